This design comes from an exercise in tuning for small area on the open sky130 flow, not from production work.
The RTL was checked by simulation tests, not by an equivalence proof against the original design.
The runs stand in the order in which they began. Some may have run side by side, so a run need not build on the results above it, and the first need not be the original design.
The series may have gaps, and a smaller design here may also do less where the tests do not look.
No driver is modelled on the clock port, so clocking that relies on it looks cheaper here than on a real chip.
No activity file was given, so power comes from the tool's default toggle rates.

==> design.v <==
module rot_encoder
  #(parameter
    BAND_WIDTH = 32)
   (input logic                   sa,
    input logic                   sb,
    output logic [BAND_WIDTH-1:0] count,
    input logic                   clk,
    input logic                   rstn);
   logic [BAND_WIDTH-1:0]         count_r;
   logic [3:0]                    patern;
   logic [1:0]                    sa_q, sb_q;
   always_comb begin
      count  = count_r;
      patern = {sa_q[1], sb_q[1], sa_q[0], sb_q[0]};
   end
   always_ff @(posedge clk) begin
      if(!rstn) begin
         count_r <= 0;
         sa_q    <= 0;
         sb_q    <= 0;
      end
      else begin
         sa_q[1] <= sa_q[0];
         sb_q[1] <= sb_q[0];
         sa_q[0] <= sa;
         sb_q[0] <= sb;
         case(patern)
           4'b0010: count_r <= count_r + 1;
           4'b1011: count_r <= count_r + 1;
           4'b1101: count_r <= count_r + 1;
           4'b0100: count_r <= count_r + 1;
           4'b0001: count_r <= count_r - 1;
           4'b0111: count_r <= count_r - 1;
           4'b1110: count_r <= count_r - 1;
           4'b1000: count_r <= count_r - 1;
           default: count_r <= count_r;
         endcase
      end
   end
endmodule
module pwm_generator
  #(parameter
    BAND_WIDTH       = 32,
    PWM_PERIOD_CYCLE = 1000)
   (input logic [BAND_WIDTH-1:0] width,
    output logic                 pwm,
    input logic                  clk,
    input logic                  rstn);
   logic [BAND_WIDTH-1:0]        count_r;
   always_comb begin
      pwm = (count_r < width) ? 1 : 0;
   end
   always_ff @(posedge clk) begin
      if(!rstn) begin
         count_r <= 0;
      end
      else if(count_r < PWM_PERIOD_CYCLE) begin
         count_r <= count_r + 1;
      end
      else begin
         count_r <= 0;
      end
   end
endmodule
module p_controller
  #(parameter
    BAND_WIDTH         = 32,
    CLK_FREQ           = 100_000_000,
    ONE_ROTATION_PULSE = 630,  
    SAMPLING_RATE      = 100,  
    localparam
    PI_FIXED           = 804,  
    RESOLUTION         = 2 * PI_FIXED * SAMPLING_RATE / ONE_ROTATION_PULSE,
    UPDATE_INTERVAL    = CLK_FREQ / SAMPLING_RATE)
   (input  logic [31:0]           target_rot_v,
    input  logic [31:0]           p_gain,
    input  logic [31:0]           rot_cnt,
    output logic [BAND_WIDTH-1:0] pulse_width,
    input  logic                  clk,
    input  logic                  rstn);
   typedef enum logic [1:0] {STT_GET_ERROR,
                             STT_CALC_TERM,
                             STT_CALC_PULSE,
                             STT_WAIT} p_statetype;
   p_statetype  p_state;
   logic [31:0] cnt_r;
   logic        update_flag;
   logic [31:0] rot_cnt_r;
   logic signed [BAND_WIDTH*2-1:0] pulse_width_r, pulse_width_w;
   logic signed [BAND_WIDTH*2-1:0] rotate_samp_cnt_r;
   logic signed [BAND_WIDTH*2-1:0] error_w;
   logic signed [BAND_WIDTH*2-1:0] error_r, p_error_r;
   logic signed [BAND_WIDTH*2-1:0] p_term_r;
   logic signed [BAND_WIDTH*2-1:0] p_term_w;
   logic [31:0] p_gain_r;
   always_comb begin
      update_flag   = (cnt_r == UPDATE_INTERVAL) ? 1 : 0;
      error_w       = $signed(target_rot_v) - (rotate_samp_cnt_r * $signed(RESOLUTION));
      p_term_w      = ($signed(p_gain_r) * error_r);
      pulse_width_w = pulse_width_r + p_term_r;
      pulse_width   = pulse_width_r;
   end
   always_ff @(posedge clk) begin
      if(!rstn) begin
         p_state           <= STT_WAIT;
         cnt_r             <= 0;
         pulse_width_r     <= 0;
         rotate_samp_cnt_r <= 0;
         rot_cnt_r         <= 0;
         error_r           <= 0;
         p_error_r         <= 0;
         p_term_r          <= 0;
      end
      else begin
         p_gain_r <= p_gain;
         if(update_flag) begin
            cnt_r <= 0;
         end
         else begin
            cnt_r <= cnt_r + 1;
         end
         case(p_state)
           STT_GET_ERROR: begin
              p_error_r <= error_r;
              error_r   <= error_w;
              p_state <= STT_CALC_TERM;
           end
           STT_CALC_TERM: begin
              p_term_r <= p_term_w >>> 16;
              p_state  <= STT_CALC_PULSE;
           end
           STT_CALC_PULSE: begin
              pulse_width_r <= (target_rot_v != 0) ? pulse_width_w : 0;
              p_state       <= STT_WAIT;
           end
           STT_WAIT: begin
              if(update_flag) begin
                 rotate_samp_cnt_r <= $signed(rot_cnt) - $signed(rot_cnt_r);
                 rot_cnt_r         <= rot_cnt;
                 p_state           <= STT_GET_ERROR;
              end
           end
         endcase
      end
   end
endmodule
module motor_ctrl
  #(parameter
    CLK_FREQ = 100_000,
    localparam
    BAND_WIDTH         = 32,
    ONE_ROTATION_PULSE = 630,  
    SAMPLING_RATE      = 100,  
    PWM_PERIOD         = 40,   
    PWM_PERIOD_CYCLE   = (CLK_FREQ / 100_000) * PWM_PERIOD)
   (output logic                  pwm,
    output logic                  dir,
    output logic [BAND_WIDTH-1:0] pulse_width,
    output logic [BAND_WIDTH-1:0] rot_cnt,
    input  logic [31:0]           target_rot_v,
    input  logic [31:0]           p_gain,
    input  logic                  sa,
    input  logic                  sb,
    input  logic                  clk,
    input  logic                  rstn);
   logic [BAND_WIDTH-1:0] pwm_pulse_width;
   pwm_generator #(.BAND_WIDTH(BAND_WIDTH),
                   .PWM_PERIOD_CYCLE(PWM_PERIOD_CYCLE))
   pwm_gen_inst(.width(pwm_pulse_width),
                .pwm(pwm),
                .clk(clk),
                .rstn(rstn));
   rot_encoder #(.BAND_WIDTH(BAND_WIDTH))
   rot_encoder_inst(.sa(sa),
                    .sb(sb),
                    .count(rot_cnt),
                    .clk(clk),
                    .rstn(rstn));
   p_controller #(.BAND_WIDTH(BAND_WIDTH),
                  .CLK_FREQ(CLK_FREQ),
                  .ONE_ROTATION_PULSE(ONE_ROTATION_PULSE),
                  .SAMPLING_RATE(SAMPLING_RATE))
   p_ctrl_inst(.target_rot_v(target_rot_v),
               .p_gain(p_gain),
               .rot_cnt(rot_cnt),
               .pulse_width(pulse_width),
               .clk(clk),
               .rstn(rstn));
   always_comb begin
      dir             = pulse_width[31:31] ? 1'b1 : 1'b0;
      pwm_pulse_width = pulse_width[31:31] ? ~pulse_width : pulse_width;
   end
endmodule
==> run.sh <==
#!/bin/bash
# synth_recipe.tcl (not shown) runs the flow's synth.tcl, then flattens the netlist and writes it again
# the make line also repeats each setting of config.mk as NAME=value (left out here)
make -C /OpenROAD-flow-scripts/flow DESIGN_CONFIG=/design/flow/config.mk WORK_HOME=/design/flow/orfs CLKGATE_MAP_FILE= SYNTH_SCRIPT=/design/flow/synth_recipe.tcl finish
==> config.mk <==
export PLATFORM = sky130hd
export DESIGN_NAME = motor_ctrl
export DESIGN_NICKNAME = motor_ctrl
export VERILOG_FILES = /design/flow/design.v
export SDC_FILE = /design/flow/constraint.sdc
export NUM_CORES = 4
export LEC_CHECK = 0
export CAP_MARGIN = 20
export CORE_MARGIN = 2
export CORE_UTILIZATION = 45
export PLACE_DENSITY = 0.6
export SLEW_MARGIN = 20
==> constraint.sdc <==
create_clock -name core_clock -period 10.0 [get_ports {clk}]
set_input_delay 2.0000 -clock core_clock [delete_from_list [all_inputs] [get_ports {clk}]]
set_output_delay 2.0000 -clock core_clock [all_outputs]
set_load 0.01 [all_outputs]
==> out/metrics.cfg, run 1 <==
[floorplan]
dieArea_um2 = 125000
rows = 128
core_area_um2 = 121000
initial_core_util = 0.452
die_h_um = 353
die_w_um = 353
ios = 134

[power]
combinationalPowerShare = 0.586
p_per_area_nw_per_um2 = 123
p_sw_w = 0.00334
leakagePower_nw = 27.7
clock_power_share = 0.201
p_sw_frac = 0.458
peakVddDrop_uv = 141
seq_power_share = 0.213
p_int_w = 0.00395

[worst_setup_path]
required_ns = 10.47
worstPathCellList = buf_4 > nand2_1 > fa_1 > fa_1 > fa_1 > fa_1 > inv_1 > fa_1 > fa_1 > fa_1 > fa_1 > ha_1 > a21oi_1 > o21ai_1 > a221o_1 > a221oi_1 > o21ai_1 > a221oi_2 > o21ai_2 > a31o_2 > a21oi_1 > xor2_1 > o21ai_1
timing.rr.start = p_ctrl_inst.p_gain_r[2]
cp_max_fo = 26
worstSetupStartpointType = flip-flop
crit_top_cell = fa_1
end_kind = flip-flop
crit_type = reg2reg
max_stage_delay_ns = 1.01
path_buf_inv = 2
startpoint = p_ctrl_inst.p_gain_r[2]
crit_family = adder cells
crit_slowest_cell = edfxtp_1
arrival_ns = 9.05

[synth]
synth.area.top_cells = fa_1 40%, dfxtp_1 10%, ha_1 9.4%, inv_1 8.0%, and2_1 5.6%
avgSynthCellArea_um2 = 9.06
synth.distinct_cells = 82
ys.warnings.count = 4
synth_edf_count = 32
yosys_register_bits = 311
synthesis.area_um2 = 54800
syn_inst = 6052
ys.flop_type = dfxtp_1
synth-seq-area-share = 0.119
async_flop_share = 0
yosysTopAreaCellShare = 0.400
yosysTopAreaCell = fa_1

[sta]
final.setup_skew_ns = 0.0256
worst-slew-pin-transition_ns = 1.18
setup_violations = 0
min_period_ns = 8.58
finalCritPeriodShare = 0.858
fmax_mhz = 117
slew_violations = 0
fin_tns_setup_ns = 0
rsz0062_at_grt = false
final-hold-violation-count = 0
relSlewSlack = 0.215

[cells_and_area]
mostFrequentLayoutCell = inv_1
areaGrowthSynthToFinish_pct = 7.92
layout_common_cells = 1169 x inv_1, 1095 x fa_1, 797 x nand2_1, 489 x and2_1, 412 x ha_1
diodes = 0
nNetsFinal = 7634
drive_gt1_frac = 0.0296
utilization = 0.487

[run]
cap_viol_max_count = 0

[routing]
viasPerCell = 5.13
drt_wl_total_um = 142000
vias = 39545
drtIter0Drc = 1694
first_pass_iters = 8
drc = 0
antenna_violating_nets_post_route = 0
wl_per_cell_um = 18.4

[place]
hpwl_um = 116000
port_buffers = 133
gp_congestion = 0.888

[clock_tree]
clk_pin_slew_ns = 0.06
cts_resized = 0
cts.path.max_buffers = 3
cts_tree = built
clkLatencyLatePin_ns = 0.60
holdBufCountCts = 0
cts_made_buffers = 39
post_cts_buffers = 0
cts-root-buf = clkbuf_16
cts.sinks = 311
cts_max_level = 2

[run_status]
status = finished clean

[grt]
grt_max_degree = 93
track_usage = 0.232
grt_pass1_vias = 42771
grt_pass1_wl_um = 230000
antenna_found_initial = 3
grt_overflow_total = 0

[hold_path]
worstHoldStart = p_ctrl_inst.rot_cnt_r[17]
hold_class = reg2reg

[sequential cells by signal, summed over array words and instances, names as in the netlist]
register / count
p_ctrl_inst.cnt_r: 32
p_ctrl_inst.pulse_width_r: 32
p_ctrl_inst.p_gain_r: 32
pwm_gen_inst.count_r: 32
p_ctrl_inst.error_r: 48
rot_encoder_inst.count_r: 32
p_ctrl_inst.rot_cnt_r: 32
rot_encoder_inst.sa_q: 2
rot_encoder_inst.sb_q: 2
p_ctrl_inst.p_state: 2
p_ctrl_inst.rotate_samp_cnt_r: 33
p_ctrl_inst.p_term_r: 32
[power groups by stage]
| stage | Sequential [W] | Combinational (W) | Clock, W |
|---|---|---|---|
| 3_5_place_dp | 0.00157 | 0.00432 | 0 |
| 6_report | 0.00155 | 0.00427 | 0.00147 |
| 5_1_grt | 0.00157 | 0.00478 | 0.00155 |
| 3_3_place_gp | 0.00157 | 0.00426 | 0 |
| 2_1_floorplan | 0.00146 | 0.00300 | 0 |
| 4_1_cts | 0.00155 | 0.00434 | 0.00152 |
[metal layers]
metal | up-vias | GRT usage | part of all wire
met1 | 20034 | 0.272 | 0.39
met3 | 247 | 0.0207 | 0.035
met2 | 802 | 0.432 | 0.53
li1 | 18462 | - | -
met4 | 0 | 0.101 | 0.049
met5 | - | 0 | 0
[final timing paths]
path	end	slack [ns]	depth (start not counted)
setup / recovery	p_ctrl_inst.p_term_r[27]	1.42	23
hold / removal	p_ctrl_inst.rot_cnt_r[17]	0.45	2
setup reg to reg	p_ctrl_inst.p_term_r[27]	1.42	23
hold reg to reg	p_ctrl_inst.rot_cnt_r[17]	0.45	2
[layout make-up]
type                            instances  area (µm²)
Sequential cell                       311        6550
Inverter                             1174        4410
Clock inverter                         17         165
Multi-Input combinational cell       4321       42900
Tap cell                             1625        2030
Clock buffer                           53        1140
Timing Repair Buffer                  211        1910
Fill cell                           11775       62200
[worst register-to-register path, cell delays in order, from the launching register on]
cell      delay, ns
edfxtp_1       1.01
buf_4          0.46
nand2_1        0.13
fa_1           0.58
fa_1           0.42
fa_1           0.47
fa_1           0.54
inv_1          0.05
fa_1           0.48
fa_1           0.58
fa_1           0.44
fa_1           0.46
ha_1           0.39
a21oi_1        0.18
o21ai_1        0.09
a221o_1        0.34
a221oi_1       0.28
o21ai_1        0.18
a221oi_2       0.49
o21ai_2        0.15
a31o_2         0.30
a21oi_1        0.18
xor2_1         0.18
o21ai_1        0.07
[Yosys cell counts (all sizes together) (33+ instances only)]
| master | n |
|---|---|
| inv | 1171 |
| fa | 1095 |
| nand2 | 798 |
| and2 | 490 |
| ha | 413 |
| dfxtp | 279 |
| clkbuf | 256 |
| a21oi | 239 |
| nor2 | 233 |
| xnor2 | 187 |
| o21ai | 113 |
| a21o | 88 |
| xor2 | 82 |
| nand3 | 61 |
| mux2i | 57 |
| nand4 | 37 |
| nand2b | 35 |
| nor2b | 34 |
| nor3 | 33 |
[cells by family after synthesis]
kind of cell,after synthesis,synth area share
buffers and inverters,1445,0.0990
XOR/XNOR,269,0.0430
flip-flops,311,0.119
AO/OA/AOI/OAI,642,0.0745
AND/OR/NAND/NOR,1818,0.159
adder cells (fa/ha/maj),1508,0.494
other,1,0.0000684
multiplexers,58,0.0106
[through the flow]
| step | worst slack, ns | instances | instance area [µm²] | power (W) | hold WS, ns |
|---|---|---|---|---|---|
| floorplan | 2.44 | 6077 | 54900 | 0.00446 | 0.425 |
| detailed placement | 1.50 | 7642 | 57900 | 0.00589 | 0.444 |
| global placement | 1.53 | 7642 | 57900 | 0.00583 | 0.438 |
| global route | 1.06 | 7712 | 59200 | 0.00790 | 0.465 |
| finish | 1.42 | 7712 | 59200 | 0.00729 | 0.448 |
| CTS | 1.49 | 7712 | 59200 | 0.00741 | 0.451 |
==> inputs of run 2 (changes only) <==
==> design.v (replaced) <==
module motor_ctrl
  (output logic        pwm,
   output logic        dir,
   output logic [31:0] pulse_width,
   output logic [31:0] rot_cnt,
   input  logic [31:0] target_rot_v,
   input  logic [31:0] p_gain,
   input  logic        sa,
   input  logic        sb,
   input  logic        clk,
   input  logic        rstn);
   logic       sa_q0, sb_q0, sa_q1, sb_q1;
   logic       en, dn;
   logic [31:0] cnt_r;
   always_comb begin
      en = sa_q1 ^ sb_q1 ^ sa_q0 ^ sb_q0;
      dn = sa_q1 ^ sb_q0;
   end
   logic [9:0] ph;      
   logic       samp;    
   logic [5:0] pc;      
   always_comb begin
      samp = &ph[9:5] & ph[3];       
   end
   logic signed [10:0] dcnt;   
   logic signed [10:0] d_r;    
   logic       t_i, d_i, dm_i, u_i, e_i;
   logic       c1, b2, e_r, c_r, tnz, pend;
   logic [4:0] ti, pi;
   logic [3:0] di, dmi;
   logic       ewin, cwin, awin, ld;
   always_comb begin
      ewin = ~|ph[9:6] & ~(ph[5] & ph[4]);    
      cwin = ~|ph[9:6] & (ph[5] ^ ph[4]);     
      awin = ~|ph[9:5];                       
      ld   = pend & (ph == 10'd49);
      ti   = ph[4:0] | {5{ph[5]}};
      pi   = {~ph[4], ph[3:0]};
      di   = (ph[5:0] >= 6'd10) ? 4'd10 : ph[3:0];
      dmi  = (ph[5:0] >= 6'd18) ? 4'd10 : {ph[4], ph[2:0]};
      t_i  = target_rot_v[ti];
      d_i  = d_r[di];
      dm_i = (ph[5:0] >= 6'd8) ? d_r[dmi] : 1'b0;
      u_i  = t_i ^ d_i ^ c1;
      e_i  = u_i ^ dm_i ^ b2;
   end
   logic [31:0] acc, lo, pw_r;
   logic [32:0] s;
   always_comb begin
      s = {acc[31], acc} + (e_r ? {p_gain[31], p_gain} : 33'd0) + {32'd0, c_r};
   end
   always_ff @(posedge clk) begin
      lo  <= {s[0], lo[31:1]};
      acc <= {s[32] & awin, s[31:1]};
      c1  <= ~samp & ((t_i & d_i) | (t_i & c1) | (d_i & c1));
      b2  <= ~samp & ((~u_i & dm_i) | (~u_i & b2) | (dm_i & b2));
      e_r <= e_i & ewin;
      c_r <= pw_r[pi] & cwin;
      tnz <= ~samp & (tnz | t_i);
      if (samp) d_r <= dcnt;
      if (!rstn) begin
         sa_q0 <= 0; sb_q0 <= 0; sa_q1 <= 0; sb_q1 <= 0;
         cnt_r <= 0;
         ph    <= 0;
         pc    <= 0;
         dcnt  <= 0;
         pend  <= 0;
         pw_r  <= 0;
      end else begin
         sa_q0 <= sa; sb_q0 <= sb; sa_q1 <= sa_q0; sb_q1 <= sb_q0;
         cnt_r <= cnt_r + {{31{en & dn}}, en};
         dcnt  <= (samp ? 11'sd0 : dcnt) + {{10{en & dn}}, en};
         ph    <= samp ? 10'd0 : ph + 10'd1;
         pc    <= (pc[5] & pc[3]) ? 6'd0 : pc + 6'd1;
         pend  <= pend | samp;
         if (ld) pw_r <= tnz ? lo : 32'd0;
      end
   end
   always_comb begin
      rot_cnt     = cnt_r;
      pulse_width = pw_r;
      dir         = pw_r[31];
      pwm         = {26'd0, pc} < (pw_r ^ {32{pw_r[31]}});
   end
endmodule
==> run 2 against run 1 <==
  * Clock-buffer cell count is 36 lower
  * Clock power down 52%
  * Fmax rose by 68%
  * Critical endpoint is now pwm
==> out/metrics.cfg, run 2 <==
[routing]
wl_met2_um = 12200
first_pass_iters = 5
drc = 0
vias = 9155
drtIter0Drc = 508
drt-met1-wl_um = 12800
wl_met3_um = 941
routed.top_layer = met4
antenna_violating_nets_post_route = 0
viasPerCell = 5.74
drt_wl_total_um = 26300
wl_per_cell_um = 16.4

[clock_tree]
clkLatencyLatePin_ns = 0.44
cts_tree = built
cts_made_buffers = 17
cts_resized = 0
cts-root-buf = clkbuf_16
cts.path.max_buffers = 2
holdBufCountCts = 0
cts_max_level = 4
cts.sinks = 176
clk_pin_slew_ns = 0.09
post_cts_buffers = 0

[worst_setup_path]
r2r_end = e_r
crit_type = reg2out
r2r_slack_ns = 6.26
required_ns = 8.00
cp_max_fo = 16
timing.rr.start = ph[0]
reg2reg_depth = 12
arrival_ns = 3.12
end_kind = primary output
worstSetupStartpointType = flip-flop

[run]
cap_viol_max_count = 0

[synth]
ys.warnings.count = 1
synth_edf_count = 11
synth_xor_xnor_area_share = 0.0690
yosysTopAreaCell = dfxtp_1
synth.area.top_cells = dfxtp_1 32%, ha_1 5.8%, xnor2_1 5.3%, and2_1 4.9%, nand2_1 3.5%
yosysMostFrequentCell = dfxtp_1
synth_top_family_by_area = simple AND/OR/NAND/NOR gates
async_flop_share = 0
ys.flop_type = dfxtp_1
avgSynthCellArea_um2 = 8.60
synth_fa_ha_area_frac = 0.0673
yosysTopAreaCellShare = 0.317
synth_compound_area_frac = 0.177
synth-simple-area-share = 0.248
synth.distinct_cells = 77
synth-seq-area-share = 0.349
synth_mux_area_frac = 0.0518
yosys_register_bits = 176
synthesis.area_um2 = 10400
syn_inst = 1210
synth_commonest_cells = 165 x dfxtp_1, 96 x nand2_1, 82 x and2_1

[hold_path]
worstHoldStart = lo[17]
hold_class = reg2reg
min_delay_path_depth = 0
hold_end = lo[16]

[grt]
grt_overflow_total = 0
grt_pass1_vias = 8739
grt_max_degree = 92
grt_pass1_wl_um = 43200
antenna_found_initial = 0
track_usage = 0.217

[cells_and_area]
layout_common_cells = 165 x dfxtp_1, 132 x clkdlybuf4s50_1, 96 x nand2_1, 82 x and2_1, 71 x nor2_1
diodes = 0
drive_gt1_frac = 0.0618
filler_cell_count = 2094
mostFrequentLayoutCell = dfxtp_1
nNetsFinal = 1419
seq_area_um2 = 3630
areaGrowthSynthToFinish_pct = 20.5
utilization = 0.554
multi_input_area_um2 = 6380
finalInstanceArea_um2 = 12500

[sta]
setup_violations = 0
final.setup_skew_ns = 0.0160
setup_slack_ns = 4.88
finalCritPeriodShare = 0.512
min_period_ns = 5.12
rsz0062_at_grt = false
worst-slew-pin-transition_ns = 1.00
fmax_mhz = 195
slew_violations = 0
relSlewSlack = 0.332
final-hold-violation-count = 0
fin_tns_setup_ns = 0

[floorplan]
dieArea_um2 = 24400
initial_core_util = 0.460
rows = 55
ios = 134
die_w_um = 156
die_h_um = 156
core_area_um2 = 22600

[run_status]
status = finished clean

[power]
peakVddDrop_uv = 106
leakagePower_nw = 4.78
p_per_area_nw_per_um2 = 245

[place]
hpwl_um = 18000
pre_cts_ws_ns = 4.52
port_buffers = 133
placed_cell_area_um2 = 11900
gp_congestion = 0.864

run 2: how the worst max path moves through the flow:
stage	start	to	slack (ns)	depth (start not counted)
4_1_cts	pw_r[31]	pwm	4.84	9
3_3_place_gp	p_gain[0]	acc[31]	4.58	11
5_1_grt	pw_r[31]	pwm	4.66	9
3_5_place_dp	p_gain[0]	acc[31]	4.52	11
2_1_floorplan	p_gain[0]	acc[31]	5.35	10
6_report	pw_r[31]	pwm	4.88	9
run 2: cells by family after synthesis:
family,Yosys count
XOR/XNOR,82
AND/OR/NAND/NOR,490
AO/OA/AOI/OAI,271
adder cells (fa/ha/maj),53
flip-flops,176
multiplexers,36
buffers and inverters,102
run 2: power by group:
part | internal [W] | switching [W] | leakage, nW
logic | 0.000611 | 0.000670 | 3.01
clock network | 0.000350 | 0.000356 | 0.307
registers | 0.000910 | 0.000175 | 1.46
total | 0.00187 | 0.00120 | 4.78
run 2: cell type report:
cell class	count	area share
multi-input combinational	932	0.509
sequential	176	0.290
timing repair buffer	147	0.114
clock buffer	17	0.0339
tap	285	0.0284
clock inverter	15	0.0177
inverter	24	0.00719
run 2: critical path, stage by stage (launching register included):
cell,delay [ns]
dfxtp_1,0.81
xnor2_1,0.16
ha_1,0.29
o21a_1,0.11
o21a_1,0.16
o21ai_0,0.14
nand2b_1,0.07
a211oi_1,0.25
or4_1,0.16
clkdlybuf4s50_1,0.53
run 2: through the flow:
step                      total power [W]  hold slack (ns)  cells
after floorplan                   0.00204            0.332   1210
after global placement            0.00236            0.335   1564
after detailed placement          0.00237            0.339   1564
after CTS                         0.00309            0.352   1596
after global routing              0.00330            0.357   1596
final                             0.00307            0.345   1596
run 2: routing by layer:
metal  global-route usage  vias to the layer above
met3               0.0308                       28
met4               0.0629                        0
met5                    0                        -
li1                     -                     4569
met1                0.299                     4368
met2                0.355                      190
==> inputs of run 3 (changes only) <==
--- a/design.v
+++ b/design.v
@@ -17,4 +17,11 @@
       dn = sa_q1 ^ sb_q0;
    end
+   logic [31:0] cnt_sum, cnt_c;
+   always_comb begin
+      cnt_c[0] = en & ~dn;
+      for (int i = 0; i < 31; i++)
+        cnt_c[i+1] = (cnt_r[i] & (en & dn)) | (cnt_r[i] & cnt_c[i]) | ((en & dn) & cnt_c[i]);
+      cnt_sum = cnt_r ^ {32{en & dn}} ^ cnt_c;
+   end
    logic [9:0] ph;      
    logic       samp;    
@@ -25,4 +32,12 @@
    logic signed [10:0] dcnt;   
    logic signed [10:0] d_r;    
+   logic [10:0] dc_a, dc_sum, dc_c;
+   always_comb begin
+      dc_a    = samp ? 11'd0 : dcnt;
+      dc_c[0] = en & ~dn;
+      for (int i = 0; i < 10; i++)
+        dc_c[i+1] = (dc_a[i] & (en & dn)) | (dc_a[i] & dc_c[i]) | ((en & dn) & dc_c[i]);
+      dc_sum = dc_a ^ {11{en & dn}} ^ dc_c;
+   end
    logic       t_i, d_i, dm_i, u_i, e_i;
    logic       c1, b2, e_r, c_r, tnz, pend;
@@ -46,7 +61,11 @@
    end
    logic [31:0] acc, lo, pw_r;
-   logic [32:0] s;
+   logic [32:0] s, ma, mb, mc;
    always_comb begin
-      s = {acc[31], acc} + (e_r ? {p_gain[31], p_gain} : 33'd0) + {32'd0, c_r};
+      ma = {acc[31], acc};
+      mb = {33{e_r}} & {p_gain[31], p_gain};
+      mc[0] = c_r;
+      for (int i = 0; i < 32; i++) mc[i+1] = (ma[i] & mb[i]) | (ma[i] & mc[i]) | (mb[i] & mc[i]);
+      s = ma ^ mb ^ mc;
    end
    always_ff @(posedge clk) begin
@@ -69,6 +88,6 @@
       end else begin
          sa_q0 <= sa; sb_q0 <= sb; sa_q1 <= sa_q0; sb_q1 <= sb_q0;
-         cnt_r <= cnt_r + {{31{en & dn}}, en};
-         dcnt  <= (samp ? 11'sd0 : dcnt) + {{10{en & dn}}, en};
+         cnt_r <= cnt_sum;
+         dcnt  <= dc_sum;
          ph    <= samp ? 10'd0 : ph + 10'd1;
          pc    <= (pc[5] & pc[3]) ? 6'd0 : pc + 6'd1;
==> run 3 against run 2 <==
  * Largest power group is now registers
  * Now fails the layout checks on negative setup slack
  * Critical path depth up 26
  * Clock skew decreased by 0.0060 ns
  * Clock power down 5.7%
==> out/metrics.cfg, run 3 <==
[place]
hpwl_um = 12100
gp_congestion = 0.805
pre_cts_ws_ns = -4.05
place_inst = 1059
port_buffers = 133

[clock_tree]
cts.path.max_buffers = 2
cts_made_buffers = 17
cts_max_level = 4
clk_pin_slew_ns = 0.07
clkLatencyLatePin_ns = 0.43
cts_tree = built
holdBufCountCts = 0
cts.sinks = 176
cts-root-buf = clkbuf_16

[synth]
ys.warnings.count = 1
yosysTopAreaCell = dfxtp_1
synth_edf_count = 11
yosys_register_bits = 176
syn_inst = 721
ys.flop_type = dfxtp_1
synthesis.area_um2 = 8210
synth-seq-area-share = 0.443
yosysTopAreaCellShare = 0.402
synth.distinct_cells = 60
async_flop_share = 0
avgSynthCellArea_um2 = 11.4
yosysMostFrequentCell = dfxtp_1
synth_commonest_cells = 165 x dfxtp_1, 75 x fa_1, 56 x nand2_1
synth.area.top_cells = dfxtp_1 40%, fa_1 18%, mux4_2 4.1%, edfxtp_1 4.0%, nor2b_1 3.4%

[sta]
worst-slew-pin-transition_ns = 0.725
final-hold-violation-count = 0
fmax_mhz = 75.7
slew_violations = 0
min_period_ns = 13.21
setup_slack_ns = -3.21
finalCritPeriodShare = 1.32
rsz0062_at_grt = true
setup_violations = 17
relSlewSlack = 0.517
fin_tns_setup_ns = -26.34
final.setup_skew_ns = 0.0100

[routing]
antenna_violating_nets_post_route = 0
wl_per_cell_um = 16.0
drt_wl_total_um = 17400
drc = 0
first_pass_iters = 4
viasPerCell = 5.10
vias = 5573
drtIter0Drc = 260

[worst_setup_path]
crit_top_cell = fa_2
crit_type = in2reg
max_stage_delay_ns = 0.37
arrival_ns = 13.57
crit_slowest_cell = fa_2
required_ns = 10.35
worstSetupStartpointType = input port
reg2reg_depth = 38
cp_max_fo = 2
r2r_end = cnt_r[31]
end_kind = flip-flop
r2r_slack_ns = -1.93
timing.rr.start = sb_q1

[hold_path]
hold_end = lo[14]
min_delay_path_depth = 0
hold_class = reg2reg
worstHoldStart = lo[15]

[floorplan]
core_area_um2 = 17900
rows = 49
die_h_um = 139
die_w_um = 139
initial_core_util = 0.459
dieArea_um2 = 19300
ios = 134

[cells_and_area]
diodes = 0
seq_area_um2 = 3640
fin_cells = 1092
mostFrequentLayoutCell = dfxtp_1
utilization = 0.589
drive_gt1_frac = 0.173
layout_common_cells = 162 x dfxtp_1, 130 x clkdlybuf4s50_1, 62 x fa_2, 55 x nand2_1, 44 x nor2b_1
filler_cell_count = 1496
areaGrowthSynthToFinish_pct = 28.5
nNetsFinal = 1007
multi_input_area_um2 = 4410

[run]
cap_viol_max_count = 0

[power]
total_power_w = 0.00226
leakagePower_nw = 3.74
p_per_area_nw_per_um2 = 215
peakVddDrop_uv = 145

[run_status]
violations = negative setup slack
status = failed layout checks

[grt]
grt_pass1_wl_um = 29800
grt_pass1_vias = 5927
grt_overflow_total = 0
antenna_found_initial = 0
grt_max_degree = 87
track_usage = 0.193

run 3: changes by cell type after synthesis, moves of 30 or more:
cell,change
fa_1,+70
nor2_1,-49
xnor2_1,-46
a21oi_1,-45
clkbuf_1,-43
o21ai_0,-43
and2_1,-40
nand2_1,-40
nor3_1,-38
a21boi_0,-34
ha_1,-34
nor2b_1,+32
a21boi_1,+30
run 3: metrics by stage:
step | cell area [µm²] | hold WS [ns]
floorplan | 8410 | 0.332
global placement | 9910 | 0.336
detailed placement | 9910 | 0.339
CTS | 10500 | 0.347
global route | 10500 | 0.359
finish | 10500 | 0.348
run 3: routing by layer:
| layer | vias up | track usage | routed length (µm) |
|---|---|---|---|
| li1 | 2667 | - | - |
| met1 | 2736 | 0.258 | 7890 |
| met2 | 156 | 0.302 | 8140 |
| met3 | 14 | 0.0632 | 1170 |
| met4 | 0 | 0.0542 | 216 |
| met5 | - | 0 | 0 |
run 3: cell type report:
cell class,instances,share of cell area
Multi-Input combinational cell,461,0.418
Sequential cell,176,0.345
Timing Repair Buffer,150,0.138
Clock buffer,18,0.0427
Tap cell,229,0.0272
Inverter,44,0.0157
Clock inverter,14,0.0135
run 3: kinds of logic (layout without fill, tap and decap cells):
family          Yosys count  in the layout  synth area share
fa+ha+maj                89             89             0.204
flops                   176            176             0.443
compound gates           82             82            0.0735
buf+inv                  84            226            0.0453
simple gates            246            246             0.160
mux                      24             24            0.0526
xor+xnor                 20             20            0.0213
run 3: power breakdown:
part | switching (W) | internal [W] | total, W
Clock | 0.000299 | 0.000367 | 0.000666
Sequential | 0.000112 | 0.000913 | 0.00103
Combinational | 0.000270 | 0.000303 | 0.000573
run 3: what timing repair did:
action / CTS / global route
endpoints found under the setup margin: 19 / 18
resized for setup: 8 / 5
buffers inserted: 0 / 1
pin swaps: 2 / 2
run 3: how the worst max path moves through the flow:
stage                   end      start  slack (ns)  cells past startpoint
floorplan           acc[30]  p_gain[0]       -3.25                     33
global placement    acc[31]  p_gain[0]       -3.80                     35
detailed placement  acc[31]  p_gain[0]       -4.05                     35
CTS                 acc[31]  p_gain[0]       -3.24                     35
global route        acc[31]  p_gain[0]       -3.42                     35
finish              acc[31]  p_gain[0]       -3.21                     35
run 3: worst max-delay path, delay by kind of cell:
family        cells  cell delay [ns]
fa+ha+maj        32            11.17
simple gates      2             0.31
buf+inv           1             0.09
==> inputs of run 4 (changes only) <==
==> design.v (replaced) <==
module motor_ctrl
  (output logic        pwm,
   output logic        dir,
   output logic [31:0] pulse_width,
   output logic [31:0] rot_cnt,
   input  logic [31:0] target_rot_v,
   input  logic [31:0] p_gain,
   input  logic        sa,
   input  logic        sb,
   input  logic        clk,
   input  logic        rstn);
   logic        sa_q0, sb_q0, sa_q1, sb_q1;
   logic        en, dn, up;
   logic [31:0] cnt_r, cnt_sum;
   logic [16:0] cnt_c;
   logic [15:0] hi_c, hi_pm;
   always_comb begin
      en = sa_q1 ^ sb_q1 ^ sa_q0 ^ sb_q0;
      dn = en & (sa_q1 ^ sb_q0);
      up = en & ~(sa_q1 ^ sb_q0);
      cnt_c[0] = up;
      for (int i = 0; i < 16; i++)
        cnt_c[i+1] = (cnt_r[i] & dn) | (cnt_r[i] & cnt_c[i]) | (dn & cnt_c[i]);
      cnt_sum[15:0] = cnt_r[15:0] ^ {16{dn}} ^ cnt_c[15:0];
      hi_c[0] = ~dn;
      for (int i = 0; i < 15; i++)
        hi_c[i+1] = (cnt_r[16+i] & dn) | (cnt_r[16+i] & hi_c[i]) | (dn & hi_c[i]);
      hi_pm = cnt_r[31:16] ^ {16{dn}} ^ hi_c;
      cnt_sum[31:16] = (cnt_c[16] ^ dn) ? hi_pm : cnt_r[31:16];
   end
   logic [9:0] ph;      
   logic       samp;    
   logic [5:0] pc;      
   always_comb samp = &ph[9:5] & ph[3];       
   logic [10:0] dcnt, dc_a, dc_sum, dc_c;     
   always_comb begin
      dc_a    = samp ? 11'd0 : dcnt;
      dc_c[0] = up;
      for (int i = 0; i < 10; i++)
        dc_c[i+1] = (dc_a[i] & dn) | (dc_a[i] & dc_c[i]) | (dn & dc_c[i]);
      dc_sum = dc_a ^ {11{dn}} ^ dc_c;
   end
   logic [10:0] d_r;
   logic        d_sg, d_hi, p_sg;
   logic        kneg, kpos;
   always_comb begin
      kneg = ~p_sg & cnt_r[31] & ~cnt_r[30];    
      kpos = p_sg & ~cnt_r[31] & cnt_r[30];     
   end
   logic       t_i, d_i, dm_i, u_i, e_i;
   logic       c1, b2, tnz, pend;
   logic [4:0] ti, pi;
   logic       ewin, cwin, awin, ld;
   always_comb begin
      ewin = ~|ph[9:6] & ~(ph[5] & ph[4]);    
      cwin = ~|ph[9:6] & (ph[5] ^ ph[4]);     
      awin = ~|ph[9:5];                       
      ld   = pend & (ph == 10'd49);
      ti   = ph[4:0] | {5{ph[5]}};
      pi   = {~ph[4], ph[3:0]};
      t_i  = target_rot_v[ti];
      d_i  = (ph[5:0] <= 6'd10) ? d_r[0] : (ph[5] ? d_hi : d_sg);
      dm_i = (ph[5:0] <  6'd8)  ? 1'b0 :
             (ph[5:0] <= 6'd18) ? d_r[3] :
             (ph[5:0] <= 6'd39) ? d_sg : d_hi;
      u_i  = t_i ^ d_i ^ c1;
      e_i  = u_i ^ dm_i ^ b2;
   end
   logic [31:0] lo, pw_r;
   logic [14:0] a_lo;
   logic [15:0] a_hi;
   logic        e_r, e_d, c_r, k_r;
   logic [15:0] la, lb, ls;
   logic [16:0] lc;
   logic [16:0] ha, hb, hs, hc;
   always_comb begin
      ha = {a_hi[15], a_hi};
      hb = {17{e_d}} & {p_gain[31], p_gain[31:16]};
      hc[0] = k_r;
      for (int i = 0; i < 16; i++) hc[i+1] = (ha[i] & hb[i]) | (ha[i] & hc[i]) | (hb[i] & hc[i]);
      hs = ha ^ hb ^ hc;
      la = {hs[0], a_lo};
      lb = {16{e_r}} & p_gain[15:0];
      lc[0] = c_r;
      for (int i = 0; i < 16; i++) lc[i+1] = (la[i] & lb[i]) | (la[i] & lc[i]) | (lb[i] & lc[i]);
      ls = la ^ lb ^ lc[15:0];
   end
   always_ff @(posedge clk) begin
      lo   <= {ls[0], lo[31:1]};
      a_lo <= ls[15:1];
      k_r  <= lc[16];
      a_hi <= {hs[16] & awin, hs[15:1]};
      e_r  <= e_i & ewin;
      e_d  <= e_r;
      c_r  <= pw_r[pi] & cwin;
      c1  <= ~samp & ((t_i & d_i) | (t_i & c1) | (d_i & c1));
      b2  <= ~samp & ((~u_i & dm_i) | (~u_i & b2) | (dm_i & b2));
      tnz <= ~samp & (tnz | t_i);
      d_r <= samp ? dcnt : {d_r[0], d_r[10:1]};
      if (samp) begin
         d_sg <= dcnt[10];
         d_hi <= kneg | (~kpos & dcnt[10]);
      end
      if (!rstn) begin
         sa_q0 <= 0; sb_q0 <= 0; sa_q1 <= 0; sb_q1 <= 0;
         cnt_r <= 0;
         ph    <= 0;
         pc    <= 0;
         dcnt  <= 0;
         p_sg  <= 0;
         pend  <= 0;
         pw_r  <= 0;
      end else begin
         sa_q0 <= sa; sb_q0 <= sb; sa_q1 <= sa_q0; sb_q1 <= sb_q0;
         cnt_r <= cnt_sum;
         dcnt  <= dc_sum;
         ph    <= samp ? 10'd0 : ph + 10'd1;
         pc    <= (pc[5] & pc[3]) ? 6'd0 : pc + 6'd1;
         pend  <= pend | samp;
         if (samp) p_sg <= cnt_r[31];
         if (ld) pw_r <= tnz ? lo : 32'd0;
      end
   end
   always_comb begin
      rot_cnt     = cnt_r;
      pulse_width = pw_r;
      dir         = pw_r[31];
      pwm         = {26'd0, pc} < (pw_r ^ {32{pw_r[31]}});
   end
endmodule
--- a/config.mk
+++ b/config.mk
@@ -9,4 +9,5 @@
 export CORE_MARGIN = 2
 export CORE_UTILIZATION = 45
+export CTS_BUF_LIST = sky130_fd_sc_hd__clkbuf_4 sky130_fd_sc_hd__clkbuf_8
 export PLACE_DENSITY = 0.6
 export SLEW_MARGIN = 20
==> run 4 against run 3 <==
  * Now clean on timing, DRC and antenna
  * Area after synthesis increased by 1.0%
  * Critical path type unchanged
  * First-iteration DRC count decreased by 18%
  * Flip-flop and latch count increased by 4
  * Clock power decreased by 21%
  * Largest power group unchanged
  * Cell count increased by 3.5%
==> out/metrics.cfg, run 4 <==
[run_status]
status = finished clean

[floorplan]
initial_core_util = 0.460
rows = 49
die_w_um = 140
die_h_um = 140
core_area_um2 = 18000
ios = 134
dieArea_um2 = 19500

[worst_setup_path]
max_stage_delay_ns = 0.43
startpoint = p_gain[0]
crit_type = in2reg
end_kind = flip-flop
path_buf_inv = 1
reg2reg_depth = 25
worstSetupStartpointType = input port
r2r_slack_ns = 1.50
r2r_end = cnt_r[17]
required_ns = 10.32
crit_top_cell = fa_1
worstPathCellList = clkdlybuf4s50_1 > and2_1 > fa_1 > fa_1 > fa_1 > fa_1 > fa_1 > fa_1 > fa_1 > fa_1 > fa_1 > fa_1 > fa_1 > fa_1 > fa_1 > fa_1 > fa_1 > fa_1
cp_max_fo = 1
cp_num_cells = 18
timing.rr.start = sa_q0
crit_family = adder cells
crit_end = a_lo[14]
crit_slowest_cell = fa_1
arrival_ns = 8.85

[synth]
ys.warnings.count = 1
synth.area.top_cells = dfxtp_1 43%, fa_1 18%, nand2_1 4.9%, mux4_2 3.8%, and2_1 3.0%
yosys_register_bits = 180
yosysMostFrequentCell = dfxtp_1
synthesis.area_um2 = 8290
async_flop_share = 0
syn_inst = 768
yosysTopAreaCellShare = 0.430
synth.distinct_cells = 52
yosysTopAreaCell = dfxtp_1
synth_edf_count = 2
ys.flop_type = dfxtp_1
synth_commonest_cells = 178 x dfxtp_1, 108 x nand2_1, 74 x fa_1
synth-seq-area-share = 0.437
avgSynthCellArea_um2 = 10.8

[clock_tree]
cts_max_level = 4
holdBufCountCts = 0
clkLatencyLatePin_ns = 0.45
clk_pin_slew_ns = 0.08
cts_made_buffers = 17
cts_resized = 0
cts-root-buf = clkbuf_8
cts.sinks = 180
cts.path.max_buffers = 2
cts_tree = built
post_cts_buffers = 0

[sta]
worst-slew-pin-transition_ns = 0.760
fmax_mhz = 117
relSlewSlack = 0.493
hold_slack_ns = 0.348
min_period_ns = 8.52
slew_violations = 0
final.setup_skew_ns = 0.0119
setup_violations = 0
finalCritPeriodShare = 0.852
rsz0062_at_grt = false
fin_tns_setup_ns = 0
final-hold-violation-count = 0

[routing]
drtIter0Drc = 214
wl_per_cell_um = 15.6
antenna_violating_nets_post_route = 0
first_pass_iters = 4
drt_wl_total_um = 17600
viasPerCell = 5.07
vias = 5725
drc = 0

[grt]
antenna_found_initial = 0
grt_pass1_vias = 5963
track_usage = 0.188
grt_overflow_total = 0
grt_pass1_wl_um = 29800
grt_max_degree = 88

[place]
gp_congestion = 0.803
port_buffers = 133
hpwl_um = 12400

[cells_and_area]
diodes = 0
areaGrowthSynthToFinish_pct = 22.9
mostFrequentLayoutCell = dfxtp_1
nNetsFinal = 1046
layout_common_cells = 177 x dfxtp_1, 132 x clkdlybuf4s50_1, 107 x nand2_1, 74 x fa_1, 48 x inv_1
filler_cell_count = 1576
drive_gt1_frac = 0.0721
largestRegisters = cnt_r: 32 flops, lo: 32 flops, pw_r: 32 flops

[power]
clock_power_share = 0.264
seq_power_share = 0.515
combinationalPowerShare = 0.220
p_int_w = 0.00141
leakagePower_nw = 3.89
p_sw_frac = 0.291
p_sw_w = 0.000577
p_per_area_nw_per_um2 = 194
total_power_w = 0.00198
peakVddDrop_uv = 97.9

[run]
cap_viol_max_count = 0

[hold_path]
hold_class = reg2reg

==> run 4: cell types whose count changed after synthesis, sizes merged, moves of 3 or more <==
cell    delta
and3       +4
buf        -3
clkinv     -3
dfxtp     +13
edfxtp     -9
inv        +8
nand2     +52
nor2b     -16
o211a     +13
o21ai      +7
==> run 4: cells by family after synthesis <==
| kind of cell | share of synthesized area |
|---|---|
| AND/OR/NAND/NOR | 0.166 |
| flip-flops | 0.437 |
| AO/OA/AOI/OAI | 0.0807 |
| adder cells (fa/ha/maj) | 0.201 |
| buffers and inverters | 0.0453 |
| multiplexers | 0.0490 |
| XOR/XNOR | 0.0210 |
==> run 4: layout make-up <==
| cell class | instances | area (µm²) | share of cell area |
|---|---|---|---|
| Multi-Input combinational cell | 501 | 4300 | 0.421 |
| Tap cell | 229 | 287 | 0.0281 |
| Clock buffer | 20 | 275 | 0.0270 |
| Sequential cell | 180 | 3620 | 0.355 |
| Timing Repair Buffer | 140 | 1380 | 0.135 |
| Clock inverter | 11 | 150 | 0.0147 |
| Inverter | 49 | 184 | 0.0180 |
==> run 4: stage by stage <==
stage          instance area, µm²  utilization  instances  setup WS, ns
2_1_floorplan                8290            -        768          1.04
3_3_place_gp                 9770        0.542       1099          1.18
3_5_place_dp                 9770        0.542       1099         0.987
4_1_cts                     10200        0.566       1130          1.42
5_1_grt                     10200        0.566       1130          1.03
6_report                    10200        0.566       1130          1.48
==> run 4: layer usage <==
metal / GRT usage / vias to the layer above / part of all wire / routed length (µm)
met5: 0 / - / 0 / 0
met4: 0.0553 / 0 / 0.014 / 243
met3: 0.0454 / 22 / 0.056 / 980
met2: 0.294 / 147 / 0.46 / 8160
met1: 0.260 / 2796 / 0.47 / 8250
li1: - / 2760 / - / -
==> run 4: how the worst min path moves through the flow <==
stage	cells after the start	end	from	slack, ns
finish	0	lo[29]	lo[30]	0.35
global route	0	lo[29]	lo[30]	0.35
CTS	0	lo[29]	lo[30]	0.35
detailed placement	0	lo[28]	lo[29]	0.34
global placement	0	lo[28]	lo[29]	0.34
floorplan	0	lo[3]	lo[4]	0.33
==> run 4: power groups by stage <==
stage	clock (W)	combinational, W	sequential, W
CTS	0.000540	0.000455	0.00103
detailed placement	0	0.000451	0.00104
floorplan	0	0.000268	0.00102
finish	0.000524	0.000437	0.00102
global route	0.000566	0.000519	0.00105
global placement	0	0.000411	0.00103
==> run 4: worst reg2reg max path: cells and delay by family (launching register included) <==
kind          cells  cell delay, ns
simple gates      3            0.62
mux               1            0.22
flops             1            0.33
xor+xnor          2            0.38
buf+inv           3            0.69
fa+ha+maj        16            6.18
==> inputs of run 5 (changes only) <==
==> flow/run.sh (new file) <==
#!/bin/bash
set -euo pipefail
export BUFFER_PORTS_ARGS="-buffer_cell sky130_fd_sc_hd__buf_1"
export CTS_ARGS="-sink_clustering_enable -repair_clock_nets -dont_use_dummy_load -buf_list {sky130_fd_sc_hd__clkbuf_4 sky130_fd_sc_hd__clkbuf_8}"
bash standard.sh > standard.log 2>&1
==> standard.sh (new file) <==
#!/bin/bash
# synth_recipe.tcl (not shown) runs the flow's synth.tcl, then flattens the netlist and writes it again
# the make line also repeats each setting of config.mk as NAME=value (left out here)
make -C /OpenROAD-flow-scripts/flow DESIGN_CONFIG=/design/flow/config.mk WORK_HOME=/design/flow/orfs CLKGATE_MAP_FILE= SYNTH_SCRIPT=/design/flow/synth_recipe.tcl "${@:-finish}"
--- a/config.mk
+++ b/config.mk
@@ -9,5 +9,4 @@
 export CORE_MARGIN = 2
 export CORE_UTILIZATION = 45
-export CTS_BUF_LIST = sky130_fd_sc_hd__clkbuf_4 sky130_fd_sc_hd__clkbuf_8
 export PLACE_DENSITY = 0.6
 export SLEW_MARGIN = 20
removed: run.sh
==> run 5 against run 4 <==
  * Still clean
  * Sequential power is essentially flat
  * Clock power shrank about 30%
  * Area after synthesis is the same
  * Via count shrank 3.8%
  * Non-clock buffer count is the same
  * Cell count shrank 1.2%
  * Worst setup slack gained 0.091 ns
  * Die area is the same
  * Utilization shrank 5.6 points
  * Routed wire length shrank 8.3%
  * Clock-buffer cell count shrank 3
  * Largest cell class unchanged
==> out/metrics.cfg, run 5 <==
[sta]
fmax_mhz = 119
setup_slack_ns = 1.57
final.setup_skew_ns = 0.0256
fin_tns_setup_ns = 0
min_period_ns = 8.43
setup_violations = 0
relSlewSlack = 0.463
final-hold-violation-count = 0
finalCritPeriodShare = 0.843
hold_slack_ns = 0.336
slew_violations = 0
worst-slew-pin-transition_ns = 0.804
rsz0062_at_grt = false

[synth]
ys.flop_type = dfxtp_1
async_flop_share = 0
yosysTopAreaCellShare = 0.430
syn_inst = 768
synth_edf_count = 2
avgSynthCellArea_um2 = 10.8
synth.distinct_cells = 52
ys.warnings.count = 1
synthesis.area_um2 = 8290
yosysMostFrequentCell = dfxtp_1
yosysTopAreaCell = dfxtp_1
synth-seq-area-share = 0.437
synth.area.top_cells = dfxtp_1 43%, fa_1 18%, nand2_1 4.9%, mux4_2 3.8%, and2_1 3.0%
synth_commonest_cells = 178 x dfxtp_1, 108 x nand2_1, 74 x fa_1
yosys_register_bits = 180

[clock_tree]
cts_max_level = 4
cts-root-buf = clkbuf_8
cts_resized = 0
cts_made_buffers = 17
post_cts_buffers = 0
clk_pin_slew_ns = 0.09
cts_tree = built
holdBufCountCts = 0
cts.path.max_buffers = 2
cts.sinks = 180
clkLatencyLatePin_ns = 0.46

[grt]
grt_pass1_wl_um = 27100
track_usage = 0.173
grt_use_met1 = 0.256
grt_max_degree = 88
grt_overflow_total = 0
grt-busiest-layer = met1
grt_use_met2 = 0.243
use_met3 = 0.0547
grt_pass1_vias = 5336
antenna_found_initial = 0

[cells_and_area]
diodes = 0
layout_common_cells = 177 x dfxtp_1, 132 x buf_1, 107 x nand2_1, 74 x fa_1, 48 x inv_1
areaGrowthSynthToFinish_pct = 10.7
mostFrequentLayoutCell = dfxtp_1
seq_area_um2 = 3620
largestRegisters = cnt_r: 32 flops, lo: 32 flops, pw_r: 32 flops
nNetsFinal = 1046
filler_cell_count = 1671
drive_gt1_frac = 0.0575
multi_input_area_um2 = 4300
utilization = 0.509

[power]
p_sw_frac = 0.300
p_per_area_nw_per_um2 = 192
combinationalPowerShare = 0.213
clock_power_share = 0.209
p_int_w = 0.00123
p_sw_w = 0.000528
leakagePower_nw = 3.47
peakVddDrop_uv = 152
seq_power_share = 0.578

[floorplan]
die_h_um = 140
die_w_um = 140
rows = 49
ios = 134
dieArea_um2 = 19500
initial_core_util = 0.460
core_area_um2 = 18000

[routing]
drc = 0
viasPerCell = 4.93
drt_wl_total_um = 16200
vias = 5506
drtIter0Drc = 237
first_pass_iters = 4
wl_per_cell_um = 14.5
antenna_violating_nets_post_route = 0

[worst_setup_path]
cp_max_fo = 27
required_ns = 10.34
crit_top_cell = fa_1
crit_slowest_cell = fa_1
max_stage_delay_ns = 0.51
path_buf_inv = 3
crit_family = adder cells
crit_type = reg2reg
arrival_ns = 8.77
worstSetupStartpointType = flip-flop
end_kind = flip-flop

[place]
pre_cts_ws_ns = 1.38
gp_congestion = 0.742
hpwl_um = 11100
port_buffers = 133

[run_status]
status = finished clean

[hold_path]
hold_class = reg2reg

[run]
cap_viol_max_count = 0

[run 5: power groups by stage]
stage / registers (W) / logic (W) / clock network [W]
2_1_floorplan: 0.00102 / 0.000268 / 0
3_3_place_gp: 0.00104 / 0.000376 / 0
3_5_place_dp: 0.00104 / 0.000383 / 0
4_1_cts: 0.00102 / 0.000389 / 0.000386
5_1_grt: 0.00105 / 0.000454 / 0.000412
6_report: 0.00102 / 0.000376 / 0.000368
[run 5: final cells by class]
type	instances	share of cell area
Inverter	49	0.0200
Tap cell	229	0.0312
Sequential cell	180	0.395
Timing Repair Buffer	140	0.0602
Clock buffer	17	0.0255
Multi-Input combinational cell	501	0.468
[run 5: metrics by stage]
| stage | std cells | power (W) | instance area, µm² |
|---|---|---|---|
| 4_1_cts | 1116 | 0.00180 | 9180 |
| 3_5_place_dp | 1099 | 0.00142 | 8940 |
| 2_1_floorplan | 768 | 0.00129 | 8290 |
| 5_1_grt | 1116 | 0.00191 | 9180 |
| 6_report | 1116 | 0.00176 | 9180 |
| 3_3_place_gp | 1099 | 0.00141 | 8940 |
[run 5: cell families after synthesis]
| group | Yosys count | share of synthesized area |
|---|---|---|
| AND/OR/NAND/NOR | 280 | 0.166 |
| flip-flops | 180 | 0.437 |
| AO/OA/AOI/OAI | 90 | 0.0807 |
| adder cells (fa/ha/maj) | 89 | 0.201 |
| buffers and inverters | 87 | 0.0453 |
| multiplexers | 23 | 0.0490 |
| XOR/XNOR | 19 | 0.0210 |
[run 5: routing by layer]
| metal | wire length [µm] | up-vias | share of wire |
|---|---|---|---|
| met5 | 0 | - | 0 |
| met3 | 1050 | 22 | 0.065 |
| li1 | - | 2757 | - |
| met1 | 7960 | 2591 | 0.49 |
| met2 | 6930 | 136 | 0.43 |
| met4 | 226 | 0 | 0.014 |
[run 5: worst paths after layout]
| path | startpoint | end | slack (ns) | cells after the start |
|---|---|---|---|---|
| max | sa_q0 | cnt_r[17] | 1.57 | 25 |
| min | lo[6] | lo[5] | 0.34 | 0 |
| max reg2reg | sa_q0 | cnt_r[17] | 1.57 | 25 |
| min reg2reg | lo[6] | lo[5] | 0.34 | 0 |
==> inputs of run 6 (changes only) <==
--- a/design.v
+++ b/design.v
@@ -51,9 +51,8 @@
    logic       c1, b2, tnz, pend;
    logic [4:0] ti, pi;
-   logic       ewin, cwin, awin, ld;
+   logic       ewin, cwin, ld;
    always_comb begin
       ewin = ~|ph[9:6] & ~(ph[5] & ph[4]);    
       cwin = ~|ph[9:6] & (ph[5] ^ ph[4]);     
-      awin = ~|ph[9:5];                       
       ld   = pend & (ph == 10'd49);
       ti   = ph[4:0] | {5{ph[5]}};
@@ -67,5 +66,7 @@
       e_i  = u_i ^ dm_i ^ b2;
    end
-   logic [31:0] lo, pw_r;
+   logic [31:0] pw_r;
+   logic [15:0] lo;
+   logic        sh_top, sh_off;
    logic [14:0] a_lo;
    logic [15:0] a_hi;
@@ -85,12 +86,14 @@
       for (int i = 0; i < 16; i++) lc[i+1] = (la[i] & lb[i]) | (la[i] & lc[i]) | (lb[i] & lc[i]);
       ls = la ^ lb ^ lc[15:0];
+      sh_top = ~|ph[9:6] & (ph[5] ? lo[0] : hs[16]);
+      sh_off = ~|ph[9:6] & ph[5] & (|ph[4:0]);   
    end
    always_ff @(posedge clk) begin
-      lo   <= {ls[0], lo[31:1]};
+      lo   <= {ls[0], lo[15:1]};
       a_lo <= ls[15:1];
-      k_r  <= lc[16];
-      a_hi <= {hs[16] & awin, hs[15:1]};
+      k_r  <= lc[16] & ~sh_off;
+      a_hi <= {sh_top, hs[15:1]};
       e_r  <= e_i & ewin;
-      e_d  <= e_r;
+      e_d  <= e_r & ~sh_off;
       c_r  <= pw_r[pi] & cwin;
       c1  <= ~samp & ((t_i & d_i) | (t_i & c1) | (d_i & c1));
@@ -119,5 +122,5 @@
          pend  <= pend | samp;
          if (samp) p_sg <= cnt_r[31];
-         if (ld) pw_r <= tnz ? lo : 32'd0;
+         if (ld) pw_r <= tnz ? {lo, a_hi} : 32'd0;
       end
    end
==> run 6 against run 5 <==
  * Area after synthesis is 3.7% lower
  * Clock skew shrank 0.0086 ns
  * Clock-buffer cell count did not move
  * Sequential power fell by about 10%
  * Register-to-register slack worse by 0.14 ns
  * Flip-flop and latch count down 16
  * Die area is 3.6% lower
  * Final area is 3.2% lower
  * Critical path type unchanged
  * Critical endpoint is now cnt_r[30]
  * Largest cell class unchanged
  * Highest routed layer unchanged
==> out/metrics.cfg, run 6 <==
[worst_setup_path]
r2r_end = cnt_r[30]
required_ns = 10.33
timing.rr.start = sa_q1
crit_type = reg2reg
reg2reg_depth = 23
cp_max_fo = 15
end_kind = flip-flop
r2r_slack_ns = 1.43
arrival_ns = 8.90
worstSetupStartpointType = flip-flop

[routing]
drc = 0
wl_per_cell_um = 15.9
drt_wl_total_um = 17200
viasPerCell = 5.14
drtIter0Drc = 279
routed.top_layer = met4
wl_met2_um = 8330
drt-met1-wl_um = 7630
wl_met3_um = 1060
first_pass_iters = 4
antenna_violating_nets_post_route = 0
vias = 5560

[synth]
yosysTopAreaCell = dfxtp_1
synthesis.area_um2 = 7990
async_flop_share = 0
syn_inst = 736
avgSynthCellArea_um2 = 10.8
yosys_register_bits = 164
synth.distinct_cells = 53
yosysMostFrequentCell = dfxtp_1
synth_commonest_cells = 162 x dfxtp_1, 87 x nand2_1, 77 x and2_1
yosysTopAreaCellShare = 0.406
synth.area.top_cells = dfxtp_1 41%, fa_1 19%, and2_1 6.0%, nand2_1 4.1%, mux4_2 3.4%
ys.warnings.count = 1
synth_edf_count = 2
synth-seq-area-share = 0.414
ys.flop_type = dfxtp_1

[clock_tree]
clkLatencyLatePin_ns = 0.44
cts_tree = built
cts.path.max_buffers = 2
post_cts_buffers = 0
cts_made_buffers = 17
cts.sinks = 164
clk_pin_slew_ns = 0.08
cts-root-buf = clkbuf_8
cts_resized = 0
cts_max_level = 4
holdBufCountCts = 0

[cells_and_area]
diodes = 0
nNetsFinal = 1016
drive_gt1_frac = 0.0537
finalInstanceArea_um2 = 8880
areaGrowthSynthToFinish_pct = 11.2
seq_area_um2 = 3300
mostFrequentLayoutCell = dfxtp_1
layout_common_cells = 161 x dfxtp_1, 132 x buf_1, 87 x nand2_1, 77 x and2_1, 74 x fa_1
multi_input_area_um2 = 4430
largestRegisters = cnt_r: 32 flops, pw_r: 32 flops
filler_cell_count = 1612

[floorplan]
dieArea_um2 = 18800
core_area_um2 = 17300
ios = 134
die_h_um = 137
die_w_um = 137
initial_core_util = 0.462
rows = 48

[sta]
worst-slew-pin-transition_ns = 1.00
relSlewSlack = 0.329
setup_slack_ns = 1.43
finalCritPeriodShare = 0.857
setup_violations = 0
slew_violations = 0
hold_slack_ns = 0.347
final.setup_skew_ns = 0.0170
rsz0062_at_grt = false
fmax_mhz = 117
min_period_ns = 8.57
final-hold-violation-count = 0
fin_tns_setup_ns = 0

[hold_path]
min_delay_path_depth = 0
hold_class = reg2reg
hold_end = lo[4]
worstHoldStart = lo[5]

[run]
cap_viol_max_count = 0

[place]
pre_cts_ws_ns = 1.25
hpwl_um = 12100
gp_congestion = 0.835
placed_cell_area_um2 = 8650
port_buffers = 133

[power]
p_per_area_nw_per_um2 = 184
peakVddDrop_uv = 89.5
total_power_w = 0.00164
leakagePower_nw = 3.56

[grt]
grt_pass1_vias = 5699
track_usage = 0.196
grt_pass1_wl_um = 28500
antenna_found_initial = 0
grt_max_degree = 89
grt_overflow_total = 0

[run_status]
status = finished clean

[run 6: cell count changes after synthesis, sizes merged, moves of 10 or more]
| cell | previous run | this run |
|---|---|---|
| and2 | 40 | 77 |
| dfxtp | 178 | 162 |
| inv | 49 | 22 |
| mux2i | 8 | 18 |
| nand2 | 108 | 87 |
| nor2b | 29 | 19 |
| o211a | 13 | 0 |
[run 6: worst max-delay path, stage by stage (launching register included)]
cell and delay (ns):
dfxtp_1 0.31, xor2_1 0.16, nand2_1 0.25, inv_2 0.09, or2_2 0.30, ha_1 0.19
fa_1 0.38, fa_1 0.39, fa_1 0.39, fa_1 0.39, fa_1 0.38, fa_1 0.39
fa_1 0.38, fa_1 0.39, fa_1 0.39, fa_1 0.39, fa_1 0.40, fa_1 0.40
fa_1 0.40, fa_1 0.39, fa_1 0.50, xnor2_2 0.84, mux2i_1 0.28, nor2b_1 0.07
[run 6: cells by family after synthesis]
kind of cell	count (synthesis)	synth area share
compound gates	78	0.0672
buf+inv	59	0.0323
xor+xnor	18	0.0207
simple gates	290	0.184
flops	164	0.414
fa+ha+maj	92	0.213
mux	35	0.0691
[run 6: worst max path at each step]
stage,startpoint,endpoint,cells after the start
after floorplan,sa_q1,cnt_r[22],24
after detailed placement,p_gain[0],k_r,19
final,sa_q1,cnt_r[30],23
after CTS,sa_q0,cnt_r[30],23
after global placement,p_gain[0],k_r,19
after global routing,sa_q0,cnt_r[22],23
[run 6: stage by stage]
step           cells   util
2_1_floorplan    736      -
3_3_place_gp    1064  0.500
3_5_place_dp    1064  0.500
4_1_cts         1081  0.514
5_1_grt         1081  0.514
6_report        1081  0.514
[run 6: power breakdown]
group,switching [W],internal [W],leakage [nW],total [W]
Sequential,0.000107,0.000807,1.35,0.000914
Clock,0.000203,0.000150,0.122,0.000353
Combinational,0.000192,0.000179,2.09,0.000371
[run 6: final cells by class]
cell class,instances,share of cell area
Clock buffer,17,0.0263
Timing Repair Buffer,140,0.0623
Tap cell,225,0.0317
Sequential cell,164,0.372
Multi-Input combinational cell,513,0.498
Inverter,22,0.00930
[run 6: routing by layer]
| layer | vias to the layer above | global-route usage |
|---|---|---|
| li1 | 2669 | - |
| met1 | 2727 | 0.255 |
| met2 | 153 | 0.327 |
| met3 | 11 | 0.0489 |
| met4 | 0 | 0.0550 |
| met5 | - | 0 |
==> inputs of run 7 (changes only) <==
--- a/config.mk
+++ b/config.mk
@@ -8,5 +8,5 @@
 export CAP_MARGIN = 20
 export CORE_MARGIN = 2
-export CORE_UTILIZATION = 45
-export PLACE_DENSITY = 0.6
+export CORE_UTILIZATION = 70
+export PLACE_DENSITY = 0.8
 export SLEW_MARGIN = 20
==> run 7 against run 6 <==
  * Still clean on timing, DRC and antenna
  * Clock skew rose by 0.0070 ns
  * Sequential share of layout area rose by 0.45 points
  * Register-to-register slack got worse by 0.08 ns
  * Area after synthesis did not move
  * First-iteration DRC count rose by 55%
  * Routed wire length fell by 6.8%
  * Power fell by 0.15%
  * Cell count fell by 7.7%
  * Clock-buffer cell count did not move
  * Critical path type unchanged
  * Critical endpoint is now cnt_r[25]
  * Highest routed layer unchanged
==> out/metrics.cfg, run 7 <==
[routing]
first_pass_iters = 5
drc = 0
wl_per_cell_um = 16.0
drt_wl_total_um = 16000
antenna_violating_nets_post_route = 0
drtIter0Drc = 432
viasPerCell = 5.59
vias = 5578

[synth]
avgSynthCellArea_um2 = 10.8
synth-seq-area-share = 0.414
synth.area.top_cells = dfxtp_1 41%, fa_1 19%, and2_1 6.0%, nand2_1 4.1%, mux4_2 3.4%
yosys_register_bits = 164
synthesis.area_um2 = 7990
yosysTopAreaCellShare = 0.406
synth_commonest_cells = 162 x dfxtp_1, 87 x nand2_1, 77 x and2_1
yosysTopAreaCell = dfxtp_1
ys.flop_type = dfxtp_1
syn_inst = 736
async_flop_share = 0
yosysMostFrequentCell = dfxtp_1
synth.distinct_cells = 53
synth_edf_count = 2
ys.warnings.count = 1

[clock_tree]
cts.path.max_buffers = 2
cts.sinks = 164
cts_tree = built
cts_made_buffers = 17
cts_max_level = 4
cts-root-buf = clkbuf_8
clk_pin_slew_ns = 0.08
post_cts_buffers = 0
holdBufCountCts = 0
clkLatencyLatePin_ns = 0.43
cts_resized = 0

[floorplan]
die_w_um = 111
ios = 134
dieArea_um2 = 12300
rows = 39
initial_core_util = 0.708
die_h_um = 111
core_area_um2 = 11300

[worst_setup_path]
crit_family = adder cells
r2r_end = cnt_r[25]
crit_top_cell = fa_1
crit_type = reg2reg
reg2reg_depth = 22
cp_max_fo = 39
timing.rr.start = sa_q1
path_buf_inv = 2
r2r_slack_ns = 1.35
required_ns = 10.31
worstPathCellList = xor2_1 > nand2_1 > inv_2 > buf_4 > fa_1 > fa_1 > fa_1 > fa_1 > fa_1 > fa_1 > fa_1 > fa_1 > fa_1 > fa_1 > fa_1 > fa_1 > fa_1 > fa_1 > fa_1 > xnor2_2 > mux2i_1 > nor2b_1
worstSetupStartpointType = flip-flop
end_kind = flip-flop
crit_slowest_cell = xnor2_2
cp_num_cells = 22
arrival_ns = 8.96
max_stage_delay_ns = 0.87

[place]
gp_congestion = 0.823
hpwl_um = 11600
port_buffers = 133
pre_cts_ws_ns = 1.27
place_inst = 981

[grt]
antenna_found_initial = 0
grt_overflow_total = 0
track_usage = 0.284
grt_max_degree = 89
grt_pass1_vias = 5899
grt_pass1_wl_um = 28100

[run_status]
status = finished clean

[sta]
fin_tns_setup_ns = 0
worst-slew-pin-transition_ns = 1.04
fmax_mhz = 116
slew_violations = 0
final.setup_skew_ns = 0.0240
min_period_ns = 8.65
relSlewSlack = 0.304
final-hold-violation-count = 0
finalCritPeriodShare = 0.865
setup_slack_ns = 1.35
rsz0062_at_grt = false
setup_violations = 0

[cells_and_area]
layout_common_cells = 161 x dfxtp_1, 132 x buf_1, 87 x nand2_1, 77 x and2_1, 74 x fa_1
utilization = 0.779
diodes = 0
nNetsFinal = 1015
filler_cell_count = 783
seq_area_um2 = 3300
largestRegisters = cnt_r: 32 flops, pw_r: 32 flops
mostFrequentLayoutCell = dfxtp_1
drive_gt1_frac = 0.0538
fin_cells = 998
areaGrowthSynthToFinish_pct = 9.92
multi_input_area_um2 = 4430

[power]
p_per_area_nw_per_um2 = 186
leakagePower_nw = 3.56
peakVddDrop_uv = 199

[hold_path]
hold_class = reg2reg
worstHoldStart = lo[13]
hold_end = lo[12]
min_delay_path_depth = 0

[run]
cap_viol_max_count = 0

[run 7: cell types whose count changed in the layout (fill, tap and decap cells not counted)]
cell / delta
buf_4: -1
nand3_2: +1
nand3_1: -1
[run 7: worst max path at each step]
stage / endpoint / startpoint
after global routing: cnt_r[30] / sa_q1
after detailed placement: k_r / p_gain[0]
after global placement: k_r / p_gain[0]
after CTS: cnt_r[25] / sa_q1
final: cnt_r[25] / sa_q1
after floorplan: cnt_r[22] / sa_q1
[run 7: logic make-up (layout without fill, tap and decap cells)]
family,count (synthesis),after routing,synth area share
simple gates,290,290,0.184
xor+xnor,18,18,0.0207
buf+inv,59,178,0.0323
fa+ha+maj,92,92,0.213
mux,35,35,0.0691
compound gates,78,78,0.0672
flops,164,164,0.414
[run 7: report_power, final]
| part | internal (W) | switching [W] |
|---|---|---|
| registers | 0.000807 | 0.000105 |
| clock network | 0.000150 | 0.000196 |
| logic | 0.000181 | 0.000197 |
| total | 0.00114 | 0.000498 |
[run 7: stage by stage]
stage | total power [W] | hold slack [ns] | cell area, µm²
2_1_floorplan | 0.00117 | 0.330 | 7990
3_3_place_gp | 0.00127 | 0.333 | 8540
3_5_place_dp | 0.00130 | 0.337 | 8540
4_1_cts | 0.00165 | 0.343 | 8780
5_1_grt | 0.00176 | 0.353 | 8780
6_report | 0.00164 | 0.347 | 8780
[run 7: area by class of cell]
class | count | area share
multi-input combinational | 513 | 0.505
sequential | 164 | 0.376
timing repair buffer | 139 | 0.0622
clock buffer | 17 | 0.0267
tap | 143 | 0.0204
inverter | 22 | 0.00941
[run 7: per-layer routing]
| layer | share of wire | track usage | vias up |
|---|---|---|---|
| met5 | 0 | 0 | - |
| met4 | 0.018 | 0.0983 | 0 |
| met3 | 0.064 | 0.0733 | 22 |
| met2 | 0.48 | 0.456 | 177 |
| met1 | 0.43 | 0.379 | 2707 |
| li1 | - | - | 2672 |
[run 7: worst register-to-register path, cell delays in order (launching register included)]
cell     delay (ns)
dfxtp_1        0.31
xor2_1         0.16
nand2_1        0.27
inv_2          0.06
buf_4          0.36
fa_1           0.54
fa_1           0.40
fa_1           0.39
fa_1           0.39
fa_1           0.39
fa_1           0.40
fa_1           0.40
fa_1           0.39
fa_1           0.39
fa_1           0.39
fa_1           0.40
fa_1           0.39
fa_1           0.39
fa_1           0.39
fa_1           0.51
xnor2_2        0.87
mux2i_1        0.28
nor2b_1        0.06
==> inputs of run 8 (changes only) <==
==> flow/run.sh (replaced) <==
#!/bin/bash
# The standard layout, with: the standard synthesis's combinational logic
# re-mapped for area (registers and adders untouched), single-strength port
# buffers, and a clock tree of clkbuf_4 without dummy loads (a buffer close to
# the slew limit is upsized after CTS). Each tool's output goes to its own log
# here and under orfs/logs.
set -euo pipefail
W=$PWD
RES=$W/orfs/results/$FLOW_PLATFORM/motor_ctrl/base
LIB=$FLOW_HOME/platforms/sky130hd/lib/sky130_fd_sc_hd__tt_025C_1v80.lib
export BUFFER_PORTS_ARGS="-buffer_cell sky130_fd_sc_hd__buf_1"
export CTS_ARGS="-sink_clustering_enable -repair_clock_nets -dont_use_dummy_load -buf_list {sky130_fd_sc_hd__clkbuf_4}"
export POST_CTS_TCL=$W/flow/post_cts.tcl

bash standard.sh synth > standard_synth.log 2>&1
cp $RES/1_2_yosys.v $W/standard_synth_netlist.v
REMAP_LIB=$LIB REMAP_IN=$W/standard_synth_netlist.v REMAP_OUT=$W/remapped.v REMAP_TOP=$FLOW_TOP \
  REMAP_SCRIPT=$W/flow/abc_area.script \
  DONT_USE_CELLS="sky130_fd_sc_hd__probe_p_8 sky130_fd_sc_hd__probec_p_8 sky130_fd_sc_hd__lpflow_bleeder_1 sky130_fd_sc_hd__lpflow_clkbufkapwr_1 sky130_fd_sc_hd__lpflow_clkbufkapwr_16 sky130_fd_sc_hd__lpflow_clkbufkapwr_2 sky130_fd_sc_hd__lpflow_clkbufkapwr_4 sky130_fd_sc_hd__lpflow_clkbufkapwr_8 sky130_fd_sc_hd__lpflow_clkinvkapwr_1 sky130_fd_sc_hd__lpflow_clkinvkapwr_16 sky130_fd_sc_hd__lpflow_clkinvkapwr_2 sky130_fd_sc_hd__lpflow_clkinvkapwr_4 sky130_fd_sc_hd__lpflow_clkinvkapwr_8 sky130_fd_sc_hd__lpflow_decapkapwr_12 sky130_fd_sc_hd__lpflow_decapkapwr_3 sky130_fd_sc_hd__lpflow_decapkapwr_4 sky130_fd_sc_hd__lpflow_decapkapwr_6 sky130_fd_sc_hd__lpflow_decapkapwr_8 sky130_fd_sc_hd__lpflow_inputiso0n_1 sky130_fd_sc_hd__lpflow_inputiso0p_1 sky130_fd_sc_hd__lpflow_inputiso1n_1 sky130_fd_sc_hd__lpflow_inputiso1p_1 sky130_fd_sc_hd__lpflow_inputisolatch_1 sky130_fd_sc_hd__lpflow_isobufsrc_1 sky130_fd_sc_hd__lpflow_isobufsrc_16 sky130_fd_sc_hd__lpflow_isobufsrc_2 sky130_fd_sc_hd__lpflow_isobufsrc_4 sky130_fd_sc_hd__lpflow_isobufsrc_8 sky130_fd_sc_hd__lpflow_isobufsrckapwr_16 sky130_fd_sc_hd__lpflow_lsbuf_lh_hl_isowell_tap_1 sky130_fd_sc_hd__lpflow_lsbuf_lh_hl_isowell_tap_2 sky130_fd_sc_hd__lpflow_lsbuf_lh_hl_isowell_tap_4 sky130_fd_sc_hd__lpflow_lsbuf_lh_isowell_4 sky130_fd_sc_hd__lpflow_lsbuf_lh_isowell_tap_1 sky130_fd_sc_hd__lpflow_lsbuf_lh_isowell_tap_2 sky130_fd_sc_hd__lpflow_lsbuf_lh_isowell_tap_4 " \
  $FLOW_HOME/../tools/install/yosys/bin/yosys -c $W/flow/remap.tcl > remap.log 2>&1
cp $W/remapped.v $RES/1_2_yosys.v
rm -f $RES/1_synth.odb $RES/1_synth.sdc
bash standard.sh > standard.log 2>&1
==> flow/abc_area.script (new file) <==
strash
dch -f
amap
topo
==> flow/post_cts.tcl (new file) <==
estimate_parasitics -placement
set n 0
foreach inst [get_cells -quiet clkbuf_*] {
  set m [get_property $inst ref_name]
  if {$m ne "sky130_fd_sc_hd__clkbuf_4"} continue
  set x [get_pins [get_name $inst]/X]
  set s [expr {max([get_property $x slew_max_rise], [get_property $x slew_max_fall])}]
  if {$s > 0.100} {
    replace_cell $inst sky130_fd_sc_hd__clkbuf_8
    incr n
  }
}
puts "POST_CTS: upsized $n clock buffers"
if {$n > 0} { detailed_placement }
==> flow/remap.tcl (new file) <==
# yosys -c remap.tcl: re-map the combinational logic of the standard
# synthesis netlist with an area-oriented ABC script. Flip-flops, full and
# half adders keep their cells and instance names; the other cells are
# rebuilt from their liberty functions and mapped again.
yosys -import
set lib $::env(REMAP_LIB)
set net $::env(REMAP_IN)
read_liberty -ignore_miss_func $lib
read_verilog $net
hierarchy -top $::env(REMAP_TOP)
set keep {}
foreach m [split [exec grep -o {^ *sky130_fd_sc_hd__[a-z0-9_]*} $net] "\n"] {
  set m [string trim $m]
  if {[regexp {__(dfxtp|edfxtp|dfrtp|dfstp|dfbbp|dfxbp|sdff|fa_|ha_)} $m]} { lappend keep $m }
}
set keep [lsort -unique $keep]
puts "REMAP keep: $keep"
foreach m $keep { setattr -mod -set keep_hierarchy 1 $m }
flatten
yosys rename -hide w:*.*
opt_clean
set dont_use {}
foreach c $::env(DONT_USE_CELLS) { lappend dont_use -dont_use $c }
abc -liberty $lib -script $::env(REMAP_SCRIPT) {*}$dont_use
splitnets
opt_clean -purge
hilomap -singleton -hicell sky130_fd_sc_hd__conb_1 HI -locell sky130_fd_sc_hd__conb_1 LO
insbuf -buf sky130_fd_sc_hd__buf_4 A X
select $::env(REMAP_TOP)
write_verilog -noattr -nohex -nodec -selected $::env(REMAP_OUT)
--- a/config.mk
+++ b/config.mk
@@ -8,5 +8,5 @@
 export CAP_MARGIN = 20
 export CORE_MARGIN = 2
-export CORE_UTILIZATION = 70
-export PLACE_DENSITY = 0.8
+export CORE_UTILIZATION = 45
+export PLACE_DENSITY = 0.6
 export SLEW_MARGIN = 20
==> run 8 against run 7 <==
  * Clock skew increased by 0.0011 ns
  * Flip-flop and latch count did not move
  * Critical path type unchanged
  * Sequential power up 1%
  * Power is 2.7% higher
  * Still clean on timing, DRC and antenna
  * Combinational power rose by 13%
  * Die area rose by 45%
  * Critical path depth up 4
  * Worst setup slack better by 0.24 ns
  * Clock power down 4%
==> out/metrics.cfg, run 8 <==
[routing]
drtIter0Drc = 297
drc = 0
vias = 5858
antenna_violating_nets_post_route = 0
first_pass_iters = 4
drt_wl_total_um = 17700
viasPerCell = 5.30
wl_per_cell_um = 16.0

[sta]
setup_violations = 0
finalCritPeriodShare = 0.840
final-hold-violation-count = 0
final.setup_skew_ns = 0.0251
rsz0062_at_grt = false
worst-slew-pin-transition_ns = 0.924
slew_violations = 0
relSlewSlack = 0.383
fin_tns_setup_ns = 0
min_period_ns = 8.40
fmax_mhz = 119
setup_slack_ns = 1.60

[hold_path]
worstHoldStart = lo[2]
hold_class = reg2reg
min_delay_path_depth = 0
hold_end = lo[1]

[worst_setup_path]
required_ns = 10.28
worstSetupStartpointType = flip-flop
timing.rr.start = sa_q0
path_buf_inv = 3
arrival_ns = 8.68
max_stage_delay_ns = 0.44
r2r_end = cnt_r[29]
reg2reg_depth = 26
crit_family = adder cells
crit_slowest_cell = fa_1
end_kind = flip-flop
cp_max_fo = 15
crit_type = reg2reg
r2r_slack_ns = 1.60
crit_top_cell = fa_1

[cells_and_area]
largestRegisters = cnt_r: 32 flops, pw_r: 32 flops
utilization = 0.521
filler_cell_count = 1544
drive_gt1_frac = 0.0317
fin_cells = 1105
layout_common_cells = 161 x dfxtp_1, 133 x buf_1, 89 x nor2_1, 78 x clkinv_1, 74 x fa_1
nNetsFinal = 1044
mostFrequentLayoutCell = dfxtp_1
areaGrowthSynthToFinish_pct = 13.7

[floorplan]
initial_core_util = 0.458
die_h_um = 133
rows = 47
dieArea_um2 = 17800
core_area_um2 = 16500
ios = 134
die_w_um = 133

[clock_tree]
clkLatencyLatePin_ns = 0.44
clk_pin_slew_ns = 0.09
cts.sinks = 164
cts_tree = built

[power]
total_power_w = 0.00168
leakagePower_nw = 3.27
p_per_area_nw_per_um2 = 196
peakVddDrop_uv = 115

[place]
hpwl_um = 12800
pre_cts_ws_ns = 1.27
gp_congestion = 0.840
port_buffers = 133
place_inst = 1087

[grt]
grt_overflow_total = 0
antenna_found_initial = 1
grt_pass1_wl_um = 29800
grt_pass1_vias = 5866
track_usage = 0.210
grt_max_degree = 81

[synth]
ys.warnings.count = 1
syn_inst = 729
synthesis.area_um2 = 7530
avgSynthCellArea_um2 = 10.3

[run]
cap_viol_max_count = 0

[run_status]
status = finished clean

[run 8: power by group]
group          internal (W)  switching, W  leakage [nW]
registers          0.000812      0.000109          1.35
clock network      0.000134      0.000199         0.112
logic              0.000190      0.000237          1.80
total               0.00114      0.000545          3.27
[run 8: layout make-up]
class / instances / area, µm² / share of cell area
tap: 220 / 275 / 0.0321
antenna: 1 / 2.50 / 0.000292
multi-input combinational: 484 / 3930 / 0.459
sequential: 164 / 3300 / 0.386
timing repair buffer: 139 / 544 / 0.0635
inverter: 80 / 302 / 0.0352
clock buffer: 17 / 209 / 0.0244
[run 8: worst max-delay path by stage]
stage / from / end / cells past startpoint
floorplan: sa_q0 / cnt_r[17] / 23
global placement: p_gain[0] / k_r / 19
detailed placement: p_gain[0] / k_r / 19
global route: sa_q0 / cnt_r[20] / 26
finish: sa_q0 / cnt_r[29] / 26
[run 8: metrics by stage]
stage,hold WS [ns],instance area (µm²)
floorplan,0.331,7540
global placement,0.335,8360
detailed placement,0.336,8360
global route,0.359,8570
finish,0.342,8570
[run 8: per-layer routing]
metal	global-route usage	share of wire	up-vias	routed length (µm)
li1	-	-	2849	-
met1	0.282	0.44	2802	7760
met2	0.336	0.47	182	8400
met3	0.0594	0.073	25	1290
met4	0.0591	0.015	0	272
met5	0	0	-	0
==> inputs of run 9 (changes only) <==
--- a/flow/run.sh
+++ b/flow/run.sh
@@ -12,4 +12,5 @@
 export CTS_ARGS="-sink_clustering_enable -repair_clock_nets -dont_use_dummy_load -buf_list {sky130_fd_sc_hd__clkbuf_4}"
 export POST_CTS_TCL=$W/flow/post_cts.tcl
+export CLK_UPSIZE_SLEW=0.120
 
 bash standard.sh synth > standard_synth.log 2>&1
==> flow/abc_area.script (replaced) <==
strash
&get -n
&st
&syn2
&dch -f
&nf -R 1000
&put
topo
--- a/flow/post_cts.tcl
+++ b/flow/post_cts.tcl
@@ -6,5 +6,6 @@
   set x [get_pins [get_name $inst]/X]
   set s [expr {max([get_property $x slew_max_rise], [get_property $x slew_max_fall])}]
-  if {$s > 0.100} {
+  puts "POST_CTS: [get_name $inst] slew $s"
+  if {$s > $::env(CLK_UPSIZE_SLEW)} {
     replace_cell $inst sky130_fd_sc_hd__clkbuf_8
     incr n
==> run 9 against run 8 <==
  * Cell count fell by 7.0%
  * Non-clock buffer count decreased by 1
  * Clock power fell by 9.9%
  * Clock-buffer cell count is the same
  * Power fell by 4.8%
  * Highest routed layer unchanged
==> out/metrics.cfg, run 9 <==
[floorplan]
dieArea_um2 = 17500
rows = 46
die_h_um = 132
initial_core_util = 0.463
ios = 134
core_area_um2 = 16000
die_w_um = 132

[routing]
antenna_violating_nets_post_route = 0
vias = 5220
drc = 0
drt_wl_total_um = 16300
drtIter0Drc = 217
first_pass_iters = 5
wl_per_cell_um = 15.9
viasPerCell = 5.08

[power]
p_int_w = 0.00109
p_sw_w = 0.000511
leakagePower_nw = 3.29
seq_power_share = 0.575
p_sw_frac = 0.320
peakVddDrop_uv = 83.9
p_per_area_nw_per_um2 = 191
combinationalPowerShare = 0.238
clock_power_share = 0.188

[clock_tree]
clkLatencyLatePin_ns = 0.44
cts.sinks = 164
clk_pin_slew_ns = 0.12
cts_tree = built

[sta]
finalCritPeriodShare = 0.843
rsz0062_at_grt = false
final.setup_skew_ns = 0.0376
fin_tns_setup_ns = 0
min_period_ns = 8.43
setup_violations = 0
relSlewSlack = 0.409
fmax_mhz = 119
final-hold-violation-count = 0
slew_violations = 0
worst-slew-pin-transition_ns = 0.885

[grt]
grt_pass1_vias = 5614
grt_max_degree = 58
antenna_found_initial = 0
grt_pass1_wl_um = 27800
grt_overflow_total = 0
track_usage = 0.198

[worst_setup_path]
end_kind = flip-flop
timing.rr.start = sb_q0
crit_type = reg2reg
crit_top_cell = fa_1
worstPathCellList = xor2_1 > nand2_1 > inv_2 > buf_4 > fa_1 > fa_1 > fa_1 > fa_1 > fa_1 > fa_1 > fa_1 > fa_1 > fa_1 > fa_1 > fa_1 > fa_1 > fa_1 > fa_1 > fa_1 > nor2_1 > clkinv_1 > and2_0 > a21oi_1 > nor2b_1
reg2reg_depth = 24
max_stage_delay_ns = 0.51
worstSetupStartpointType = flip-flop
required_ns = 10.30
cp_max_fo = 38
arrival_ns = 8.74
crit_slowest_cell = fa_1
r2r_end = cnt_r[16]
r2r_slack_ns = 1.57

[cells_and_area]
largestRegisters = cnt_r: 32 flops, pw_r: 32 flops
fin_cells = 1028
diodes = 0
areaGrowthSynthToFinish_pct = 13.1
layout_common_cells = 162 x dfxtp_1, 132 x buf_1, 94 x nor2_1, 77 x and2_0, 74 x fa_1
mostFrequentLayoutCell = dfxtp_1
nNetsFinal = 972
drive_gt1_frac = 0.0406

[synth]
ys.warnings.count = 1
avgSynthCellArea_um2 = 11.3
syn_inst = 658
synthesis.area_um2 = 7400

[run_status]
status = finished clean

[place]
gp_congestion = 0.800
hpwl_um = 11800
place_inst = 1011
port_buffers = 133

[run]
cap_viol_max_count = 0

[hold_path]
hold_class = reg2reg
worstHoldStart = lo[5]
min_delay_path_depth = 0
hold_end = lo[4]

## run 9: cell type report
class / count / area [µm²]
sequential: 164 / 3300
tap: 216 / 270
inverter: 21 / 78.8
fill: 1476 / 7630
multi-input combinational: 472 / 4020
timing repair buffer: 138 / 538
clock buffer: 17 / 165
## run 9: layer usage
metal | track usage | wire length [µm] | share of wire
met5 | 0 | 0 | 0
met3 | 0.0581 | 1010 | 0.061
met4 | 0.0544 | 110 | 0.0067
met2 | 0.326 | 7970 | 0.49
met1 | 0.256 | 7260 | 0.44
## run 9: power groups by stage
stage / combinational, W / clock (W) / sequential [W]
5_1_grt: 0.000458 / 0.000341 / 0.000943
3_5_place_dp: 0.000383 / 0 / 0.000936
6_report: 0.000380 / 0.000300 / 0.000919
3_3_place_gp: 0.000351 / 0 / 0.000931
2_1_floorplan: 0.000242 / 0 / 0.000924
## run 9: worst max-delay path: cells and delay by family (launching register included)
family,cells,cell delay (ns)
buffers and inverters,3,0.53
DFF,1,0.34
AOI/OAI and AO/OA,1,0.25
adders and majority gates,15,6.13
xor gates and xnor gates,1,0.15
and+or+nand+nor,4,0.90
## run 9: stage by stage
| step | cell area, µm² | hold slack [ns] | setup WS, ns | utilization | total power [W] |
|---|---|---|---|---|---|
| floorplan | 7400 | 0.332 | 0.334 | - | 0.00117 |
| global placement | 8210 | 0.335 | 1.36 | 0.513 | 0.00128 |
| detailed placement | 8210 | 0.345 | 1.20 | 0.513 | 0.00132 |
| global route | 8370 | 0.351 | 1.04 | 0.523 | 0.00174 |
| finish | 8370 | 0.353 | 1.57 | 0.523 | 0.00160 |
## run 9: how the worst max path moves through the flow
stage | from | endpoint | slack [ns]
after floorplan | sa_q1 | cnt_r[16] | 0.33
after global placement | p_gain[0] | k_r | 1.36
after detailed placement | p_gain[0] | k_r | 1.20
after global routing | sa_q0 | cnt_r[16] | 1.04
final | sb_q0 | cnt_r[16] | 1.57
==> inputs of run 10 (changes only) <==
--- a/flow/run.sh
+++ b/flow/run.sh
@@ -12,5 +12,5 @@
 export CTS_ARGS="-sink_clustering_enable -repair_clock_nets -dont_use_dummy_load -buf_list {sky130_fd_sc_hd__clkbuf_4}"
 export POST_CTS_TCL=$W/flow/post_cts.tcl
-export CLK_UPSIZE_SLEW=0.120
+export CLK_UPSIZE_SLEW=0.100
 
 bash standard.sh synth > standard_synth.log 2>&1
==> run 10 against run 9 <==
  * Still clean
  * Sequential share of layout area is 0.21 points lower
  * First-iteration DRC count is 6.5% higher
  * Flip-flop and latch count stayed put
  * Fmax is 0.63% higher
  * Worst setup slack better by 0.053 ns
  * Critical path depth stayed put
  * Utilization is 0.27 points higher
  * Via count is 0.23% higher
  * Area after synthesis stayed put
  * Highest routed layer unchanged
==> out/metrics.cfg, run 10 <==
[sta]
finalCritPeriodShare = 0.838
fmax_mhz = 119
worst-slew-pin-transition_ns = 0.937
setup_violations = 0
final-hold-violation-count = 0
hold_slack_ns = 0.323
fin_tns_setup_ns = 0
relSlewSlack = 0.375
min_period_ns = 8.38
final.setup_skew_ns = 0.0348
slew_violations = 0
rsz0062_at_grt = false

[clock_tree]
cts_tree = built
clkLatencyLatePin_ns = 0.46
clk_pin_slew_ns = 0.10
cts.sinks = 164

[cells_and_area]
utilization = 0.526
diodes = 0
mostFrequentLayoutCell = dfxtp_1
nNetsFinal = 972
layout_common_cells = 162 x dfxtp_1, 132 x buf_1, 94 x nor2_1, 77 x and2_0, 74 x fa_1
drive_gt1_frac = 0.0406
largestRegisters = cnt_r: 32 flops, pw_r: 32 flops
areaGrowthSynthToFinish_pct = 13.7

[worst_setup_path]
required_ns = 10.33
crit_type = reg2reg
arrival_ns = 8.71
worstSetupStartpointType = flip-flop
end_kind = flip-flop
cp_max_fo = 38

[power]
leakagePower_nw = 3.31
p_per_area_nw_per_um2 = 194
peakVddDrop_uv = 90.0

[routing]
vias = 5232
wl_per_cell_um = 16.0
first_pass_iters = 4
drtIter0Drc = 231
viasPerCell = 5.09
drc = 0
antenna_violating_nets_post_route = 0
drt_wl_total_um = 16400

[floorplan]
ios = 134
initial_core_util = 0.463
die_w_um = 132
die_h_um = 132
core_area_um2 = 16000
rows = 46
dieArea_um2 = 17500

[grt]
grt_pass1_wl_um = 27800
antenna_found_initial = 0
track_usage = 0.198
grt_pass1_vias = 5622
grt_max_degree = 58
grt_overflow_total = 0

[synth]
syn_inst = 658
synthesis.area_um2 = 7400
ys.warnings.count = 1
avgSynthCellArea_um2 = 11.3

[run_status]
status = finished clean

[place]
port_buffers = 133
hpwl_um = 11800
gp_congestion = 0.800

[hold_path]
hold_class = reg2reg

[run]
cap_viol_max_count = 0

run 10: power breakdown:
part	internal [W]	leakage (nW)	switching (W)	total, W
clock network	0.000134	0.112	0.000200	0.000334
logic	0.000173	1.84	0.000207	0.000380
registers	0.000810	1.35	0.000109	0.000920
total	0.00112	3.31	0.000516	0.00163
run 10: stage by stage:
stage	cell area [µm²]	worst slack (ns)	total power, W	std cells
6_report	8420	1.62	0.00163	1028
5_1_grt	8420	1.10	0.00178	1028
3_5_place_dp	8210	1.20	0.00132	1011
3_3_place_gp	8210	1.36	0.00128	1011
2_1_floorplan	7400	0.334	0.00117	658
run 10: per-layer routing:
metal | track usage | vias up | part of all wire
met3 | 0.0581 | 16 | 0.064
met2 | 0.324 | 134 | 0.48
li1 | - | 2546 | -
met4 | 0.0603 | 0 | 0.011
met1 | 0.256 | 2536 | 0.45
met5 | 0 | - | 0
run 10: area by class of cell:
class | count | area (µm²)
tap | 216 | 270
inverter | 21 | 78.8
clock buffer | 17 | 209
multi-input combinational | 472 | 4020
sequential | 164 | 3300
timing repair buffer | 138 | 538
fill | 1466 | 7580
run 10: worst max-delay path, cell delays in order, from the launching register on:
cell and delay (ns):
dfxtp_1 0.32, xor2_1 0.15, nand2_1 0.22, inv_2 0.05, buf_4 0.37, fa_1 0.51, fa_1 0.40, fa_1 0.40
fa_1 0.39, fa_1 0.39, fa_1 0.40, fa_1 0.39, fa_1 0.40, fa_1 0.40, fa_1 0.40, fa_1 0.39
fa_1 0.41, fa_1 0.40, fa_1 0.42, fa_1 0.43, nor2_1 0.21, clkinv_1 0.11, and2_0 0.41, a21oi_1 0.25
nor2b_1 0.06
run 10: worst paths after layout:
path | cells after the start | startpoint | endpoint | slack, ns
hold reg to reg | 0 | lo[11] | lo[10] | 0.32
setup / recovery | 24 | sb_q0 | cnt_r[16] | 1.62
hold / removal | 0 | lo[11] | lo[10] | 0.32
setup reg to reg | 24 | sb_q0 | cnt_r[16] | 1.62
==> inputs of run 11 (changes only) <==
==> flow/abc_area.script (replaced) <==
strash
&get -n
&st
&deepsyn -T 30
&dch -f
&nf -R 1000
&put
topo
==> run 11 against run 10 <==
  * Cell count is 1.9% lower
  * Still clean on timing, DRC and antenna
  * Largest cell class unchanged
  * Worst hold slack improved by 0.0016 ns
  * Sequential share of layout area up 0.82 points
  * Register-to-register slack got worse by 0.20 ns
  * Final area fell by 2.1%
  * Non-clock buffer count is the same
  * Worst setup slack worse by 0.20 ns
  * Clock-buffer cell count stayed put
  * Power down 1.3%
  * Combinational power decreased by 4%
  * Clock power hardly changed
==> out/metrics.cfg, run 11 <==
[floorplan]
ios = 134
dieArea_um2 = 17100
core_area_um2 = 15800
rows = 46
die_w_um = 131
initial_core_util = 0.459
die_h_um = 131

[cells_and_area]
utilization = 0.523
areaGrowthSynthToFinish_pct = 14.0
diodes = 0
fin_cells = 1008
drive_gt1_frac = 0.0303
largestRegisters = cnt_r: 32 flops, pw_r: 32 flops
layout_common_cells = 162 x dfxtp_1, 133 x buf_1, 79 x nor2_1, 76 x and2_0, 74 x fa_1
nNetsFinal = 952
mostFrequentLayoutCell = dfxtp_1
seq_area_um2 = 3300
filler_cell_count = 1468
multi_input_area_um2 = 3850

[place]
hpwl_um = 11700
place_inst = 991
port_buffers = 133
gp_congestion = 0.864

[routing]
wl_per_cell_um = 16.0
viasPerCell = 5.22
antenna_violating_nets_post_route = 0
drtIter0Drc = 277
drc = 0
first_pass_iters = 4
vias = 5266
drt_wl_total_um = 16100

[worst_setup_path]
arrival_ns = 8.94
end_kind = flip-flop
crit_type = reg2reg
worstSetupStartpointType = flip-flop
cp_max_fo = 14
required_ns = 10.36

[grt]
grt_max_degree = 45
antenna_found_initial = 0
grt_overflow_total = 0
grt_pass1_wl_um = 26800
grt_pass1_vias = 5332
track_usage = 0.202

[power]
seq_power_share = 0.567
total_power_w = 0.00161
clock_power_share = 0.207
p_int_w = 0.00111
p_sw_frac = 0.313
leakagePower_nw = 3.25
p_per_area_nw_per_um2 = 196
combinationalPowerShare = 0.226
p_sw_w = 0.000505
peakVddDrop_uv = 91.5

[clock_tree]
cts_tree = built
cts.sinks = 164
clkLatencyLatePin_ns = 0.46
clk_pin_slew_ns = 0.10

[synth]
synthesis.area_um2 = 7230
avgSynthCellArea_um2 = 11.3
ys.warnings.count = 1
syn_inst = 638

[hold_path]
hold_class = reg2reg

[sta]
relSlewSlack = 0.318
worst-slew-pin-transition_ns = 1.02
fmax_mhz = 117
setup_violations = 0
min_period_ns = 8.58
final.setup_skew_ns = 0.0333
finalCritPeriodShare = 0.858
slew_violations = 0
rsz0062_at_grt = false
final-hold-violation-count = 0
hold_slack_ns = 0.324
fin_tns_setup_ns = 0

[run_status]
status = finished clean

[run]
cap_viol_max_count = 0

## run 11: cell type report
cell class,instances,area share
flip-flops and latches,164,0.401
well taps,216,0.0328
inverters,19,0.00865
repair buffers,138,0.0651
clock buffers,17,0.0253
multi-input cells,454,0.467
## run 11: power groups by stage
stage	clock (W)	combinational, W	sequential [W]
2_1_floorplan	0	0.000237	0.000915
3_3_place_gp	0	0.000340	0.000928
3_5_place_dp	0	0.000366	0.000931
5_1_grt	0.000369	0.000437	0.000941
6_report	0.000334	0.000364	0.000915
## run 11: final timing paths
path	startpoint	depth (start not counted)	to	slack, ns
setup reg to reg	sa_q1	24	cnt_r[17]	1.42
setup / recovery	sa_q1	24	cnt_r[17]	1.42
hold / removal	lo[12]	0	lo[11]	0.32
hold reg to reg	lo[12]	0	lo[11]	0.32
## run 11: worst max-delay path, cell delays in order, from the launching register on
cell and delay, ns:
dfxtp_1 0.32, xor2_1 0.16, nand2_1 0.25, inv_2 0.09
or2_0 0.23, ha_1 0.19, fa_1 0.38, fa_1 0.39
fa_1 0.43, fa_1 0.41, fa_1 0.40, fa_1 0.39
fa_1 0.39, fa_1 0.39, fa_1 0.39, fa_1 0.39
fa_1 0.38, fa_1 0.41, fa_1 0.39, fa_1 0.38
fa_1 0.43, xor2_1 0.19, nor2b_1 0.80, clkinv_1 0.15
o21ai_0 0.16
## run 11: stage by stage
step / setup slack (ns) / instance area (µm²)
final: 1.42 / 8240
after detailed placement: 1.26 / 8040
after floorplan: 0.153 / 7230
after global placement: 1.40 / 8040
after global routing: 1.05 / 8240
## run 11: routing by layer
layer,GRT usage,routed length [µm]
met5,0,0
met4,0.0745,278
met3,0.0505,926
met2,0.325,7680
met1,0.267,7220
==> inputs of run 12 (changes only) <==
--- a/design.v
+++ b/design.v
@@ -33,11 +33,13 @@
    logic [5:0] pc;      
    always_comb samp = &ph[9:5] & ph[3];       
-   logic [10:0] dcnt, dc_a, dc_sum, dc_c;     
+   logic [10:0] dcnt, dc_a, dc_sum, dc_c;
+   logic        dc_dn;     
    always_comb begin
-      dc_a    = samp ? 11'd0 : dcnt;
-      dc_c[0] = up;
+      dc_a    = (samp | ~rstn) ? 11'd0 : dcnt;
+      dc_dn   = dn & rstn;
+      dc_c[0] = up & rstn;
       for (int i = 0; i < 10; i++)
-        dc_c[i+1] = (dc_a[i] & dn) | (dc_a[i] & dc_c[i]) | (dn & dc_c[i]);
-      dc_sum = dc_a ^ {11{dn}} ^ dc_c;
+        dc_c[i+1] = (dc_a[i] & dc_dn) | (dc_a[i] & dc_c[i]) | (dc_dn & dc_c[i]);
+      dc_sum = dc_a ^ {11{dc_dn}} ^ dc_c;
    end
    logic [10:0] d_r;
@@ -101,4 +103,5 @@
       tnz <= ~samp & (tnz | t_i);
       d_r <= samp ? dcnt : {d_r[0], d_r[10:1]};
+      dcnt <= dc_sum;
       if (samp) begin
          d_sg <= dcnt[10];
@@ -110,5 +113,4 @@
          ph    <= 0;
          pc    <= 0;
-         dcnt  <= 0;
          p_sg  <= 0;
          pend  <= 0;
@@ -117,5 +119,4 @@
          sa_q0 <= sa; sb_q0 <= sb; sa_q1 <= sa_q0; sb_q1 <= sb_q0;
          cnt_r <= cnt_sum;
-         dcnt  <= dc_sum;
          ph    <= samp ? 10'd0 : ph + 10'd1;
          pc    <= (pc[5] & pc[3]) ? 6'd0 : pc + 6'd1;
--- a/flow/run.sh
+++ b/flow/run.sh
@@ -12,5 +12,5 @@
 export CTS_ARGS="-sink_clustering_enable -repair_clock_nets -dont_use_dummy_load -buf_list {sky130_fd_sc_hd__clkbuf_4}"
 export POST_CTS_TCL=$W/flow/post_cts.tcl
-export CLK_UPSIZE_SLEW=0.100
+export CLK_UPSIZE_SLEW=0.110
 
 bash standard.sh synth > standard_synth.log 2>&1
==> run 12 against run 11 <==
  * Still clean
  * Routed wire length down 0.45%
  * Flip-flop and latch count is the same
  * Sequential power fell by 1%
  * Global-route usage shrank 0.088 points
  * Die area fell by 0.69%
  * Worst hold slack better by 0.019 ns
  * Worst setup slack improved by 0.065 ns
  * Clock power is 5% lower
  * Final area is 0.67% lower
  * Clock skew grew 0.0012 ns
  * Largest cell class unchanged
==> out/metrics.cfg, run 12 <==
[floorplan]
ios = 134
die_w_um = 130
rows = 46
initial_core_util = 0.457
dieArea_um2 = 17000
die_h_um = 130
core_area_um2 = 15700

[worst_setup_path]
crit_type = reg2reg
r2r_slack_ns = 1.48
crit_family = adder cells
end_kind = flip-flop
reg2reg_depth = 24
worstPathCellList = xor2_1 > or2_0 > nand2_1 > ha_1 > fa_1 > fa_1 > fa_1 > fa_1 > fa_1 > fa_1 > fa_1 > fa_1 > fa_1 > fa_1 > fa_1 > fa_1 > fa_1 > fa_1 > fa_1 > nor2_1 > nand2b_1 > and2_0 > clkinv_1 > o21ai_0
cp_max_fo = 14
max_stage_delay_ns = 0.58
crit_end = cnt_r[17]
required_ns = 10.35
r2r_end = cnt_r[17]
startpoint = sa_q0
arrival_ns = 8.86
crit_top_cell = fa_1
crit_slowest_cell = and2_0
timing.rr.start = sa_q0
path_buf_inv = 1
worstSetupStartpointType = flip-flop
cp_num_cells = 24

[grt]
track_usage = 0.201
antenna_found_initial = 0
grt_max_degree = 41
grt_pass1_wl_um = 26400
grt_pass1_vias = 5253
grt_overflow_total = 0

[routing]
drc = 0
first_pass_iters = 5
drt_wl_total_um = 16000
viasPerCell = 5.27
drtIter0Drc = 328
antenna_violating_nets_post_route = 0
vias = 5299
wl_per_cell_um = 15.9

[cells_and_area]
drive_gt1_frac = 0.0316
seq_area_um2 = 3300
multi_input_area_um2 = 3790
filler_cell_count = 1458
nNetsFinal = 950
mostFrequentLayoutCell = dfxtp_1
areaGrowthSynthToFinish_pct = 14.0
diodes = 0
utilization = 0.521
largestRegisters = cnt_r: 32 flops, pw_r: 32 flops
layout_common_cells = 162 x dfxtp_1, 133 x buf_1, 74 x fa_1, 56 x and2_0, 55 x nand2_1

[place]
pre_cts_ws_ns = 1.26
gp_congestion = 0.819
hpwl_um = 11800
port_buffers = 133

[synth]
synthesis.area_um2 = 7180
avgSynthCellArea_um2 = 11.3
syn_inst = 634
ys.warnings.count = 1

[clock_tree]
cts.sinks = 164
clk_pin_slew_ns = 0.09
cts_tree = built
clkLatencyLatePin_ns = 0.45

[sta]
setup_slack_ns = 1.48
rsz0062_at_grt = false
worst-slew-pin-transition_ns = 0.897
setup_violations = 0
min_period_ns = 8.52
fmax_mhz = 117
final-hold-violation-count = 0
final.setup_skew_ns = 0.0345
relSlewSlack = 0.399
fin_tns_setup_ns = 0
finalCritPeriodShare = 0.852
slew_violations = 0

[power]
peakVddDrop_uv = 74.9
total_power_w = 0.00153
p_per_area_nw_per_um2 = 187
leakagePower_nw = 3.30

[run_status]
status = finished clean

[hold_path]
hold_class = reg2reg

[run]
cap_viol_max_count = 0

## run 12: metal layers
layer | up-vias | global-route usage | wire (µm) | part of all wire
li1 | 2511 | - | - | -
met1 | 2612 | 0.255 | 6950 | 0.43
met2 | 149 | 0.342 | 7930 | 0.49
met3 | 27 | 0.0439 | 825 | 0.051
met4 | 0 | 0.0732 | 328 | 0.020
met5 | - | 0 | 0 | 0
## run 12: power by group
| part | leakage [nW] | internal [W] | switching [W] |
|---|---|---|---|
| clock | 0.104 | 0.000121 | 0.000196 |
| sequential | 1.35 | 0.000802 | 0.000102 |
| combinational | 1.84 | 0.000140 | 0.000171 |
## run 12: final cells by class
class	instances	area share
flip-flops and latches	164	0.403
multi-input cells	448	0.463
clock buffers	17	0.0232
repair buffers	140	0.0674
inverters	21	0.00963
well taps	216	0.0330
## run 12: worst min-delay path by stage
stage	from	to	slack, ns	cells past startpoint
floorplan	lo[1]	lo[0]	0.33	0
global placement	lo[14]	lo[13]	0.34	0
detailed placement	lo[14]	lo[13]	0.34	0
global route	lo[11]	lo[10]	0.36	0
finish	lo[11]	lo[10]	0.34	0
## run 12: worst reg2reg max path: cells and delay by family (launching register included)
| family | cells | cell delay (ns) |
|---|---|---|
| adder cells (fa/ha/maj) | 16 | 6.15 |
| AND/OR/NAND/NOR | 5 | 1.49 |
| flip-flops | 1 | 0.34 |
| XOR/XNOR | 1 | 0.17 |
| AO/OA/AOI/OAI | 1 | 0.16 |
| buffers and inverters | 1 | 0.13 |
## run 12: through the flow
stage          cells  cell area (µm²)  hold slack (ns)
2_1_floorplan    634             7180            0.332
3_3_place_gp     989             8000            0.338
3_5_place_dp     989             8000            0.338
5_1_grt         1006             8190            0.362
6_report        1006             8190            0.344
==> inputs of run 13 (changes only) <==
--- a/config.mk
+++ b/config.mk
@@ -8,5 +8,5 @@
 export CAP_MARGIN = 20
 export CORE_MARGIN = 2
-export CORE_UTILIZATION = 45
-export PLACE_DENSITY = 0.6
+export CORE_UTILIZATION = 70
+export PLACE_DENSITY = 0.8
 export SLEW_MARGIN = 20
==> run 13 against run 12 <==
  * Die area shrank 35%
  * Utilization grew 29 points
  * Cell count shrank 8.4%
  * Critical path type unchanged
==> out/metrics.cfg, run 13 <==
[worst_setup_path]
reg2reg_depth = 24
r2r_slack_ns = 1.20
crit_slowest_cell = and2_0
crit_type = reg2reg
timing.rr.start = sa_q0
r2r_end = cnt_r[17]
crit_top_cell = fa_1
max_stage_delay_ns = 0.60
worstSetupStartpointType = flip-flop
end_kind = flip-flop
arrival_ns = 9.15
worstPathCellList = xor2_1 > or2_0 > clkinv_1 > buf_4 > fa_1 > fa_1 > fa_1 > fa_1 > fa_1 > fa_1 > fa_1 > fa_1 > fa_1 > fa_1 > fa_1 > fa_1 > fa_1 > fa_1 > fa_1 > nor2_1 > nand2b_1 > and2_0 > clkinv_1 > o21ai_0
cp_max_fo = 28
required_ns = 10.35

[grt]
grt_overflow_total = 0
grt_max_degree = 41
grt_pass1_wl_um = 26300
grt_pass1_vias = 5440
antenna_found_initial = 0
track_usage = 0.307

[hold_path]
min_delay_path_depth = 0
worstHoldStart = lo[1]
hold_end = lo[0]
hold_class = reg2reg

[power]
leakagePower_nw = 3.27
p_sw_w = 0.000476
clock_power_share = 0.186
combinationalPowerShare = 0.216
p_per_area_nw_per_um2 = 189
p_int_w = 0.00105
peakVddDrop_uv = 158
seq_power_share = 0.598
p_sw_frac = 0.313

[cells_and_area]
drive_gt1_frac = 0.0305
diodes = 0
mostFrequentLayoutCell = dfxtp_1
nNetsFinal = 948
layout_common_cells = 162 x dfxtp_1, 133 x buf_1, 74 x fa_1, 56 x and2_0, 55 x nand2_1
finalInstanceArea_um2 = 8030
largestRegisters = cnt_r: 32 flops, pw_r: 32 flops
areaGrowthSynthToFinish_pct = 11.9
utilization = 0.814

[sta]
fin_tns_setup_ns = 0
slew_violations = 0
worst-slew-pin-transition_ns = 0.881
fmax_mhz = 114
rsz0062_at_grt = false
finalCritPeriodShare = 0.880
final.setup_skew_ns = 0.0348
setup_violations = 0
final-hold-violation-count = 0
min_period_ns = 8.80
relSlewSlack = 0.410

[floorplan]
dieArea_um2 = 11100
core_area_um2 = 9860
rows = 36
die_h_um = 105
ios = 134
die_w_um = 105
initial_core_util = 0.728

[synth]
synthesis.area_um2 = 7180
ys.warnings.count = 1
avgSynthCellArea_um2 = 11.3
syn_inst = 634

[routing]
drtIter0Drc = 347
drt_wl_total_um = 16100
vias = 5374
first_pass_iters = 6
drc = 0
antenna_violating_nets_post_route = 0
viasPerCell = 5.83
wl_per_cell_um = 17.5

[place]
placed_cell_area_um2 = 7880
port_buffers = 133
gp_congestion = 0.871
hpwl_um = 11900

[run_status]
status = finished clean

[run]
cap_viol_max_count = 0

[clock_tree]
clk_pin_slew_ns = 0.11
cts_tree = built
cts.sinks = 164
clkLatencyLatePin_ns = 0.43

-- run 13: cell types whose count changed in the layout (fill, tap and decap cells not counted) --
cell	previous run	this run
and3_1	14	13
and3_2	0	1
buf_4	7	5
clkbuf_4	7	13
clkbuf_8	10	4
-- run 13: worst max-delay path: cells and delay by family, from the launching register on --
family	cells	cell delay, ns
AOI/OAI and AO/OA	1	0.15
xor gates and xnor gates	1	0.18
adders and majority gates	15	6.09
buffers and inverters	3	0.58
DFF	1	0.35
and+or+nand+nor	4	1.39
-- run 13: metrics by stage --
step           power [W]  cells  worst slack [ns]  hold WS (ns)
3_5_place_dp     0.00125    904              1.17         0.340
6_report         0.00152    921              1.20         0.360
5_1_grt          0.00162    921             0.878         0.368
3_3_place_gp     0.00121    904              1.45         0.338
2_1_floorplan    0.00111    634             0.758         0.332
-- run 13: power groups by stage --
stage                     combinational [W]  sequential, W  clock, W
after floorplan                    0.000203       0.000906         0
after global placement             0.000290       0.000916         0
after detailed placement           0.000328       0.000923         0
after global routing               0.000379       0.000930  0.000312
final                              0.000329       0.000909  0.000284
-- run 13: final cells by class --
cell class,count,area [µm²]
Multi-Input combinational cell,448,3800
Tap cell,133,166
Sequential cell,164,3300
Timing Repair Buffer,138,537
Clock buffer,17,153
Fill cell,626,1830
Inverter,21,78.8
-- run 13: layer usage --
metal	vias up	routed length, µm	global-route usage
met2	241	7980	0.504
met1	2598	6430	0.384
met5	-	0	0
met3	27	1410	0.105
met4	0	314	0.100
li1	2508	-	-
-- run 13: how the worst max path moves through the flow --
| stage | depth (start not counted) | start | slack (ns) | end |
|---|---|---|---|---|
| 2_1_floorplan | 23 | sa_q0 | 0.76 | cnt_r[17] |
| 3_3_place_gp | 19 | p_gain[0] | 1.45 | k_r |
| 3_5_place_dp | 19 | p_gain[0] | 1.17 | k_r |
| 5_1_grt | 24 | sa_q0 | 0.88 | cnt_r[17] |
| 6_report | 24 | sa_q0 | 1.20 | cnt_r[17] |
==> inputs of run 14 (changes only) <==
--- a/design.v
+++ b/design.v
@@ -33,20 +33,10 @@
    logic [5:0] pc;      
    always_comb samp = &ph[9:5] & ph[3];       
-   logic [10:0] dcnt, dc_a, dc_sum, dc_c;
-   logic        dc_dn;     
+   logic [10:0] d_r, p_r;
+   logic        d_sg, d_hi, p_sg, bw;
+   logic        dwin, d_bit;
    always_comb begin
-      dc_a    = (samp | ~rstn) ? 11'd0 : dcnt;
-      dc_dn   = dn & rstn;
-      dc_c[0] = up & rstn;
-      for (int i = 0; i < 10; i++)
-        dc_c[i+1] = (dc_a[i] & dc_dn) | (dc_a[i] & dc_c[i]) | (dc_dn & dc_c[i]);
-      dc_sum = dc_a ^ {11{dc_dn}} ^ dc_c;
-   end
-   logic [10:0] d_r;
-   logic        d_sg, d_hi, p_sg;
-   logic        kneg, kpos;
-   always_comb begin
-      kneg = ~p_sg & cnt_r[31] & ~cnt_r[30];    
-      kpos = p_sg & ~cnt_r[31] & cnt_r[30];     
+      dwin  = ~|ph[9:4] & (ph[3:0] <= 4'd10);    
+      d_bit = d_r[0] ^ p_r[0] ^ bw;
    end
    logic       t_i, d_i, dm_i, u_i, e_i;
@@ -61,5 +51,5 @@
       pi   = {~ph[4], ph[3:0]};
       t_i  = target_rot_v[ti];
-      d_i  = (ph[5:0] <= 6'd10) ? d_r[0] : (ph[5] ? d_hi : d_sg);
+      d_i  = (ph[5:0] <= 6'd10) ? d_bit : (ph[5] ? d_hi : d_sg);
       dm_i = (ph[5:0] <  6'd8)  ? 1'b0 :
              (ph[5:0] <= 6'd18) ? d_r[3] :
@@ -102,9 +92,12 @@
       b2  <= ~samp & ((~u_i & dm_i) | (~u_i & b2) | (dm_i & b2));
       tnz <= ~samp & (tnz | t_i);
-      d_r <= samp ? dcnt : {d_r[0], d_r[10:1]};
-      dcnt <= dc_sum;
+      d_r <= samp ? cnt_r[10:0] : {dwin ? d_bit : d_r[0], d_r[10:1]};
+      bw  <= ~samp & ((~d_r[0] & p_r[0]) | (~d_r[0] & bw) | (p_r[0] & bw));
       if (samp) begin
-         d_sg <= dcnt[10];
-         d_hi <= kneg | (~kpos & dcnt[10]);
+         d_hi <= ~p_sg & cnt_r[31] & ~cnt_r[30];
+         d_sg <= p_sg & ~cnt_r[31] & cnt_r[30];
+      end else if (ph[3:0] == 4'd10 && ~|ph[9:4]) begin
+         d_sg <= d_bit;
+         d_hi <= d_hi | (~d_sg & d_bit);
       end
       if (!rstn) begin
@@ -114,4 +107,5 @@
          pc    <= 0;
          p_sg  <= 0;
+         p_r   <= 0;
          pend  <= 0;
          pw_r  <= 0;
@@ -123,4 +117,5 @@
          pend  <= pend | samp;
          if (samp) p_sg <= cnt_r[31];
+         p_r   <= {(dwin & pend) ? d_r[0] : p_r[0], p_r[10:1]};
          if (ld) pw_r <= tnz ? {lo, a_hi} : 32'd0;
       end
==> run 14 against run 13 <==
  * Via count grew 0.69%
  * Clock-buffer cell count is the same
  * Critical path depth shrank 4
  * Worst hold slack lost 0.034 ns
  * Die area shrank 1.8%
  * Area after synthesis shrank 1.9%
  * Synthesized cell count shrank 0.47%
  * Fmax grew 6.0%
  * Sequential share of layout area grew 0.76 points
  * Non-clock buffer count is the same
  * Flip-flop and latch count grew 1
  * Sequential power grew 0.6%
  * Largest cell class unchanged
==> out/metrics.cfg, run 14 <==
[sta]
min_period_ns = 8.30
slew_violations = 0
setup_violations = 0
final.setup_skew_ns = 0.0359
fmax_mhz = 121
finalCritPeriodShare = 0.830
fin_tns_setup_ns = 0
relSlewSlack = 0.389
rsz0062_at_grt = false
hold_slack_ns = 0.326
final-hold-violation-count = 0
worst-slew-pin-transition_ns = 0.917

[grt]
grt_pass1_wl_um = 26800
grt_max_degree = 39
antenna_found_initial = 0
grt_overflow_total = 0
grt_pass1_vias = 5698
track_usage = 0.313

[floorplan]
dieArea_um2 = 10900
die_w_um = 104
core_area_um2 = 9770
initial_core_util = 0.721
rows = 36
ios = 134
die_h_um = 104

[clock_tree]
clk_pin_slew_ns = 0.10
clkLatencyLatePin_ns = 0.46
cts_tree = built
cts.sinks = 165

[routing]
first_pass_iters = 5
vias = 5411
drtIter0Drc = 412
antenna_violating_nets_post_route = 0
drt_wl_total_um = 15800
wl_per_cell_um = 17.3
viasPerCell = 5.89
drc = 0

[worst_setup_path]
max_stage_delay_ns = 0.42
arrival_ns = 8.65
cp_max_fo = 2
required_ns = 10.35
worstPathCellList = buf_1 > nand2_1 > fa_1 > clkinv_1 > fa_1 > fa_1 > fa_1 > fa_1 > fa_1 > fa_1 > fa_1 > fa_1 > fa_1 > fa_1 > fa_1 > fa_1 > fa_1 > fa_1 > fa_1 > a211oi_1
end_kind = flip-flop
crit_slowest_cell = fa_1
crit_family = adder cells
crit_top_cell = fa_1
path_buf_inv = 2
worstSetupStartpointType = input port
crit_type = in2reg

[hold_path]
hold_class = reg2reg

[power]
p_per_area_nw_per_um2 = 198
leakagePower_nw = 3.10
peakVddDrop_uv = 149

[place]
gp_congestion = 0.893
hpwl_um = 11600
port_buffers = 133

[run]
cap_viol_max_count = 0

[cells_and_area]
areaGrowthSynthToFinish_pct = 12.6
diodes = 0
nNetsFinal = 936
utilization = 0.812
largestRegisters = cnt_r: 32 flops, pw_r: 32 flops
drive_gt1_frac = 0.0331
layout_common_cells = 163 x dfxtp_1, 133 x buf_1, 74 x nor2_1, 65 x fa_1, 64 x and2_0
mostFrequentLayoutCell = dfxtp_1

[synth]
ys.warnings.count = 1
synthesis.area_um2 = 7050
syn_inst = 631
avgSynthCellArea_um2 = 11.2

[run_status]
status = finished clean

[run 14: area by class of cell]
type	count	area, µm²
clock buffers	17	178
well taps	133	166
fillers	657	1840
flip-flops and latches	165	3320
multi-input cells	441	3640
inverters	24	90.1
repair buffers	138	537
[run 14: metrics by stage]
| stage | power, W | area [µm²] | std cells | setup WS [ns] |
|---|---|---|---|---|
| finish | 0.00157 | 7940 | 918 | 1.70 |
| floorplan | 0.00113 | 7050 | 631 | 1.58 |
| detailed placement | 0.00127 | 7750 | 901 | 1.26 |
| global placement | 0.00122 | 7750 | 901 | 1.46 |
| global route | 0.00169 | 7940 | 918 | 1.53 |
[run 14: metal layers]
metal | vias up | GRT usage | part of all wire
met5 | - | 0 | 0
met4 | 0 | 0.131 | 0.028
met3 | 48 | 0.0702 | 0.074
met2 | 262 | 0.538 | 0.51
met1 | 2601 | 0.382 | 0.39
li1 | 2500 | - | -
[run 14: report_power, final]
group | total, W | internal [W] | switching (W) | leakage (nW)
Combinational | 0.000351 | 0.000160 | 0.000191 | 1.64
Sequential | 0.000914 | 0.000802 | 0.000112 | 1.36
Clock | 0.000308 | 0.000113 | 0.000195 | 0.0989
Total | 0.00157 | 0.00107 | 0.000498 | 3.10
[run 14: worst paths after layout]
kind / from / depth (start not counted) / end / slack, ns
worst max-delay path: p_gain[16] / 20 / a_hi[15] / 1.70
worst min-delay path: lo[8] / 0 / lo[7] / 0.33
worst min register to register: lo[8] / 0 / lo[7] / 0.33
worst max register to register: sa_q0 / 24 / cnt_r[18] / 1.93
==> inputs of run 15 (changes only) <==
--- a/design.v
+++ b/design.v
@@ -35,7 +35,8 @@
    logic [10:0] d_r, p_r;
    logic        d_sg, d_hi, p_sg, bw;
-   logic        dwin, d_bit;
+   logic        dwin, dfree, d_bit;
    always_comb begin
       dwin  = ~|ph[9:4] & (ph[3:0] <= 4'd10);    
+      dfree = ~(~|ph[9:5] & (ph[4:0] <= 5'd18));  
       d_bit = d_r[0] ^ p_r[0] ^ bw;
    end
@@ -59,5 +60,5 @@
    end
    logic [31:0] pw_r;
-   logic [15:0] lo;
+   logic [4:0]  lo;
    logic        sh_top, sh_off;
    logic [14:0] a_lo;
@@ -78,9 +79,9 @@
       for (int i = 0; i < 16; i++) lc[i+1] = (la[i] & lb[i]) | (la[i] & lc[i]) | (lb[i] & lc[i]);
       ls = la ^ lb ^ lc[15:0];
-      sh_top = ~|ph[9:6] & (ph[5] ? lo[0] : hs[16]);
+      sh_top = ~|ph[9:6] & (ph[5] ? d_r[0] : hs[16]);
       sh_off = ~|ph[9:6] & ph[5] & (|ph[4:0]);   
    end
    always_ff @(posedge clk) begin
-      lo   <= {ls[0], lo[15:1]};
+      lo   <= {ls[0], lo[4:1]};
       a_lo <= ls[15:1];
       k_r  <= lc[16] & ~sh_off;
@@ -92,5 +93,5 @@
       b2  <= ~samp & ((~u_i & dm_i) | (~u_i & b2) | (dm_i & b2));
       tnz <= ~samp & (tnz | t_i);
-      d_r <= samp ? cnt_r[10:0] : {dwin ? d_bit : d_r[0], d_r[10:1]};
+      d_r <= samp ? cnt_r[10:0] : {dwin ? d_bit : (dfree ? lo[0] : d_r[0]), d_r[10:1]};
       bw  <= ~samp & ((~d_r[0] & p_r[0]) | (~d_r[0] & bw) | (p_r[0] & bw));
       if (samp) begin
@@ -118,5 +119,5 @@
          if (samp) p_sg <= cnt_r[31];
          p_r   <= {(dwin & pend) ? d_r[0] : p_r[0], p_r[10:1]};
-         if (ld) pw_r <= tnz ? {lo, a_hi} : 32'd0;
+         if (ld) pw_r <= tnz ? {lo, d_r, a_hi} : 32'd0;
       end
    end
==> run 15 against run 14 <==
  * Utilization shrank 1.1 points
  * Still clean
  * Critical endpoint is now k_r
  * Clock skew shrank 0.0049 ns
  * Die area decreased by 2.3%
  * Via count decreased by 2.2%
  * Non-clock buffer count is 2 lower
  * Area after synthesis is 2.4% lower
  * Cell count decreased by 1.5%
  * Fmax fell by 0.18%
  * Flip-flop and latch count decreased by 11
==> out/metrics.cfg, run 15 <==
[clock_tree]
cts_tree = built
clkLatencyLatePin_ns = 0.43
cts.sinks = 154
clk_pin_slew_ns = 0.10

[hold_path]
hold_end = lo[1]
hold_class = reg2reg
min_delay_path_depth = 0
worstHoldStart = lo[2]

[place]
pre_cts_ws_ns = 1.25
hpwl_um = 11800
place_inst = 887
gp_congestion = 0.888
port_buffers = 133

[worst_setup_path]
required_ns = 10.33
arrival_ns = 8.64
crit_type = in2reg
timing.rr.start = sa_q0
worstSetupStartpointType = input port
end_kind = flip-flop
r2r_end = cnt_r[17]
cp_max_fo = 1
reg2reg_depth = 23
r2r_slack_ns = 1.96

[power]
combinationalPowerShare = 0.233
seq_power_share = 0.574
p_per_area_nw_per_um2 = 187
clock_power_share = 0.192
peakVddDrop_uv = 133
p_sw_frac = 0.317
p_int_w = 0.000986
p_sw_w = 0.000457
leakagePower_nw = 2.99
total_power_w = 0.00144

[synth]
syn_inst = 619
synthesis.area_um2 = 6880
ys.warnings.count = 1
avgSynthCellArea_um2 = 11.1

[floorplan]
ios = 134
core_area_um2 = 9640
dieArea_um2 = 10600
rows = 36
initial_core_util = 0.713
die_h_um = 103
die_w_um = 103

[sta]
rsz0062_at_grt = false
fin_tns_setup_ns = 0
setup_slack_ns = 1.69
finalCritPeriodShare = 0.831
final-hold-violation-count = 0
slew_violations = 0
setup_violations = 0
fmax_mhz = 120
min_period_ns = 8.31
final.setup_skew_ns = 0.0310
worst-slew-pin-transition_ns = 1.06
relSlewSlack = 0.297

[routing]
drt_wl_total_um = 15600
drc = 0
first_pass_iters = 6
viasPerCell = 5.85
drtIter0Drc = 350
antenna_violating_nets_post_route = 0
wl_per_cell_um = 17.3
vias = 5291

[grt]
antenna_found_initial = 0
track_usage = 0.313
grt_pass1_vias = 5207
grt_max_degree = 38
grt_pass1_wl_um = 25200
grt_overflow_total = 0

[cells_and_area]
nNetsFinal = 922
areaGrowthSynthToFinish_pct = 12.3
mostFrequentLayoutCell = dfxtp_1
largestRegisters = cnt_r: 32 flops, pw_r: 32 flops, a_hi: 16 flops
fin_cells = 904
diodes = 0
drive_gt1_frac = 0.0298
seq_area_um2 = 3100
multi_input_area_um2 = 3680
utilization = 0.801
layout_common_cells = 152 x dfxtp_1, 133 x buf_1, 68 x nor2_1, 65 x fa_1, 63 x and2_0
filler_cell_count = 665

[run]
cap_viol_max_count = 0

[run_status]
status = finished clean

==> run 15: cell count changes in the layout (fill, tap and decap cells not counted), sizes merged, moves of 4 or more <==
cell,change
o21ai,-5
nor2,-7
a21oi,+4
dfxtp,-11
o22ai,-4
==> run 15: how the worst max path moves through the flow <==
stage	start	end	slack (ns)	cells past startpoint
3_5_place_dp	p_gain[0]	k_r	1.25	19
6_report	p_gain[0]	k_r	1.69	19
5_1_grt	p_gain[0]	k_r	1.45	19
2_1_floorplan	sa_q1	cnt_r[17]	1.29	22
3_3_place_gp	p_gain[0]	k_r	1.42	19
==> run 15: worst max-delay path, stage by stage <==
cell	delay, ns
buf_1	0.06
and2_0	0.15
fa_1	0.39
fa_1	0.41
fa_1	0.40
fa_1	0.39
fa_1	0.40
fa_1	0.39
fa_1	0.39
fa_1	0.38
fa_1	0.38
fa_1	0.40
fa_1	0.41
fa_1	0.40
fa_1	0.39
fa_1	0.38
fa_1	0.39
fa_1	0.37
and2_0	0.14
==> run 15: final cells by class <==
type,instances,share of cell area
clock buffers,17,0.0206
inverters,25,0.0122
multi-input cells,439,0.476
flip-flops and latches,154,0.402
well taps,133,0.0216
repair buffers,136,0.0676
==> run 15: power groups by stage <==
stage / Clock [W] / Combinational (W) / Sequential, W
after floorplan: 0 / 0.000216 / 0.000831
after global placement: 0 / 0.000308 / 0.000838
after detailed placement: 0 / 0.000333 / 0.000843
after global routing: 0.000304 / 0.000400 / 0.000849
final: 0.000278 / 0.000337 / 0.000829
==> run 15: layer usage <==
layer / GRT usage / share of wire / vias up / wire length (µm)
met3: 0.0888 / 0.081 / 48 / 1260
li1: - / - / 2480 / -
met1: 0.401 / 0.41 / 2515 / 6360
met2: 0.501 / 0.48 / 248 / 7530
met5: 0 / 0 / - / 0
met4: 0.139 / 0.030 / 0 / 474
==> run 15: per-stage QoR <==
| step | area [µm²] | hold WS, ns |
|---|---|---|
| after floorplan | 6880 | 0.332 |
| after global placement | 7560 | 0.346 |
| after detailed placement | 7560 | 0.352 |
| after global routing | 7720 | 0.376 |
| final | 7720 | 0.367 |
==> inputs of run 16 (changes only) <==
--- a/design.v
+++ b/design.v
@@ -122,9 +122,15 @@
       end
    end
+   logic [5:0] w_lo;
+   logic       w_hi, lt;
    always_comb begin
       rot_cnt     = cnt_r;
       pulse_width = pw_r;
       dir         = pw_r[31];
-      pwm         = {26'd0, pc} < (pw_r ^ {32{pw_r[31]}});
+      w_lo        = pw_r[5:0] ^ {6{pw_r[31]}};
+      w_hi        = ~(&pw_r[31:6]) & (|pw_r[31:6]);    
+      lt          = 1'b0;
+      for (int i = 0; i < 6; i++) lt = (pc[i] ^ w_lo[i]) ? w_lo[i] : lt;
+      pwm         = w_hi | lt;
    end
 endmodule
==> run 16 against run 15 <==
  * Utilization is 0.21 points lower
  * Clock power is 3% higher
  * Global-route usage is 1.2 points lower
  * Power is 3.0% higher
  * Non-clock buffer count is 2 higher
  * Area after synthesis is 0.60% lower
  * Critical path depth stayed put
  * Die area is 0.58% lower
  * Final area is 0.26% lower
  * Worst setup slack worse by 0.14 ns
  * Routed wire length is 1.8% lower
==> out/metrics.cfg, run 16 <==
[worst_setup_path]
crit_top_cell = fa_1
cp_max_fo = 1
path_buf_inv = 1
reg2reg_depth = 23
worstPathCellList = buf_1 > and2_0 > fa_1 > fa_1 > fa_1 > fa_1 > fa_1 > fa_1 > fa_1 > fa_1 > fa_1 > fa_1 > fa_1 > fa_1 > fa_1 > fa_1 > fa_1 > fa_1 > and2_0
crit_family = adder cells
required_ns = 10.31
crit_type = in2reg
arrival_ns = 8.76
max_stage_delay_ns = 0.43
end_kind = flip-flop
cp_num_cells = 19
worstSetupStartpointType = input port
crit_slowest_cell = fa_1

[floorplan]
ios = 134
initial_core_util = 0.709
die_w_um = 103
dieArea_um2 = 10600
core_area_um2 = 9640
rows = 36
die_h_um = 103

[grt]
grt_overflow_total = 0
grt_use_met1 = 0.381
grt_pass1_vias = 5110
grt_pass1_wl_um = 24200
grt_max_degree = 33
use_met3 = 0.0800
grt-busiest-layer = met2
antenna_found_initial = 0
grt_use_met2 = 0.495
track_usage = 0.301

[cells_and_area]
layout_common_cells = 152 x dfxtp_1, 133 x buf_1, 72 x nor2_1, 65 x fa_1, 65 x and2_0
nNetsFinal = 928
areaGrowthSynthToFinish_pct = 12.7
filler_cell_count = 658
largestRegisters = cnt_r: 32 flops, pw_r: 32 flops, a_hi: 16 flops
diodes = 0
drive_gt1_frac = 0.0320
mostFrequentLayoutCell = dfxtp_1

[synth]
syn_inst = 628
synthesis.area_um2 = 6830
avgSynthCellArea_um2 = 10.9
ys.warnings.count = 1

[hold_path]
min_delay_path_depth = 0
hold_class = reg2reg

[sta]
relSlewSlack = 0.315
worst-slew-pin-transition_ns = 1.03
fin_tns_setup_ns = 0
final-hold-violation-count = 0
final.setup_skew_ns = 0.0338
fmax_mhz = 118
rsz0062_at_grt = false
min_period_ns = 8.45
slew_violations = 0
hold_slack_ns = 0.361
setup_violations = 0
finalCritPeriodShare = 0.845

[routing]
vias = 5386
antenna_violating_nets_post_route = 0
viasPerCell = 5.89
first_pass_iters = 5
drc = 0
drt_wl_total_um = 15300
wl_per_cell_um = 16.8
drtIter0Drc = 283

[run]
cap_viol_max_count = 0

[power]
p_per_area_nw_per_um2 = 193
peakVddDrop_uv = 135
leakagePower_nw = 3.01

[clock_tree]
clk_pin_slew_ns = 0.09
clkLatencyLatePin_ns = 0.43
cts.sinks = 154
cts_tree = built

[run_status]
status = finished clean

[place]
port_buffers = 133
hpwl_um = 11500
gp_congestion = 0.910

-- run 16: final timing paths --
check / start / endpoint / slack (ns)
worst max-delay path: p_gain[0] / k_r / 1.55
worst min-delay path: lo[3] / lo[2] / 0.36
worst max register to register: sb_q0 / cnt_r[17] / 2.25
worst min register to register: lo[3] / lo[2] / 0.36
-- run 16: area by class of cell --
class                      instances  area (µm²)  area share
timing repair buffer             138         537      0.0697
clock buffer                      17         165      0.0214
multi-input combinational        443        3620       0.470
tap                              133         166      0.0216
inverter                          30         113      0.0146
sequential                       154        3100       0.403
-- run 16: report_power, final --
group          total (W)  internal [W]  switching [W]
clock network   0.000286      0.000104       0.000182
logic           0.000365      0.000166       0.000199
registers       0.000835      0.000736      0.0000990
-- run 16: per-layer routing --
layer / routed length, µm / share of wire
met5: 0 / 0
met4: 337 / 0.022
met3: 984 / 0.064
met2: 7660 / 0.50
met1: 6370 / 0.42
-- run 16: metrics by stage --
step	instance area (µm²)	power [W]	std cells	worst slack (ns)	utilization
finish	7700	0.00149	915	1.55	0.799
detailed placement	7530	0.00121	897	1.13	0.781
floorplan	6830	0.00106	628	1.41	-
global route	7700	0.00159	915	1.43	0.799
global placement	7530	0.00116	897	1.41	0.781
==> inputs of run 17 (changes only) <==
--- a/flow/run.sh
+++ b/flow/run.sh
@@ -12,5 +12,5 @@
 export CTS_ARGS="-sink_clustering_enable -repair_clock_nets -dont_use_dummy_load -buf_list {sky130_fd_sc_hd__clkbuf_4}"
 export POST_CTS_TCL=$W/flow/post_cts.tcl
-export CLK_UPSIZE_SLEW=0.110
+export CLK_UPSIZE_SLEW=0.120
 
 bash standard.sh synth > standard_synth.log 2>&1
==> run 17 against run 16 <==
  * Critical path depth did not move
  * Clock skew increased by 0.0082 ns
  * Combinational power is essentially flat
  * Power decreased by 1.6%
  * Flip-flop and latch count is the same
  * Final area fell by 0.41%
  * Area after synthesis did not move
  * Routed wire length down 0.20%
  * Cell count stayed put
  * Sequential power barely moved
  * Critical endpoint unchanged
==> out/metrics.cfg, run 17 <==
[run_status]
status = finished clean

[floorplan]
rows = 36
core_area_um2 = 9640
dieArea_um2 = 10600
initial_core_util = 0.709
die_w_um = 103
die_h_um = 103
ios = 134

[worst_setup_path]
crit_type = in2reg
required_ns = 10.29
worstPathCellList = buf_1 > and2_0 > fa_1 > fa_1 > fa_1 > fa_1 > fa_1 > fa_1 > fa_1 > fa_1 > fa_1 > fa_1 > fa_1 > fa_1 > fa_1 > fa_1 > fa_1 > fa_1 > and2_0
arrival_ns = 8.76
reg2reg_depth = 23
max_stage_delay_ns = 0.43
crit_slowest_cell = fa_1
crit_top_cell = fa_1
worstSetupStartpointType = input port
startpoint = p_gain[0]
cp_max_fo = 1
timing.rr.start = sb_q0
end_kind = flip-flop

[hold_path]
hold_class = reg2reg
worstHoldStart = lo[2]
min_delay_path_depth = 0

[grt]
track_usage = 0.301
antenna_found_initial = 0
grt_overflow_total = 0
grt_pass1_vias = 5124
grt_max_degree = 33
grt_pass1_wl_um = 24200

[synth]
avgSynthCellArea_um2 = 10.9
synthesis.area_um2 = 6830
syn_inst = 628
ys.warnings.count = 1

[sta]
setup_violations = 0
fmax_mhz = 118
slew_violations = 0
relSlewSlack = 0.304
fin_tns_setup_ns = 0
final.setup_skew_ns = 0.0420
final-hold-violation-count = 0
setup_slack_ns = 1.54
finalCritPeriodShare = 0.846
worst-slew-pin-transition_ns = 1.04
min_period_ns = 8.46
rsz0062_at_grt = false

[power]
leakagePower_nw = 3.00
peakVddDrop_uv = 127
p_per_area_nw_per_um2 = 191

[routing]
drtIter0Drc = 307
first_pass_iters = 7
drt_wl_total_um = 15300
vias = 5394
antenna_violating_nets_post_route = 0
wl_per_cell_um = 16.7
drc = 0
viasPerCell = 5.90

[cells_and_area]
largestRegisters = cnt_r: 32 flops, pw_r: 32 flops, a_hi: 16 flops
layout_common_cells = 152 x dfxtp_1, 133 x buf_1, 72 x nor2_1, 65 x fa_1, 65 x and2_0
areaGrowthSynthToFinish_pct = 12.2
fin_cells = 915
mostFrequentLayoutCell = dfxtp_1
diodes = 0
nNetsFinal = 928
drive_gt1_frac = 0.0320
finalInstanceArea_um2 = 7670

[clock_tree]
cts.sinks = 154
clk_pin_slew_ns = 0.11
clkLatencyLatePin_ns = 0.42
cts_tree = built

[place]
port_buffers = 133
place_inst = 897
placed_cell_area_um2 = 7530
gp_congestion = 0.910
pre_cts_ws_ns = 1.13
hpwl_um = 11500

[run]
cap_viol_max_count = 0

-- run 17: through the flow --
stage	util	hold slack [ns]	power, W
floorplan	-	0.332	0.00106
global placement	0.781	0.341	0.00116
detailed placement	0.781	0.345	0.00121
global route	0.796	0.328	0.00157
finish	0.796	0.327	0.00146
-- run 17: layer usage --
metal / part of all wire / vias to the layer above / wire (µm) / global-route usage
li1: - / 2514 / - / -
met1: 0.41 / 2611 / 6350 / 0.378
met2: 0.50 / 232 / 7590 / 0.494
met3: 0.063 / 37 / 964 / 0.0786
met4: 0.027 / 0 / 414 / 0.133
met5: 0 / - / 0 / 0
-- run 17: final cells by class --
class | instances | area (µm²)
Fill cell | 662 | 1970
Multi-Input combinational cell | 443 | 3620
Clock buffer | 17 | 134
Sequential cell | 154 | 3100
Tap cell | 133 | 166
Timing Repair Buffer | 138 | 537
Inverter | 30 | 113
-- run 17: power breakdown --
part,switching [W],internal (W),total [W]
Combinational,0.000199,0.000167,0.000365
Sequential,0.0000989,0.000736,0.000835
Clock,0.000179,0.0000836,0.000262
Total,0.000476,0.000986,0.00146
-- run 17: worst max-delay path, delay by kind of cell --
family	cells	cell delay [ns]
buf+inv	1	0.07
simple gates	2	0.31
fa+ha+maj	16	6.37
-- run 17: path summary, 6_finish.rpt --
path | end | slack, ns
setup reg to reg | cnt_r[17] | 2.20
hold reg to reg | lo[1] | 0.33
hold / removal | lo[1] | 0.33
setup / recovery | k_r | 1.54

==> static timing again, ports no longer ideal <==
The flow's constraints put no driver on any port. The routed layouts listed below were extracted and timed again, unchanged, in two steps. Step 1 (the two cells are an assumption about what drives the block):
set clk [get_ports {clk}]
set_driving_cell -lib_cell sky130_fd_sc_hd__clkbuf_16 $clk
set_driving_cell -lib_cell sky130_fd_sc_hd__buf_2 [delete_from_list [all_inputs] $clk]
Step 2 times the ports against the registers' clock, not the clock port: input delays grow and output delays shrink by t, the midpoint of the rising clock arrivals with the driver on. Slacks: ideal ports / drivers / drivers and shift; pairs: ideal ports / drivers.
run | t, ns | slack for setup (ns) | latest minus earliest clock arrival (ns) | slew at the worst register clock pin (ns)
run 1 | 0.663 | 1.422 / 1.422 / 1.422 | 0.029 / 0.028 | 0.07 / 0.07
run 2 | 0.484 | 4.882 / 4.832 / 4.564 | 0.017 / 0.017 | 0.09 / 0.09
run 3 | 0.471 | -3.214 / -3.206 / -3.677 | 0.012 / 0.012 | 0.07 / 0.07
run 4 | 0.485 | 1.477 / 1.494 / 1.009 | 0.015 / 0.015 | 0.09 / 0.09
run 5 | 0.485 | 1.568 / 1.568 / 1.372 | 0.029 / 0.029 | 0.10 / 0.10
run 6 | 0.470 | 1.433 / 1.433 / 1.266 | 0.018 / 0.018 | 0.08 / 0.08
run 7 | 0.458 | 1.354 / 1.354 / 1.233 | 0.024 / 0.024 | 0.08 / 0.08
run 8 | 0.465 | 1.599 / 1.599 / 1.270 | 0.025 / 0.025 | 0.09 / 0.09
run 9 | 0.459 | 1.566 / 1.566 / 1.190 | 0.037 / 0.038 | 0.12 / 0.12
run 10 | 0.473 | 1.618 / 1.618 / 1.203 | 0.036 / 0.036 | 0.10 / 0.10
run 11 | 0.472 | 1.418 / 1.418 / 1.248 | 0.034 / 0.033 | 0.10 / 0.10
run 12 | 0.468 | 1.483 / 1.483 / 1.247 | 0.035 / 0.035 | 0.11 / 0.11
run 13 | 0.448 | 1.204 / 1.204 / 1.204 | 0.035 / 0.035 | 0.11 / 0.11
run 14 | 0.476 | 1.703 / 1.717 / 1.241 | 0.037 / 0.037 | 0.11 / 0.11
run 15 | 0.447 | 1.689 / 1.703 / 1.256 | 0.031 / 0.031 | 0.10 / 0.10
run 16 | 0.449 | 1.549 / 1.565 / 1.116 | 0.034 / 0.034 | 0.11 / 0.11
run 17 | 0.434 | 1.536 / 1.550 / 1.116 | 0.042 / 0.042 | 0.12 / 0.12
For run 4, which loses most, drivers alone change the setup slack by +0.017 ns; drivers and shift together by -0.468 ns.
